From an optimization exercise on the open Yosys and OpenROAD flow, aimed at small area; shortcuts taken in it are not production practice. At most, simulation tests tie the RTL to the original design; equivalence was not proved. Runs are listed by start time; runs that overlapped did not see each other's results, and the first one shown may already differ from the original design. Not every run is shown, and edits may drop behaviour that the tests do not exercise. Only the layout flow was run in runs 3 to 6; the RTL was not checked for function there.

**config.mk**
```make
export PLATFORM = sky130hd
export DESIGN_NAME = sent_rx
export DESIGN_NICKNAME = sent_rx
export VERILOG_FILES = /design/flow/design.v
export SDC_FILE = /design/flow/constraint.sdc
export NUM_CORES = 4
export LEC_CHECK = 0
export CAP_MARGIN = 20
export CORE_MARGIN = 2
export CORE_UTILIZATION = 40
export SLEW_MARGIN = 20
```
**constraint.sdc**
```tcl
create_clock -name core_clock -period 40.0 [get_ports {clk}]
set_input_delay 8.0000 -clock core_clock [delete_from_list [all_inputs] [get_ports {clk}]]
set_output_delay 8.0000 -clock core_clock [all_outputs]
set_load 0.01 [all_outputs]
```
**design.v**
```verilog
module sent_rx_crc_check(
	input [31:0] frame_buffer,       
	input [3:0] frame_count,         
	input [15:0] data_short_to_check_crc,
	input [29:0] data_enhanced_to_check_crc,
	output reg valid_data_fast,
	output reg valid_data_serial,
	output reg valid_data_enhanced
	);
	reg [35:0] temp_fast;
	reg [19:0] temp_data_serial;
	reg [35:0] temp_data_enhanced;
	reg [31:0] fast_bits;
	integer p;
	localparam [4:0] poly4 = 5'b11101;
	localparam [6:0] poly6 = 7'b1011001;
	always @(*) begin
		fast_bits = frame_buffer << ((4'd8 - (frame_count - 4'd1)) * 4);
		temp_fast = {4'b0101, fast_bits};
		for (p = 35; p > 3; p = p - 1) begin
			if (temp_fast[p] == 1'b1 && (p > 35 - 4 * (frame_count - 1))) begin
				temp_fast[p-0] = temp_fast[p-0] ^ 1'b1;
				temp_fast[p-1] = temp_fast[p-1] ^ poly4[3];
				temp_fast[p-2] = temp_fast[p-2] ^ poly4[2];
				temp_fast[p-3] = temp_fast[p-3] ^ poly4[1];
				temp_fast[p-4] = temp_fast[p-4] ^ poly4[0];
			end
		end
		valid_data_fast = (temp_fast[35 - 4 * (frame_count - 1) -: 4] == 4'b0000);
		temp_data_serial = {4'b0101, data_short_to_check_crc};
		for (p = 19; p > 3; p = p - 1) begin
			if (temp_data_serial[p] == 1'b1) begin
				temp_data_serial[p-0] = temp_data_serial[p-0] ^ 1'b1;
				temp_data_serial[p-1] = temp_data_serial[p-1] ^ poly4[3];
				temp_data_serial[p-2] = temp_data_serial[p-2] ^ poly4[2];
				temp_data_serial[p-3] = temp_data_serial[p-3] ^ poly4[1];
				temp_data_serial[p-4] = temp_data_serial[p-4] ^ poly4[0];
			end
		end
		valid_data_serial = (temp_data_serial[3:0] == 4'b0000);
		temp_data_enhanced = {6'b010101, data_enhanced_to_check_crc};
		for (p = 35; p > 5; p = p - 1) begin
			if (temp_data_enhanced[p] == 1'b1) begin
				temp_data_enhanced[p-0] = temp_data_enhanced[p-0] ^ 1'b1;
				temp_data_enhanced[p-1] = temp_data_enhanced[p-1] ^ poly6[5];
				temp_data_enhanced[p-2] = temp_data_enhanced[p-2] ^ poly6[4];
				temp_data_enhanced[p-3] = temp_data_enhanced[p-3] ^ poly6[3];
				temp_data_enhanced[p-4] = temp_data_enhanced[p-4] ^ poly6[2];
				temp_data_enhanced[p-5] = temp_data_enhanced[p-5] ^ poly6[1];
				temp_data_enhanced[p-6] = temp_data_enhanced[p-6] ^ poly6[0];
			end
		end
		valid_data_enhanced = (temp_data_enhanced[5:0] == 6'b000000);
	end
endmodule
module sent_rx_pulse_check (
	input clk,
	input reset,
	input data_pulse,
	output reg locked,
	output reg [7:0] tick_len,
	output reg [31:0] frame_buffer,
	output reg [3:0] frame_count,
	output reg frame_end
	);
	localparam WAIT_EDGE = 0;
	localparam CALIBRATE = 1;
	localparam RUN = 2;
	reg [1:0] state;
	reg a;
	reg [15:0] counter2;
	reg collecting;
	reg [15:0] ticks_now;
	reg [15:0] tick_calc;
	wire fall = a & ~data_pulse;
	always @(*) begin
		tick_calc = counter2 / 56;
		if (tick_len != 0) ticks_now = counter2 / tick_len;
		else ticks_now = 16'hffff;
	end
	always @(posedge clk or posedge reset) begin
		if(reset) begin
			state <= WAIT_EDGE;
			a <= 1;
			counter2 <= 0;
			locked <= 0;
			tick_len <= 0;
			collecting <= 0;
			frame_buffer <= 0;
			frame_count <= 0;
			frame_end <= 0;
		end
		else begin
			a <= data_pulse;
			frame_end <= 0;
			if (fall) counter2 <= 1;
			else if (counter2 != 16'hffff) counter2 <= counter2 + 1;
			case(state)
				WAIT_EDGE: begin
					if (fall) state <= CALIBRATE;
				end
				CALIBRATE: begin
					if (fall && tick_calc != 0) begin
						state <= RUN;
						locked <= 1;
						if (tick_calc > 255) tick_len <= 8'd255;
						else tick_len <= tick_calc[7:0];
						collecting <= 1;
						frame_count <= 0;
					end
				end
				RUN: begin
					if (collecting && ticks_now == 28) begin
						collecting <= 0;
						if (frame_count >= 3) frame_end <= 1;
					end
					if (fall) begin
						if (ticks_now == 56) begin
							collecting <= 1;
							frame_count <= 0;
						end
						else if (ticks_now >= 12 && ticks_now <= 27) begin
							if (collecting) begin
								if (frame_count == 8) begin
									collecting <= 0;
								end
								else begin
									frame_buffer <= {frame_buffer[27:0], ticks_now[3:0] - 4'd12};
									frame_count <= frame_count + 1;
								end
							end
						end
						else collecting <= 0;
					end
				end
				default: state <= WAIT_EDGE;
			endcase
		end
	end
endmodule
module sent_rx_control(
	input clk,
	input reset,
	input frame_end,
	input [31:0] frame_buffer,
	input [3:0] frame_count,
	input valid_data_fast,
	input valid_data_serial,
	input valid_data_enhanced,
	output reg [15:0] data_short_to_check_crc,
	output reg [29:0] data_enhanced_to_check_crc,
	output reg frame_valid,
	output reg frame_crc_ok,
	output reg [3:0] frame_status,
	output reg [23:0] frame_data,
	output reg [2:0] frame_nibbles,
	output reg serial_valid,
	output reg serial_enhanced,
	output reg serial_config,
	output reg [7:0] serial_id,
	output reg [15:0] serial_data
	);
	reg [17:0] bit3;
	reg [17:0] bit2;
	reg [4:0] count_frame;
	reg [17:0] bit3_next;
	reg [17:0] bit2_next;
	reg [3:0] status_now;
	reg [23:0] data_now;
	reg [31:0] shifted;
	always @(*) begin
		shifted = frame_buffer << ((4'd8 - frame_count) * 4);
		status_now = shifted[31:28];
		data_now = shifted[27:4] & ~(24'hffffff >> ((frame_count - 4'd2) * 4));
		bit3_next = {bit3[16:0], status_now[3]};
		bit2_next = {bit2[16:0], status_now[2]};
		data_short_to_check_crc = bit2_next[15:0];
		data_enhanced_to_check_crc = {bit2_next[11], bit3_next[11],
					bit2_next[10], bit3_next[10],
					bit2_next[9], bit3_next[9],
					bit2_next[8], bit3_next[8],
					bit2_next[7], bit3_next[7],
					bit2_next[6], bit3_next[6],
					bit2_next[5], bit3_next[5],
					bit2_next[4], bit3_next[4],
					bit2_next[3], bit3_next[3],
					bit2_next[2], bit3_next[2],
					bit2_next[1], bit3_next[1],
					bit2_next[0], bit3_next[0],
					bit2_next[17:12]};
	end
	always @(posedge clk or posedge reset) begin
		if(reset) begin
			bit3 <= 0;
			bit2 <= 0;
			count_frame <= 0;
			frame_valid <= 0;
			frame_crc_ok <= 0;
			frame_status <= 0;
			frame_data <= 0;
			frame_nibbles <= 0;
			serial_valid <= 0;
			serial_enhanced <= 0;
			serial_config <= 0;
			serial_id <= 0;
			serial_data <= 0;
		end
		else begin
			frame_valid <= 0;
			serial_valid <= 0;
			if (frame_end) begin
				frame_valid <= 1;
				frame_crc_ok <= valid_data_fast;
				frame_status <= status_now;
				frame_data <= data_now;
				frame_nibbles <= frame_count - 4'd2;
				if (!valid_data_fast) begin
					count_frame <= 0;
				end
				else begin
					bit3 <= bit3_next;
					bit2 <= bit2_next;
					if (count_frame != 18) count_frame <= count_frame + 1;
					if (count_frame >= 15 && bit3_next[15:0] == 16'h8000 && valid_data_serial) begin
						serial_valid <= 1;
						serial_enhanced <= 0;
						serial_config <= 0;
						serial_id <= {4'b0, bit2_next[15:12]};
						serial_data <= {8'b0, bit2_next[11:4]};
						count_frame <= 0;
					end
					else if (count_frame >= 17 && bit3_next[17:11] == 7'b1111110 && !bit3_next[5] && !bit3_next[0]
						&& valid_data_enhanced) begin
						serial_valid <= 1;
						serial_enhanced <= 1;
						serial_config <= bit3_next[10];
						if (!bit3_next[10]) begin
							serial_id <= {bit3_next[9:6], bit3_next[4:1]};
							serial_data <= {4'b0, bit2_next[11:0]};
						end
						else begin
							serial_id <= {4'b0, bit3_next[9:6]};
							serial_data <= {bit3_next[4:1], bit2_next[11:0]};
						end
						count_frame <= 0;
					end
				end
			end
		end
	end
endmodule
module sent_rx(
	input clk,
	input reset,
	input data_pulse,
	output locked,
	output [7:0] tick_len,
	output frame_valid,
	output frame_crc_ok,
	output [3:0] frame_status,
	output [23:0] frame_data,
	output [2:0] frame_nibbles,
	output serial_valid,
	output serial_enhanced,
	output serial_config,
	output [7:0] serial_id,
	output [15:0] serial_data
	);
	wire [31:0] frame_buffer;
	wire [3:0] frame_count;
	wire frame_end;
	wire valid_data_fast;
	wire valid_data_serial;
	wire valid_data_enhanced;
	wire [15:0] data_short_to_check_crc;
	wire [29:0] data_enhanced_to_check_crc;
	sent_rx_pulse_check sent_rx_pulse_check(
		.clk(clk),
		.reset(reset),
		.data_pulse(data_pulse),
		.locked(locked),
		.tick_len(tick_len),
		.frame_buffer(frame_buffer),
		.frame_count(frame_count),
		.frame_end(frame_end)
	);
	sent_rx_crc_check sent_rx_crc_check(
		.frame_buffer(frame_buffer),
		.frame_count(frame_count),
		.data_short_to_check_crc(data_short_to_check_crc),
		.data_enhanced_to_check_crc(data_enhanced_to_check_crc),
		.valid_data_fast(valid_data_fast),
		.valid_data_serial(valid_data_serial),
		.valid_data_enhanced(valid_data_enhanced)
	);
	sent_rx_control sent_rx_control(
		.clk(clk),
		.reset(reset),
		.frame_end(frame_end),
		.frame_buffer(frame_buffer),
		.frame_count(frame_count),
		.valid_data_fast(valid_data_fast),
		.valid_data_serial(valid_data_serial),
		.valid_data_enhanced(valid_data_enhanced),
		.data_short_to_check_crc(data_short_to_check_crc),
		.data_enhanced_to_check_crc(data_enhanced_to_check_crc),
		.frame_valid(frame_valid),
		.frame_crc_ok(frame_crc_ok),
		.frame_status(frame_status),
		.frame_data(frame_data),
		.frame_nibbles(frame_nibbles),
		.serial_valid(serial_valid),
		.serial_enhanced(serial_enhanced),
		.serial_config(serial_config),
		.serial_id(serial_id),
		.serial_data(serial_data)
	);
endmodule
```
**run.sh**
```bash
#!/bin/bash
# synth_recipe.tcl (not shown) runs the flow's synth.tcl, then flattens the netlist and writes it again
# the make line also repeats each setting of config.mk as NAME=value (left out here)
make -C /OpenROAD-flow-scripts/flow DESIGN_CONFIG=/design/flow/config.mk WORK_HOME=/design/flow/orfs CLKGATE_MAP_FILE= SYNTH_SCRIPT=/design/flow/synth_recipe.tcl finish
```
==> impl_metrics.py, run 1 <==
metrics = {
    "run_status": {
        "outcome": "complete, no violations",
    },
    "sta": {
        "rsz0062_at_grt": "false",
        "finalMaxSlewViolations": 0,
        "hold_viol": 0,
        "final.setup_skew_ns": 0.0127,
        "fin_crit_sh_pct": 91.3,
        "finalCriticalPeriod_ns": 36.51,
        "hold_slack_ns": 0.493,
        "clock.fmax_mhz": 27.4,
        "setup_violations": 0,
        "worst_slack_ns": 3.49,
        "relSlewSlack_pct": 26.1,
        "fin_tns_setup_ns": 0,
        "worstMarginPinSlew_ns": 1.08,
    },
    "synthesis": {
        "synth_area_leaders": "dfrtp_1, ha_1, xnor2_1, mux2_2, mux2i_1",
        "synth_edf_count": 0,
        "ys.flop_type": "dfrtp_1",
        "netlist-cell-type-count": 119,
        "synthArstFlopShare_pct": 100,
        "yosys.area.top_type": "dfrtp_1",
        "synth.ff_latch_count": 165,
        "yosysWarnings": 3,
        "yosysSeqAreaShare_pct": 22.1,
        "synth_fp_nets": 2314,
        "synthCells": 2184,
        "synth_area_um2": 18700,
        "synth.avg_cell_area_um2": 8.55,
        "synth_top_area_share_pct": 22.0,
    },
    "route": {
        "dr_total_vias": 16833,
        "drtIter0Drc": 1730,
        "drt_wl_total_um": 54600,
        "routedWlPerCell_um": 19.6,
        "vias_per_cell": 6.05,
        "first_pass_iters": 6,
        "antenna_left": 0,
        "post-route-drc-count": 0,
    },
    "worst_setup_path": {
        "cpPeakStageDelay_ns": 0.79,
        "rrSetupSlack_ns": 3.49,
        "crit_path_max_fanout": 24,
        "slowest_stage": "a21oi_1",
        "rr_worst_depth": 163,
        "end_kind": "flop",
        "cp_common_cell": "o21a_1",
        "cp.arrival_ns": 36.84,
        "criticalPathCategory": "flop to flop",
        "cp.required_ns": 40.32,
        "startpoint_type": "flop",
    },
    "cells_and_area": {
        "fin_util_pct": 43.9,
        "nNetsFinal": 2293,
        "final_cell_mix": "nor2_1, nand2_1, dfrtp_1, ha_1, xnor2_1",
        "final_common_cell": "nor2_1",
        "num_antenna_cells": 0,
        "area_delta_synth_final_pct": 9.08,
        "drive_gt1_share_pct": 10.8,
    },
    "clock_tree": {
        "cts_tree": "built",
        "clk_pin_slew_worst_paths_ns": 0.07,
        "cts-htree-levels": 4,
        "numCtsBuffers": 17,
        "insertion_delay_ns": 0.44,
        "root_buffer": "clkbuf_16",
        "cts.sinks": 165,
        "cts_setup_buffers": 0,
        "clock_path_buffers": 2,
    },
    "global_routing": {
        "antenna_found_initial": 0,
        "grt_first_pass_wirelength_um": 87000,
        "grt_usage_pct": 22.4,
        "grt_max_degree": 73,
        "first_global_vias": 15952,
        "grt-ovfl-total": 0,
    },
    "placed_design": {
        "io_buffers": 71,
        "hpwl_um": 40900,
        "place_congestion": 0.950,
        "dp_worst_setup_slack_ns": 3.61,
    },
    "floorplanning": {
        "die_h_um": 220,
        "rows": 79,
        "start_util_pct": 40.3,
        "die_x_um": 220,
        "die_area_um2": 48400,
        "coreArea_um2": 46400,
        "ios": 72,
    },
    "run": {
        "maxCapViolCount": 0,
    },
    "hold_path": {
        "hold_path_class": "flop to flop",
        "min_path_cells": 1,
    },
}
==> logic make-up (layout without fill, tap and decap cells) <==
group | after synthesis | count (layout) | synth area share (%)
xor+xnor | 195 | 195 | 10.5
simple gates | 718 | 718 | 19.4
mux | 212 | 212 | 14.1
flops | 165 | 165 | 22.1
buf+inv | 208 | 200 | 4.62
fa+ha+maj | 129 | 129 | 8.62
compound gates | 557 | 557 | 20.7
==> path summary, 6_finish.rpt <==
kind	start	endpoint
hold / removal	sent_rx_control.frame_data[20]$_DFFE_PP0P_	sent_rx_control.frame_data[20]$_DFFE_PP0P_
hold reg to reg	sent_rx_control.frame_data[20]$_DFFE_PP0P_	sent_rx_control.frame_data[20]$_DFFE_PP0P_
setup / recovery	sent_rx_pulse_check.tick_len[7]$_DFFE_PP0P_	sent_rx_pulse_check.frame_buffer[7]$_DFFE_PP0P_
setup reg to reg	sent_rx_pulse_check.tick_len[7]$_DFFE_PP0P_	sent_rx_pulse_check.frame_buffer[7]$_DFFE_PP0P_
min in group asynchronous	reset	sent_rx_pulse_check.counter2[11]$_DFFE_PP0P_
max in group asynchronous	reset	sent_rx_control.frame_data[19]$_DFFE_PP0P_
==> cell usage after synthesis, drive strengths merged (21+ instances only) <==
cell type  instances
a211oi            24
nand4             26
or3               22
mux2             121
o2bb2ai           21
a21oi            104
nand2            164
nand3             52
clkbuf           100
o211ai            28
xnor2            130
o21ai            123
nand2b            29
a31oi             25
mux2i             72
o31ai             28
dfrtp            164
inv               72
xor2              50
buf               33
and3              21
nor3             114
o21a              71
nor2             187
ha               127
==> worst max-delay path: cells and delay by family, from the launching register on <==
kind	cells	cell delay (ns)
buf+inv	4	0.81
mux	8	2.34
flops	1	0.45
fa+ha+maj	15	4.51
compound gates	98	20.15
simple gates	38	8.05
==> state kept, by name (all words and copies together), names as in the netlist, 2 cells and up <==
signal / count
sent_rx_control.count_frame: 5
sent_rx_pulse_check.state: 2
sent_rx_control.serial_data: 16
sent_rx_control.bit3: 17
sent_rx_pulse_check.frame_buffer: 32
sent_rx_pulse_check.tick_len: 8
sent_rx_control.frame_nibbles: 3
sent_rx_control.frame_data: 24
sent_rx_control.frame_status: 4
sent_rx_pulse_check.frame_count: 4
sent_rx_control.bit2: 17
sent_rx_control.serial_id: 8
sent_rx_pulse_check.counter2: 16
==> layout make-up <==
type                            instances  area (um2)
Fill cell                            4521       26000
Clock inverter                         15         191
Inverter                               75         287
Clock buffer                           17         425
Sequential cell                       165        4130
Multi-Input combinational cell       1811       13700
Tap cell                              607         759
Timing Repair Buffer                   93         876
==> stage by stage <==
stage	std cells	instance area, um2
floorplan	2184	18700
finish	2783	20400
detailed placement	2751	19700
global placement	2751	19700
global route	2783	20400
CTS	2783	20400
==> metal layers <==
layer | wire length, um | track usage (%)
met2 | 25200 | 36.6
met5 | 0 | 0
met1 | 25000 | 30.7
met3 | 2900 | 2.69
met4 | 1490 | 6.89
==> what timing repair did <==
action | in CTS | in global routing
gates resized for setup | 0 | 1
setup endpoints to repair | 0 | 4
hold buffers | 0 | 0
Power of run 1 is not shown: the default activity estimate is doubtful for this run.
==> inputs of run 2 (changes only) <==
==> design.v (replaced) <==
module sent_rx(
	input clk,
	input reset,
	input data_pulse,
	output reg locked,
	output reg [7:0] tick_len,
	output reg frame_valid,
	output reg frame_crc_ok,
	output reg [3:0] frame_status,
	output reg [23:0] frame_data,
	output reg [2:0] frame_nibbles,
	output reg serial_valid,
	output reg serial_enhanced,
	output reg serial_config,
	output reg [7:0] serial_id,
	output reg [15:0] serial_data
	);
	function [3:0] crc4_step(input [3:0] c, input [3:0] n);
		integer b;
		reg [4:0] t;
		begin
			t = {1'b0, c};
			for (b = 3; b >= 0; b = b - 1) begin
				t = {t[3:0], n[b]};
				if (t[4]) t = t ^ 5'b11101;
			end
			crc4_step = t[3:0];
		end
	endfunction
	reg a;
	reg cal;
	reg [7:0] r;
	reg [7:0] q;
	reg collecting;
	reg [3:0] fc;
	reg frame_end;
	reg [3:0] st_buf;
	reg [23:0] slots;
	reg [3:0] crc;
	reg [16:0] bit3;
	reg [16:0] bit2;
	reg [4:0] count_frame;
	wire fall = a & ~data_pulse;
	wire lock_now = !locked && cal && fall && q != 0;
	wire [7:0] modulus = locked ? tick_len : (lock_now ? q : 8'd56);
	wire [7:0] rb = fall ? modulus : r;
	wire [7:0] qb = fall ? 8'd0 : q;
	always @(posedge clk) begin
		if (rb == 8'd1) begin
			r <= modulus;
			if (qb != 8'd255) q <= qb + 8'd1;
			else q <= qb;
		end
		else begin
			r <= rb - 8'd1;
			q <= qb;
		end
	end
	always @(posedge clk or posedge reset) begin
		if (reset) begin
			a <= 1;
			cal <= 0;
			locked <= 0;
			tick_len <= 0;
			frame_end <= 0;
		end
		else begin
			a <= data_pulse;
			if (fall) cal <= 1;
			if (lock_now) begin
				locked <= 1;
				tick_len <= q;
			end
			frame_end <= locked && collecting && q == 8'd28 && fc >= 4'd3;
		end
	end
	wire is_nib = q >= 8'd12 && q <= 8'd27;
	wire [3:0] nib = q[3:0] + 4'd4;
	always @(posedge clk) begin
		if (lock_now) begin
			collecting <= 1;
			fc <= 0;
		end
		else if (locked) begin
			if (collecting && q == 8'd28) collecting <= 0;
			if (fall) begin
				if (q == 8'd56) begin
					collecting <= 1;
					fc <= 0;
				end
				else if (is_nib) begin
					if (collecting) begin
						if (fc == 4'd8) collecting <= 0;
						else begin
							fc <= fc + 4'd1;
							if (fc == 4'd0) begin
								st_buf <= nib;
								crc <= 4'b0101;
							end
							else begin
								crc <= crc4_step(crc, nib);
								if (fc <= 4'd6) slots[(6 - fc) * 4 +: 4] <= nib;
							end
						end
					end
				end
				else collecting <= 0;
			end
		end
	end
	wire good = crc == 4'd0;
	wire [2:0] nd = fc[2:0] - 3'd2;
	reg [23:0] mask;
	integer j;
	always @(*) begin
		for (j = 0; j < 6; j = j + 1)
			mask[23 - 4 * j -: 4] = (j < nd) ? 4'hf : 4'h0;
	end
	wire [17:0] bit3_next = {bit3, st_buf[3]};
	wire [17:0] bit2_next = {bit2, st_buf[2]};
	reg [19:0] ts;
	reg valid_short;
	reg [35:0] te;
	reg valid_enh;
	integer p;
	always @(*) begin
		ts = {4'b0101, bit2_next[15:0]};
		for (p = 19; p > 3; p = p - 1)
			if (ts[p]) ts[p -: 5] = ts[p -: 5] ^ 5'b11101;
		valid_short = ts[3:0] == 4'd0;
		te = {6'b010101,
			bit2_next[11], bit3_next[11], bit2_next[10], bit3_next[10],
			bit2_next[9], bit3_next[9], bit2_next[8], bit3_next[8],
			bit2_next[7], bit3_next[7], bit2_next[6], bit3_next[6],
			bit2_next[5], bit3_next[5], bit2_next[4], bit3_next[4],
			bit2_next[3], bit3_next[3], bit2_next[2], bit3_next[2],
			bit2_next[1], bit3_next[1], bit2_next[0], bit3_next[0],
			bit2_next[17:12]};
		for (p = 35; p > 5; p = p - 1)
			if (te[p]) te[p -: 7] = te[p -: 7] ^ 7'b1011001;
		valid_enh = te[5:0] == 6'd0;
	end
	always @(posedge clk) begin
		if (frame_end && good) begin
			bit3 <= bit3_next[16:0];
			bit2 <= bit2_next[16:0];
		end
	end
	always @(posedge clk or posedge reset) begin
		if (reset) begin
			count_frame <= 0;
			frame_valid <= 0;
			frame_crc_ok <= 0;
			frame_status <= 0;
			frame_data <= 0;
			frame_nibbles <= 0;
			serial_valid <= 0;
			serial_enhanced <= 0;
			serial_config <= 0;
			serial_id <= 0;
			serial_data <= 0;
		end
		else begin
			frame_valid <= frame_end;
			serial_valid <= 0;
			if (frame_end) begin
				frame_crc_ok <= good;
				frame_status <= st_buf;
				frame_data <= slots & mask;
				frame_nibbles <= nd;
				if (!good) count_frame <= 0;
				else begin
					if (count_frame != 5'd18) count_frame <= count_frame + 5'd1;
					if (count_frame >= 5'd15 && bit3_next[15:0] == 16'h8000 && valid_short) begin
						serial_valid <= 1;
						serial_enhanced <= 0;
						serial_config <= 0;
						serial_id <= {4'b0, bit2_next[15:12]};
						serial_data <= {8'b0, bit2_next[11:4]};
						count_frame <= 0;
					end
					else if (count_frame >= 5'd17 && bit3_next[17:11] == 7'b1111110 && !bit3_next[5] && !bit3_next[0]
						&& valid_enh) begin
						serial_valid <= 1;
						serial_enhanced <= 1;
						serial_config <= bit3_next[10];
						if (!bit3_next[10]) begin
							serial_id <= {bit3_next[9:6], bit3_next[4:1]};
							serial_data <= {4'b0, bit2_next[11:0]};
						end
						else begin
							serial_id <= {4'b0, bit3_next[9:6]};
							serial_data <= {bit3_next[4:1], bit2_next[11:0]};
						end
						count_frame <= 0;
					end
				end
			end
		end
	end
endmodule
==> impl_metrics.py, run 2 <==
metrics = {
    "clock_tree": {
        "cts-htree-levels": 4,
        "cts_setup_buffers": 0,
        "insertion_delay_ns": 0.43,
        "hold_buffers": 0,
        "root_buffer": "clkbuf_16",
        "cts.sinks": 164,
        "numCtsBuffers": 17,
        "clock_path_buffers": 2,
        "cts_tree": "built",
        "post_cts_resized": 0,
        "clk_pin_slew_worst_paths_ns": 0.06,
    },
    "route": {
        "top_layer": "met4",
        "routedWlPerCell_um": 17.8,
        "met2_length_um": 9800,
        "drtIter0Drc": 371,
        "met3_length_um": 757,
        "dr_total_vias": 5789,
        "drt_wl_total_um": 19100,
        "post-route-drc-count": 0,
        "antenna_left": 0,
        "first_pass_iters": 4,
        "vias_per_cell": 5.42,
        "wl_met1_um": 8250,
    },
    "synthesis": {
        "yosysMostFrequentCell": "dfrtp_1",
        "synth.avg_cell_area_um2": 11.7,
        "synth_area_leaders": "edfxtp_1, dfrtp_1, xnor2_1, dfxtp_1, mux2_2",
        "netlist-cell-type-count": 68,
        "yosys.area.top_type": "edfxtp_1",
        "synth_top_area_share_pct": 23.5,
        "synth.ff_latch_count": 164,
        "synth_edf_count": 66,
        "ys.flop_type": "dfrtp_1",
        "synth_fp_nets": 752,
        "yosysSeqAreaShare_pct": 51.3,
        "synthArstFlopShare_pct": 47.0,
        "synth_area_um2": 8440,
        "yosysWarnings": 1,
        "synthCells": 723,
        "synth.top_cells.by_count": "dfrtp_1, nand2_1, edfxtp_1, xnor2_1, nor2_1",
    },
    "placed_design": {
        "hpwl_um": 13300,
        "io_buffers": 71,
        "place_congestion": 0.829,
        "placed_cell_area_um2": 9380,
    },
    "hold_path": {
        "hold_path_class": "flop to flop",
    },
    "run_status": {
        "outcome": "complete, no violations",
    },
    "cells_and_area": {
        "final_cell_area_um2": 9960,
        "final_common_cell": "dfrtp_1",
        "final_cell_mix": "dfrtp_1, clkdlybuf4s50_1, nand2_1, edfxtp_1, xnor2_1",
        "nNetsFinal": 810,
        "num_antenna_cells": 0,
        "reg_top3": "frame_data: 24 flops, slots: 24 flops",
        "drive_gt1_share_pct": 10.8,
        "area_delta_synth_final_pct": 18.1,
    },
    "floorplanning": {
        "die_x_um": 149,
        "ios": 72,
        "die_h_um": 149,
        "rows": 53,
        "die_area_um2": 22300,
        "coreArea_um2": 20900,
        "start_util_pct": 40.4,
    },
    "worst_setup_path": {
        "crit_chain": "clkdlybuf4s50_1 > nand2b_1 > a22o_1 > nor4_1 > nand2_1 > nor3_1 > nor2_1 > a211oi_1",
        "crit_path_max_fanout": 18,
        "cp.depth": 8,
        "reg2reg_from": "fc[2]$_SDFFE_PP0P_",
        "cpPeakStageDelay_ns": 0.64,
        "cp.arrival_ns": 11.10,
        "rrSetupSlack_ns": 35.17,
        "end_kind": "flop",
        "slowest_stage": "nor4_1",
        "path_buf_inv": 1,
        "startpoint_type": "primary input",
        "rr_worst_depth": 15,
        "worstSetupEndpoint": "q[6]$_DFF_P_",
        "cp_top_family": "simple AND/OR/NAND/NOR gates",
        "critPathLaunch": "data_pulse",
        "reg2reg_to": "slots[8]$_DFFE_PP_",
        "criticalPathCategory": "primary input to flop",
        "cp.required_ns": 40.34,
    },
    "sta": {
        "fin_crit_sh_pct": 26.9,
        "finalMaxSlewViolations": 0,
        "hold_viol": 0,
        "final.setup_skew_ns": 0.00927,
        "finalCriticalPeriod_ns": 10.76,
        "setup_violations": 0,
        "worstMarginPinSlew_ns": 1.04,
        "clock.fmax_mhz": 93.0,
        "relSlewSlack_pct": 30.7,
        "rsz0062_at_grt": "false",
        "fin_tns_setup_ns": 0,
    },
    "run": {
        "maxCapViolCount": 0,
    },
    "global_routing": {
        "grt-ovfl-total": 0,
        "grt_first_pass_wirelength_um": 31600,
        "antenna_found_initial": 0,
        "grt_max_degree": 78,
        "first_global_vias": 6000,
        "grt_usage_pct": 18.1,
    },
}
-- run 2: cell type report --
type,count,area (um2)
fillers,1878,10900
multi-input cells,492,3840
flip-flops and latches,164,4330
inverters,31,118
clock buffers,18,429
well taps,275,344
repair buffers,75,744
clock inverters,14,151
-- run 2: how the worst min path moves through the flow --
stage / startpoint / endpoint / slack, ns / cells past startpoint
2_1_floorplan: frame_end$_DFF_PP0_ / frame_valid$_DFF_PP0_ / 0.35 / 0
3_3_place_gp: bit3[15]$_DFFE_PP_ / bit3[16]$_DFFE_PP_ / 0.43 / 0
3_5_place_dp: bit3[15]$_DFFE_PP_ / bit3[16]$_DFFE_PP_ / 0.45 / 0
4_1_cts: bit3[15]$_DFFE_PP_ / bit3[16]$_DFFE_PP_ / 0.46 / 0
5_1_grt: bit3[15]$_DFFE_PP_ / bit3[16]$_DFFE_PP_ / 0.48 / 0
6_report: bit3[15]$_DFFE_PP_ / bit3[16]$_DFFE_PP_ / 0.47 / 0
-- run 2: metal layers --
metal	GRT usage, %	up-vias
met5	0	-
met4	5.62	0
met3	3.21	25
met2	31.8	133
met1	22.8	2872
li1	-	2759
-- run 2: logic make-up (layout without fill, tap and decap cells) --
logic type	count (synthesis)	in the layout	share of synthesized area, %
xor gates and xnor gates	83	83	12.1
adders and majority gates	26	26	3.86
buffers and inverters	67	138	3.17
DFF	164	164	51.3
and+or+nand+nor	207	207	12.1
AOI/OAI and AO/OA	136	136	12.2
muxes	40	40	5.24
-- run 2: through the flow --
stage	utilization, %	cells	hold WS, ns	setup slack (ns)
final	47.7	1069	0.468	29.24
after global routing	47.7	1069	0.483	29.07
after detailed placement	44.9	1037	0.446	28.88
after CTS	47.7	1069	0.459	29.31
after floorplan	-	723	0.352	27.93
after global placement	44.9	1037	0.431	29.04
Power of run 2 is not shown: the default activity estimate is doubtful for this run.
==> inputs of run 3 (changes only) <==
--- a/design.v
+++ b/design.v
@@ -14,4 +14,4 @@
 	output reg serial_config,
-	output reg [7:0] serial_id,
-	output reg [15:0] serial_data
+	output [7:0] serial_id,
+	output [15:0] serial_data
 	);
@@ -39,2 +39,9 @@
 	reg [3:0] crc;
+	reg [3:0] sid_a;
+	reg [3:0] sid_b;
+	reg [11:0] sdata;
+	wire enh_c1 = serial_enhanced & serial_config;
+	wire enh_c0 = serial_enhanced & ~serial_config;
+	assign serial_id = {sid_a & {4{enh_c0}}, enh_c1 ? sid_a : sid_b};
+	assign serial_data = {sid_b & {4{enh_c1}}, sdata};
 	reg [16:0] bit3;
@@ -44,15 +51,11 @@
 	wire lock_now = !locked && cal && fall && q != 0;
-	wire [7:0] modulus = locked ? tick_len : (lock_now ? q : 8'd56);
-	wire [7:0] rb = fall ? modulus : r;
-	wire [7:0] qb = fall ? 8'd0 : q;
+	wire [7:0] modulus = locked ? tick_len : 8'd56;
+	wire [7:0] r_inc = r + 8'd1;
+	wire wrap = fall ? (locked ? tick_len == 8'd1 : (cal && q == 8'd1)) : (r_inc == modulus);
 	always @(posedge clk) begin
-		if (rb == 8'd1) begin
-			r <= modulus;
-			if (qb != 8'd255) q <= qb + 8'd1;
-			else q <= qb;
-		end
-		else begin
-			r <= rb - 8'd1;
-			q <= qb;
-		end
+		if (wrap) r <= 8'd0;
+		else if (fall) r <= 8'd1;
+		else r <= r_inc;
+		if (fall) q <= {7'd0, wrap};
+		else if (wrap && q != 8'd255) q <= q + 8'd1;
 	end
@@ -101,3 +104,11 @@
 								crc <= crc4_step(crc, nib);
-								if (fc <= 4'd6) slots[(6 - fc) * 4 +: 4] <= nib;
+								case (fc)
+									4'd1: slots[23:20] <= nib;
+									4'd2: slots[19:16] <= nib;
+									4'd3: slots[15:12] <= nib;
+									4'd4: slots[11:8] <= nib;
+									4'd5: slots[7:4] <= nib;
+									4'd6: slots[3:0] <= nib;
+									default: ;
+								endcase
 							end
@@ -159,4 +170,5 @@
 			serial_config <= 0;
-			serial_id <= 0;
-			serial_data <= 0;
+			sid_a <= 0;
+			sid_b <= 0;
+			sdata <= 0;
 		end
@@ -177,4 +189,5 @@
 						serial_config <= 0;
-						serial_id <= {4'b0, bit2_next[15:12]};
-						serial_data <= {8'b0, bit2_next[11:4]};
+						sid_a <= bit3_next[9:6];
+						sid_b <= bit2_next[15:12];
+						sdata <= {4'b0, bit2_next[11:4]};
 						count_frame <= 0;
@@ -186,10 +199,5 @@
 						serial_config <= bit3_next[10];
-						if (!bit3_next[10]) begin
-							serial_id <= {bit3_next[9:6], bit3_next[4:1]};
-							serial_data <= {4'b0, bit2_next[11:0]};
-						end
-						else begin
-							serial_id <= {4'b0, bit3_next[9:6]};
-							serial_data <= {bit3_next[4:1], bit2_next[11:0]};
-						end
+						sid_a <= bit3_next[9:6];
+						sid_b <= bit3_next[4:1];
+						sdata <= bit2_next[11:0];
 						count_frame <= 0;
--- a/config.mk
+++ b/config.mk
@@ -10,2 +10,3 @@
 export CORE_UTILIZATION = 40
+export CTS_BUF_LIST = sky130_fd_sc_hd__clkbuf_8
 export SLEW_MARGIN = 20
==> impl_metrics.py, run 3 <==
metrics = {
    "cells_and_area": {
        "area_delta_synth_final_pct": 18.1,
        "drive_gt1_share_pct": 7.58,
        "final_common_cell": "dfrtp_1",
        "reg_top3": "frame_data: 24 flops, slots: 24 flops",
        "nNetsFinal": 723,
        "nFillCells": 1681,
        "num_antenna_cells": 0,
        "final_cell_mix": "dfrtp_1, clkdlybuf4s50_1, edfxtp_1, xnor2_1, nand2_1",
    },
    "sta": {
        "finalCriticalPeriod_ns": 10.32,
        "fin_crit_sh_pct": 25.8,
        "hold_slack_ns": 0.452,
        "relSlewSlack_pct": 35.6,
        "rsz0062_at_grt": "false",
        "clock.fmax_mhz": 96.9,
        "hold_viol": 0,
        "finalMaxSlewViolations": 0,
        "final.setup_skew_ns": 0.0129,
        "setup_violations": 0,
        "worstMarginPinSlew_ns": 0.965,
        "fin_tns_setup_ns": 0,
    },
    "route": {
        "met2_length_um": 7000,
        "first_pass_iters": 4,
        "met3_length_um": 810,
        "drt_wl_total_um": 16300,
        "antenna_left": 0,
        "wl_met1_um": 8250,
        "vias_per_cell": 5.27,
        "post-route-drc-count": 0,
        "dr_total_vias": 4983,
        "drtIter0Drc": 292,
        "top_layer": "met4",
        "routedWlPerCell_um": 17.2,
    },
    "synthesis": {
        "synth_top_area_share_pct": 26.5,
        "synth.avg_cell_area_um2": 12.0,
        "synth_edf_count": 67,
        "ys.flop_type": "dfrtp_1",
        "synthArstFlopShare_pct": 45.6,
        "synth_area_um2": 7580,
        "synth.top_cells.by_count": "dfrtp_1, edfxtp_1, xnor2_1, nand2_1",
        "yosys.area.top_type": "edfxtp_1",
        "synthCells": 631,
        "synth_fp_nets": 654,
        "synth_area_leaders": "edfxtp_1, dfrtp_1, xnor2_1, dfxtp_1, ha_1",
        "synth.ff_latch_count": 160,
        "yosysMostFrequentCell": "dfrtp_1",
        "yosysWarnings": 1,
        "netlist-cell-type-count": 61,
        "yosysSeqAreaShare_pct": 56.0,
    },
    "clock_tree": {
        "clock_path_buffers": 2,
        "cts_tree": "built",
        "hold_buffers": 0,
        "numCtsBuffers": 17,
        "cts.sinks": 160,
        "post_cts_resized": 0,
        "cts-htree-levels": 4,
        "root_buffer": "clkbuf_8",
        "insertion_delay_ns": 0.45,
        "clk_pin_slew_worst_paths_ns": 0.08,
        "cts_setup_buffers": 0,
    },
    "worst_setup_path": {
        "cp.arrival_ns": 10.46,
        "startpoint_type": "primary input",
        "crit_chain": "clkdlybuf4s50_1 > nor2b_1 > and2_1 > and4_1 > nor3b_1 > and2_1",
        "criticalPathCategory": "primary input to flop",
        "cpPeakStageDelay_ns": 0.65,
        "crit_path_max_fanout": 13,
        "cp_common_cell": "and2_1",
        "slowest_stage": "nor2b_1",
        "end_kind": "flop",
        "cp.required_ns": 40.14,
    },
    "global_routing": {
        "grt_max_degree": 74,
        "grt_usage_pct": 17.3,
        "grt_first_pass_wirelength_um": 26900,
        "first_global_vias": 4960,
        "grt-ovfl-total": 0,
        "antenna_found_initial": 0,
    },
    "run": {
        "maxCapViolCount": 0,
    },
    "placed_design": {
        "hpwl_um": 11300,
        "io_buffers": 71,
        "place_congestion": 0.855,
    },
    "floorplanning": {
        "coreArea_um2": 18600,
        "die_h_um": 142,
        "die_x_um": 142,
        "rows": 50,
        "die_area_um2": 20100,
        "ios": 72,
        "start_util_pct": 40.7,
    },
    "hold_path": {
        "hold_path_class": "flop to flop",
    },
    "run_status": {
        "outcome": "complete, no violations",
    },
}
==> run 3: cell count changes after synthesis, sizes merged, moves of 7 or more <==
| cell | before | now |
|---|---|---|
| xor2 | 13 | 20 |
| clkbuf | 29 | 15 |
| a22o | 20 | 10 |
| and2 | 7 | 15 |
| xnor2 | 50 | 60 |
| o22ai | 19 | 12 |
| mux2 | 33 | 16 |
| nand2 | 70 | 46 |
| nor2 | 38 | 31 |
| a221oi | 8 | 1 |
| xnor3 | 17 | 9 |
| nand3 | 13 | 25 |
| nand2b | 10 | 3 |
==> run 3: per-layer routing <==
metal  track usage [%]  up-vias
met4              5.05        0
li1                  -     2381
met3              4.29       17
met2              24.8      123
met5                 0        -
met1              26.0     2462
==> run 3: final timing paths <==
kind                                     from                    endpoint  slack [ns]  cells after the start
hold reg to reg            bit3[14]$_DFFE_PP_          bit3[15]$_DFFE_PP_        0.45                      0
max in group asynchronous               reset  frame_data[14]$_DFFE_PP0P_       31.20                      3
setup reg to reg            bit2[9]$_DFFE_PP_        sid_a[3]$_DFFE_PP0P_       35.85                      9
min in group asynchronous               reset        sdata[3]$_DFFE_PP0P_        8.12                      3
hold / removal             bit3[14]$_DFFE_PP_          bit3[15]$_DFFE_PP_        0.45                      0
setup / recovery                   data_pulse          slots[4]$_DFFE_PP_       29.68                      6
==> run 3: metrics by stage <==
stage | cell area, um2 | std cells | util (%) | setup WS [ns]
floorplan | 7580 | 631 | - | 30.15
global placement | 8490 | 915 | 45.5 | 29.25
detailed placement | 8490 | 915 | 45.5 | 29.21
CTS | 8950 | 946 | 48.0 | 29.69
global route | 8950 | 946 | 48.0 | 29.50
finish | 8950 | 946 | 48.0 | 29.68
==> run 3: cell type report <==
| class | instances | area [um2] | area share [%] |
|---|---|---|---|
| clock buffers | 18 | 248 | 2.77 |
| clock inverters | 13 | 209 | 2.33 |
| inverters | 32 | 120 | 1.34 |
| multi-input cells | 416 | 3120 | 34.8 |
| flip-flops and latches | 160 | 4240 | 47.4 |
| well taps | 234 | 293 | 3.27 |
| repair buffers | 73 | 726 | 8.11 |
==> run 3: cell families after synthesis <==
| family | count (synthesis) | synth area share (%) |
|---|---|---|
| AOI/OAI and AO/OA | 105 | 10.1 |
| and+or+nand+nor | 178 | 11.9 |
| xor gates and xnor gates | 90 | 12.4 |
| muxes | 23 | 3.30 |
| buffers and inverters | 55 | 3.00 |
| DFF | 160 | 56.0 |
| adders and majority gates | 20 | 3.30 |
==> run 3: critical path, delay by kind of cell <==
family | cells | cell delay, ns
buf+inv | 1 | 0.44
simple gates | 5 | 2.02
Power of run 3 is not shown: the default activity estimate is doubtful for this run.
==> inputs of run 4 (changes only) <==
--- a/design.v
+++ b/design.v
@@ -154,3 +154,3 @@
 	always @(posedge clk) begin
-		if (frame_end && good) begin
+		if (frame_end) begin
 			bit3 <= bit3_next[16:0];
@@ -161,3 +161,3 @@
 		if (reset) begin
-			count_frame <= 0;
+			count_frame <= 5'd14;
 			frame_valid <= 0;
@@ -182,6 +182,6 @@
 				frame_nibbles <= nd;
-				if (!good) count_frame <= 0;
+				if (!good) count_frame <= 5'd14;
 				else begin
-					if (count_frame != 5'd18) count_frame <= count_frame + 5'd1;
-					if (count_frame >= 5'd15 && bit3_next[15:0] == 16'h8000 && valid_short) begin
+					if (count_frame != 5'd31) count_frame <= count_frame + 5'd1;
+					if (count_frame >= 5'd29 && bit3_next[15:0] == 16'h8000 && valid_short) begin
 						serial_valid <= 1;
@@ -192,5 +192,5 @@
 						sdata <= {4'b0, bit2_next[11:4]};
-						count_frame <= 0;
+						count_frame <= 5'd14;
 					end
-					else if (count_frame >= 5'd17 && bit3_next[17:11] == 7'b1111110 && !bit3_next[5] && !bit3_next[0]
+					else if (count_frame == 5'd31 && bit3_next[17:11] == 7'b1111110 && !bit3_next[5] && !bit3_next[0]
 						&& valid_enh) begin
@@ -202,3 +202,3 @@
 						sdata <= bit2_next[11:0];
-						count_frame <= 0;
+						count_frame <= 5'd14;
 					end
==> flow/run.sh (new file) <==
#!/bin/bash
# The standard layout, with the smallest buffer on each port and a clock
# tree of clkbuf_8 without dummy loads. Each tool's output goes to a log here.
set -euo pipefail
export BUFFER_PORTS_ARGS="-buffer_cell sky130_fd_sc_hd__buf_1"
export CTS_ARGS="-sink_clustering_enable -repair_clock_nets -buf_list sky130_fd_sc_hd__clkbuf_8 -dont_use_dummy_load"
bash standard.sh > standard_flow.log 2>&1
==> standard.sh (new file) <==
#!/bin/bash
# synth_recipe.tcl (not shown) runs the flow's synth.tcl, then flattens the netlist and writes it again
# the make line also repeats each setting of config.mk as NAME=value (left out here)
make -C /OpenROAD-flow-scripts/flow DESIGN_CONFIG=/design/flow/config.mk WORK_HOME=/design/flow/orfs CLKGATE_MAP_FILE= SYNTH_SCRIPT=/design/flow/synth_recipe.tcl "${@:-finish}"
--- a/config.mk
+++ b/config.mk
@@ -10,3 +10,2 @@
 export CORE_UTILIZATION = 40
-export CTS_BUF_LIST = sky130_fd_sc_hd__clkbuf_8
 export SLEW_MARGIN = 20
removed: run.sh
==> impl_metrics.py, run 4 <==
metrics = {
    "floorplanning": {
        "die_h_um": 141,
        "die_area_um2": 19800,
        "start_util_pct": 41.2,
        "die_x_um": 141,
        "ios": 72,
        "rows": 49,
        "coreArea_um2": 18100,
    },
    "global_routing": {
        "grt_max_degree": 74,
        "first_global_vias": 5015,
        "use_met3_pct": 3.60,
        "grt_usage_pct": 17.0,
        "grt.busiest_layer": "met2",
        "grt_util_met2_pct": 29.2,
        "grt-ovfl-total": 0,
        "grt_first_pass_wirelength_um": 26500,
        "use_met1_pct": 21.5,
        "antenna_found_initial": 0,
    },
    "route": {
        "drt_wl_total_um": 16000,
        "dr_total_vias": 4837,
        "drtIter0Drc": 271,
        "routedWlPerCell_um": 17.3,
        "vias_per_cell": 5.25,
        "first_pass_iters": 5,
        "post-route-drc-count": 0,
        "antenna_left": 0,
    },
    "cells_and_area": {
        "final_common_cell": "buf_1",
        "reg_top3": "frame_data: 24 flops, slots: 24 flops",
        "drive_gt1_share_pct": 7.23,
        "final_cell_area_um2": 8200,
        "final_cell_mix": "buf_1, dfrtp_1, edfxtp_1, xnor2_1, nor2_1",
        "fin_util_pct": 45.2,
        "area_delta_synth_final_pct": 9.71,
        "nFillCells": 1713,
        "nNetsFinal": 716,
        "num_antenna_cells": 0,
    },
    "sta": {
        "fin_tns_setup_ns": 0,
        "finalCriticalPeriod_ns": 9.94,
        "finalMaxSlewViolations": 0,
        "worst_slack_ns": 30.06,
        "hold_viol": 0,
        "rsz0062_at_grt": "false",
        "fin_crit_sh_pct": 24.9,
        "worstMarginPinSlew_ns": 0.939,
        "clock.fmax_mhz": 101,
        "setup_violations": 0,
        "relSlewSlack_pct": 37.4,
        "final.setup_skew_ns": 0.0314,
    },
    "worst_setup_path": {
        "critPathLaunch": "data_pulse",
        "startpoint_type": "primary input",
        "reg2reg_from": "bit2[9]$_DFFE_PP_",
        "rrSetupSlack_ns": 35.73,
        "slowest_stage": "a2111oi_0",
        "cpPeakStageDelay_ns": 0.67,
        "worstSetupEndpoint": "q[6]$_SDFFE_PP0P_",
        "cp.depth": 10,
        "cp_top_family": "compound AO/OA/AOI/OAI gates",
        "criticalPathCategory": "primary input to flop",
        "crit_chain": "buf_1 > nor2b_1 > buf_4 > a21oi_1 > o2111ai_1 > a2111oi_0 > o21a_1 > or3b_2 > xor2_1 > nor2_1",
        "rr_worst_depth": 9,
        "cp.arrival_ns": 10.28,
        "end_kind": "flop",
        "reg2reg_to": "sid_a[3]$_DFFE_PP0P_",
        "path_buf_inv": 2,
        "cp.required_ns": 40.34,
        "crit_path_max_fanout": 16,
    },
    "clock_tree": {
        "cts_tree": "built",
        "hold_buffers": 0,
        "root_buffer": "clkbuf_8",
        "cts.sinks": 160,
        "clk_pin_slew_worst_paths_ns": 0.07,
        "clock_path_buffers": 2,
        "insertion_delay_ns": 0.46,
        "cts-htree-levels": 4,
        "cts_setup_buffers": 0,
        "numCtsBuffers": 17,
        "post_cts_resized": 0,
    },
    "synthesis": {
        "yosysMostFrequentCell": "dfrtp_1",
        "synth.avg_cell_area_um2": 12.0,
        "synth_area_leaders": "edfxtp_1, dfrtp_1, xnor2_1, dfxtp_1, xnor3_1",
        "synth.top_cells.by_count": "dfrtp_1, edfxtp_1, xnor2_1, nor2_1, nand2_1",
        "synthCells": 621,
        "yosysSeqAreaShare_pct": 56.8,
        "yosysWarnings": 1,
        "synth.ff_latch_count": 160,
        "synth_edf_count": 67,
        "yosys.area.top_type": "edfxtp_1",
        "synth_area_um2": 7470,
        "ys.flop_type": "dfrtp_1",
        "netlist-cell-type-count": 59,
        "synth_fp_nets": 643,
        "synth_top_area_share_pct": 26.9,
        "synthArstFlopShare_pct": 45.6,
    },
    "placed_design": {
        "hpwl_um": 11200,
        "dp_worst_setup_slack_ns": 29.62,
        "io_buffers": 71,
        "placed_cell_area_um2": 7960,
        "place_congestion": 0.863,
    },
    "run": {
        "maxCapViolCount": 0,
    },
    "run_status": {
        "outcome": "complete, no violations",
    },
    "hold_path": {
        "hold_path_class": "flop to flop",
    },
}
run 4: area by class of cell:
class | instances | area [um2] | share of cell area (%)
multi-input combinational | 405 | 3010 | 36.7
tap | 229 | 287 | 3.50
inverter | 36 | 136 | 1.66
clock buffer | 17 | 234 | 2.85
sequential | 160 | 4250 | 51.8
timing repair buffer | 74 | 289 | 3.53
run 4: logic make-up (layout without fill, tap and decap cells):
group           count (synthesis)  after routing  share of synthesized area, %
flops                         160            160                          56.8
compound gates                 98             98                          9.23
fa+ha+maj                      19             19                          3.18
xor+xnor                       84             84                          12.6
mux                            19             19                          3.00
simple gates                  185            185                          12.3
buf+inv                        56            127                          2.96
run 4: routing by layer:
metal / part of all wire, % / vias up / wire (um)
met4: 1.6 / 0 / 250
met1: 45 / 2400 / 7260
li1: - / 2334 / -
met3: 3.0 / 19 / 474
met5: 0 / - / 0
met2: 50 / 84 / 7980
run 4: how the worst min path moves through the flow:
stage                                  startpoint             endpoint  slack, ns  depth (start not counted)
after floorplan                bit3[14]$_DFFE_PP_   bit3[15]$_DFFE_PP_       0.42                          0
after global placement         bit3[15]$_DFFE_PP_   bit3[16]$_DFFE_PP_       0.44                          0
after detailed placement       bit3[14]$_DFFE_PP_   bit3[15]$_DFFE_PP_       0.45                          0
after CTS                      bit3[14]$_DFFE_PP_   bit3[15]$_DFFE_PP_       0.46                          0
after global routing      collecting$_SDFFE_PP1P_  frame_end$_DFF_PP0_       0.48                          2
final                          bit3[14]$_DFFE_PP_   bit3[15]$_DFFE_PP_       0.45                          0
run 4: stage by stage:
stage                     hold WS [ns]  instances
after floorplan                  0.417        621
after CTS                        0.457        921
after global routing             0.480        921
after global placement           0.438        904
after detailed placement         0.447        904
final                            0.449        921
Power of run 4 is not shown: the default activity estimate is doubtful for this run.
==> inputs of run 5 (changes only) <==
--- a/flow/run.sh
+++ b/flow/run.sh
@@ -5,3 +5,3 @@
 export BUFFER_PORTS_ARGS="-buffer_cell sky130_fd_sc_hd__buf_1"
-export CTS_ARGS="-sink_clustering_enable -repair_clock_nets -buf_list sky130_fd_sc_hd__clkbuf_8 -dont_use_dummy_load"
+export CTS_ARGS="-sink_clustering_enable -repair_clock_nets -buf_list sky130_fd_sc_hd__clkbuf_8 -sink_clustering_size 30 -sink_clustering_max_diameter 100 -dont_use_dummy_load"
 bash standard.sh > standard_flow.log 2>&1
==> impl_metrics.py, run 5 <==
metrics = {
    "synthesis": {
        "synth.avg_cell_area_um2": 12.0,
        "yosysSeqAreaShare_pct": 56.8,
        "yosysMostFrequentCell": "dfrtp_1",
        "synth_area_leaders": "edfxtp_1, dfrtp_1, xnor2_1, dfxtp_1, xnor3_1",
        "yosys.area.top_type": "edfxtp_1",
        "synthAdderAreaFrac_pct": 3.18,
        "ys.flop_type": "dfrtp_1",
        "synth_area_um2": 7470,
        "synth_top_family_by_area": "XOR/XNOR gates",
        "netlist-cell-type-count": 59,
        "synth_edf_count": 67,
        "synthArstFlopShare_pct": 45.6,
        "yosys-mux-area-fraction_pct": 3.00,
        "synth_top_area_share_pct": 26.9,
        "synth.top_cells.by_count": "dfrtp_1, edfxtp_1, xnor2_1, nor2_1, nand2_1",
        "synth.ff_latch_count": 160,
        "synth-compound-area-share_pct": 9.23,
        "synth_xor_xnor_area_share_pct": 12.6,
        "synth_fp_nets": 643,
        "synthCells": 621,
        "synth_simple_gate_area_share_pct": 12.3,
        "yosysWarnings": 1,
    },
    "sta": {
        "finalCriticalPeriod_ns": 9.94,
        "worst_slack_ns": 30.06,
        "finalMaxSlewViolations": 0,
        "clock.fmax_mhz": 101,
        "relSlewSlack_pct": 37.4,
        "setup_violations": 0,
        "fin_crit_sh_pct": 24.9,
        "final.setup_skew_ns": 0.0314,
        "fin_tns_setup_ns": 0,
        "hold_viol": 0,
        "worstMarginPinSlew_ns": 0.939,
        "rsz0062_at_grt": "false",
    },
    "floorplanning": {
        "start_util_pct": 41.2,
        "ios": 72,
        "rows": 49,
        "coreArea_um2": 18100,
        "die_h_um": 141,
        "die_area_um2": 19800,
        "die_x_um": 141,
    },
    "route": {
        "routedWlPerCell_um": 17.3,
        "vias_per_cell": 5.25,
        "post-route-drc-count": 0,
        "dr_total_vias": 4837,
        "drt_wl_total_um": 16000,
        "first_pass_iters": 5,
        "wl_met1_um": 7260,
        "met2_length_um": 7980,
        "antenna_left": 0,
        "top_layer": "met4",
        "met3_length_um": 474,
        "drtIter0Drc": 271,
    },
    "cells_and_area": {
        "reg_top3": "frame_data: 24 flops, slots: 24 flops",
        "drive_gt1_share_pct": 7.23,
        "area_delta_synth_final_pct": 9.71,
        "final_cell_mix": "buf_1, dfrtp_1, edfxtp_1, xnor2_1, nor2_1",
        "fin_util_pct": 45.2,
        "nNetsFinal": 716,
        "final_common_cell": "buf_1",
        "num_antenna_cells": 0,
    },
    "global_routing": {
        "grt_max_degree": 74,
        "antenna_found_initial": 0,
        "grt_usage_pct": 17.0,
        "grt-ovfl-total": 0,
        "grt_first_pass_wirelength_um": 26500,
        "first_global_vias": 5015,
    },
    "placed_design": {
        "io_buffers": 71,
        "hpwl_um": 11200,
        "place_congestion": 0.863,
        "dp_worst_setup_slack_ns": 29.62,
    },
    "worst_setup_path": {
        "startpoint_type": "primary input",
        "criticalPathCategory": "primary input to flop",
        "slowest_stage": "a2111oi_0",
        "cpPeakStageDelay_ns": 0.67,
        "cp.required_ns": 40.34,
        "cp.arrival_ns": 10.28,
        "crit_path_max_fanout": 16,
        "end_kind": "flop",
        "crit_chain": "buf_1 > nor2b_1 > buf_4 > a21oi_1 > o2111ai_1 > a2111oi_0 > o21a_1 > or3b_2 > xor2_1 > nor2_1",
    },
    "run": {
        "maxCapViolCount": 0,
    },
    "clock_tree": {
        "clk_pin_slew_worst_paths_ns": 0.07,
        "root_buffer": "clkbuf_8",
        "clock_path_buffers": 2,
        "cts.sinks": 160,
        "cts_setup_buffers": 0,
        "post_cts_resized": 0,
        "cts-htree-levels": 4,
        "cts_tree": "built",
        "hold_buffers": 0,
        "insertion_delay_ns": 0.46,
        "numCtsBuffers": 17,
    },
    "run_status": {
        "outcome": "complete, no violations",
    },
    "hold_path": {
        "hold_path_class": "flop to flop",
    },
}
## run 5: cell counts after synthesis
No cell type changed its count.
## run 5: worst paths after layout
| path | startpoint | to | slack, ns | depth (start not counted) |
|---|---|---|---|---|
| max | data_pulse | q[6]$_SDFFE_PP0P_ | 30.06 | 10 |
| min | bit3[14]$_DFFE_PP_ | bit3[15]$_DFFE_PP_ | 0.45 | 0 |
| max reg2reg | bit2[9]$_DFFE_PP_ | sid_a[3]$_DFFE_PP0P_ | 35.73 | 9 |
| min reg2reg | bit3[14]$_DFFE_PP_ | bit3[15]$_DFFE_PP_ | 0.45 | 0 |
| max in group asynchronous | reset | frame_end$_DFF_PP0_ | 31.52 | 3 |
| min in group asynchronous | reset | frame_data[0]$_DFFE_PP0P_ | 7.81 | 3 |
## run 5: logic make-up after synthesis
kind of cell | count (synthesis)
xor gates and xnor gates | 84
adders and majority gates | 19
AOI/OAI and AO/OA | 98
and+or+nand+nor | 185
DFF | 160
muxes | 19
buffers and inverters | 56
## run 5: final cells by class
type	count	area, um2
fill	1713	9950
clock buffer	17	234
multi-input combinational	405	3010
inverter	36	136
sequential	160	4250
tap	229	287
timing repair buffer	74	289
## run 5: worst max-delay path, delay by kind of cell
family,cells,cell delay [ns]
AOI/OAI and AO/OA,4,1.26
and+or+nand+nor,3,0.58
buffers and inverters,2,0.30
xor gates and xnor gates,1,0.14
## run 5: per-layer routing
layer / vias to the layer above / global-route usage [%]
met5: - / 0
met4: 0 / 5.95
met3: 19 / 3.60
met2: 84 / 29.2
met1: 2400 / 21.5
li1: 2334 / -
## run 5: through the flow
step                      cell area [um2]  hold WS, ns  std cells
after floorplan                      7470        0.417        621
after global routing                 8200        0.480        921
final                                8200        0.449        921
after detailed placement             7960        0.447        904
after CTS                            8200        0.457        921
after global placement               7960        0.438        904
Power of run 5 is not shown: the default activity estimate is doubtful for this run.
==> inputs of run 6 (changes only) <==
==> flow/run.sh (replaced) <==
#!/bin/bash
# The standard layout, with the smallest buffer on each port and a clock
# tree of clkbuf_8 without dummy loads. Each tool's output goes to a log here.
set -euo pipefail
export BUFFER_PORTS_ARGS="-buffer_cell sky130_fd_sc_hd__buf_1"
export CTS_ARGS="-sink_clustering_enable -repair_clock_nets -buf_list sky130_fd_sc_hd__clkbuf_16 -sink_clustering_size 50 -sink_clustering_max_diameter 100 -dont_use_dummy_load"
bash standard.sh > standard_flow.log 2>&1
==> impl_metrics.py, run 6 <==
metrics = {
    "placed_design": {
        "place_congestion": 0.863,
        "io_buffers": 71,
        "hpwl_um": 11200,
    },
    "clock_tree": {
        "clock_path_buffers": 2,
        "cts_setup_buffers": 0,
        "cts.sinks": 160,
        "post_cts_resized": 0,
        "insertion_delay_ns": 0.43,
        "root_buffer": "clkbuf_16",
        "clk_pin_slew_worst_paths_ns": 0.05,
        "numCtsBuffers": 17,
        "cts-htree-levels": 4,
        "cts_tree": "built",
        "hold_buffers": 0,
    },
    "hold_path": {
        "hold_path_class": "flop to flop",
        "min_from": "bit3[14]$_DFFE_PP_",
        "hold_end": "bit3[15]$_DFFE_PP_",
        "min_path_cells": 0,
    },
    "worst_setup_path": {
        "rrSetupSlack_ns": 35.74,
        "cp.arrival_ns": 10.27,
        "reg2reg_to": "sid_a[3]$_DFFE_PP0P_",
        "crit_path_max_fanout": 16,
        "cp_top_family": "compound AO/OA/AOI/OAI gates",
        "cp.required_ns": 40.31,
        "startpoint_type": "primary input",
        "reg2reg_from": "bit2[9]$_DFFE_PP_",
        "rr_worst_depth": 9,
        "path_buf_inv": 2,
        "crit_chain": "buf_1 > nor2b_1 > buf_4 > a21oi_1 > o2111ai_1 > a2111oi_0 > o21a_1 > or3b_2 > xor2_1 > nor2_1",
        "end_kind": "flop",
        "slowest_stage": "a2111oi_0",
        "criticalPathCategory": "primary input to flop",
        "cpPeakStageDelay_ns": 0.66,
    },
    "floorplanning": {
        "ios": 72,
        "coreArea_um2": 18100,
        "start_util_pct": 41.2,
        "die_area_um2": 19800,
        "rows": 49,
        "die_x_um": 141,
        "die_h_um": 141,
    },
    "cells_and_area": {
        "area_delta_synth_final_pct": 12.3,
        "num_antenna_cells": 0,
        "fin_util_pct": 46.2,
        "nNetsFinal": 716,
        "drive_gt1_share_pct": 7.23,
        "reg_top3": "frame_data: 24 flops, slots: 24 flops",
        "final_cell_mix": "buf_1, dfrtp_1, edfxtp_1, xnor2_1, nor2_1",
        "final_common_cell": "buf_1",
    },
    "sta": {
        "rsz0062_at_grt": "false",
        "hold_slack_ns": 0.451,
        "hold_viol": 0,
        "worstMarginPinSlew_ns": 0.942,
        "finalCriticalPeriod_ns": 9.96,
        "relSlewSlack_pct": 37.2,
        "finalMaxSlewViolations": 0,
        "fin_tns_setup_ns": 0,
        "final.setup_skew_ns": 0.0178,
        "fin_crit_sh_pct": 24.9,
        "clock.fmax_mhz": 100,
        "setup_violations": 0,
    },
    "global_routing": {
        "grt_max_degree": 74,
        "antenna_found_initial": 0,
        "grt_usage_pct": 17.1,
        "grt_first_pass_wirelength_um": 26700,
        "first_global_vias": 5082,
        "grt-ovfl-total": 0,
    },
    "synthesis": {
        "synth.avg_cell_area_um2": 12.0,
        "yosysSeqAreaShare_pct": 56.8,
        "yosys.area.top_type": "edfxtp_1",
        "yosysMostFrequentCell": "dfrtp_1",
        "synth.ff_latch_count": 160,
        "yosysWarnings": 1,
        "synth_top_area_share_pct": 26.9,
        "synthCells": 621,
        "ys.flop_type": "dfrtp_1",
        "netlist-cell-type-count": 59,
        "synth_fp_nets": 643,
        "synth.top_cells.by_count": "dfrtp_1, edfxtp_1, xnor2_1, nor2_1, nand2_1",
        "synthArstFlopShare_pct": 45.6,
        "synth_area_um2": 7470,
        "synth_area_leaders": "edfxtp_1, dfrtp_1, xnor2_1, dfxtp_1, xnor3_1",
        "synth_edf_count": 67,
    },
    "route": {
        "vias_per_cell": 5.28,
        "dr_total_vias": 4862,
        "drtIter0Drc": 248,
        "post-route-drc-count": 0,
        "antenna_left": 0,
        "routedWlPerCell_um": 17.4,
        "first_pass_iters": 4,
        "drt_wl_total_um": 16000,
    },
    "run": {
        "maxCapViolCount": 0,
    },
    "run_status": {
        "outcome": "complete, no violations",
    },
}
==> run 6: cell counts after synthesis <==
Identical to the previous run, type by type.
==> run 6: kinds of logic (layout without fill, tap and decap cells) <==
family          Yosys count  count (layout)  synth area share [%]
fa+ha+maj                19              19                  3.18
buf+inv                  56             127                  2.96
xor+xnor                 84              84                  12.6
mux                      19              19                  3.00
compound gates           98              98                  9.23
flops                   160             160                  56.8
simple gates            185             185                  12.3
==> run 6: per-layer routing <==
metal	vias up	track usage, %	share of wire (%)	routed length [um]
met5	-	0	0	0
met3	19	3.43	3.4	542
li1	2340	-	-	-
met2	106	29.6	51	8110
met1	2397	21.4	44	7080
met4	0	6.11	1.7	273
==> run 6: worst max path at each step <==
stage               startpoint                end  slack [ns]  cells past startpoint
detailed placement  data_pulse  q[6]$_SDFFE_PP0P_       29.62                     10
global route        data_pulse  q[6]$_SDFFE_PP0P_       29.88                     10
floorplan           data_pulse  q[6]$_SDFFE_PP0P_       30.07                      9
CTS                 data_pulse  q[6]$_SDFFE_PP0P_       30.05                     10
finish              data_pulse  q[6]$_SDFFE_PP0P_       30.04                     10
global placement    data_pulse  q[6]$_SDFFE_PP0P_       29.69                     10
==> run 6: worst reg2reg max path: stages (launching register included) <==
cell,delay [ns]
edfxtp_1,0.49
xnor2_1,0.41
xnor3_1,0.41
xnor2_1,0.23
xnor3_2,0.49
xnor2_1,0.22
or3_1,0.15
a221o_1,0.60
a21o_1,0.73
mux2_2,0.41
==> run 6: metrics by stage <==
step | setup WS [ns] | instance area, um2 | instances
after floorplan | 30.07 | 7470 | 621
after global placement | 29.69 | 7960 | 904
after detailed placement | 29.62 | 7960 | 904
after CTS | 30.05 | 8390 | 921
after global routing | 29.88 | 8390 | 921
final | 30.04 | 8390 | 921
==> run 6: final cells by class <==
cell class                 count  area, um2
tap                          229        287
timing repair buffer          74        289
inverter                      36        136
clock buffer                  17        425
fill                        1684       9760
sequential                   160       4250
multi-input combinational    405       3010
Power of run 6 is not shown: the default activity estimate is doubtful for this run.
==> inputs of run 7 (changes only) <==
--- a/design.v
+++ b/design.v
@@ -131,24 +131,42 @@
 	wire [17:0] bit2_next = {bit2, st_buf[2]};
-	reg [19:0] ts;
-	reg valid_short;
-	reg [35:0] te;
-	reg valid_enh;
-	integer p;
-	always @(*) begin
-		ts = {4'b0101, bit2_next[15:0]};
-		for (p = 19; p > 3; p = p - 1)
-			if (ts[p]) ts[p -: 5] = ts[p -: 5] ^ 5'b11101;
-		valid_short = ts[3:0] == 4'd0;
-		te = {6'b010101,
-			bit2_next[11], bit3_next[11], bit2_next[10], bit3_next[10],
-			bit2_next[9], bit3_next[9], bit2_next[8], bit3_next[8],
-			bit2_next[7], bit3_next[7], bit2_next[6], bit3_next[6],
-			bit2_next[5], bit3_next[5], bit2_next[4], bit3_next[4],
-			bit2_next[3], bit3_next[3], bit2_next[2], bit3_next[2],
-			bit2_next[1], bit3_next[1], bit2_next[0], bit3_next[0],
-			bit2_next[17:12]};
-		for (p = 35; p > 5; p = p - 1)
-			if (te[p]) te[p -: 7] = te[p -: 7] ^ 7'b1011001;
-		valid_enh = te[5:0] == 6'd0;
-	end
+	wire [29:0] enh_bits = {
+		bit2_next[11], bit3_next[11], bit2_next[10], bit3_next[10],
+		bit2_next[9], bit3_next[9], bit2_next[8], bit3_next[8],
+		bit2_next[7], bit3_next[7], bit2_next[6], bit3_next[6],
+		bit2_next[5], bit3_next[5], bit2_next[4], bit3_next[4],
+		bit2_next[3], bit3_next[3], bit2_next[2], bit3_next[2],
+		bit2_next[1], bit3_next[1], bit2_next[0], bit3_next[0],
+		bit2_next[17:12]};
+	wire [15:0] short_bits = bit2_next[15:0];
+	wire ce_t0 = enh_bits[8] ^ enh_bits[10];
+	wire ce_t1 = enh_bits[11] ^ enh_bits[21];
+	wire ce_t2 = enh_bits[6] ^ ce_t0;
+	wire ce_t3 = enh_bits[7] ^ ce_t1;
+	wire ce_t4 = enh_bits[9] ^ enh_bits[22];
+	wire ce_t5 = enh_bits[12] ^ enh_bits[14];
+	wire ce_t6 = enh_bits[13] ^ enh_bits[15];
+	wire ce_t7 = enh_bits[16] ^ enh_bits[18];
+	wire ce_t8 = enh_bits[17] ^ enh_bits[22];
+	wire ce_t9 = enh_bits[19] ^ enh_bits[20];
+	wire ce_t10 = enh_bits[23] ^ enh_bits[24];
+	wire ce_t11 = enh_bits[25] ^ enh_bits[26];
+	wire ce_t12 = enh_bits[27] ^ enh_bits[28];
+	wire ce_t13 = enh_bits[29] ^ ce_t3;
+	wire ce_t14 = ce_t2 ^ ce_t6;
+	wire [5:0] enh_syn = {enh_bits[5] ^ enh_bits[8] ^ enh_bits[16] ^ enh_bits[26] ^ enh_bits[27] ^ ce_t3 ^ ce_t4 ^ ce_t5 ^ ce_t9,
+		enh_bits[4] ^ enh_bits[18] ^ ce_t9 ^ ce_t11 ^ ce_t13 ^ ce_t14,
+		enh_bits[3] ^ enh_bits[24] ^ ce_t1 ^ ce_t2 ^ ce_t7 ^ ce_t8 ^ ce_t11 ^ ce_t12,
+		enh_bits[2] ^ enh_bits[11] ^ enh_bits[15] ^ enh_bits[19] ^ enh_bits[25] ^ enh_bits[29] ^ ce_t0 ^ ce_t5 ^ ce_t8 ^ ce_t10,
+		enh_bits[1] ^ enh_bits[10] ^ enh_bits[13] ^ enh_bits[14] ^ enh_bits[28] ^ ce_t4 ^ ce_t7 ^ ce_t10 ^ ce_t13,
+		enh_bits[0] ^ enh_bits[12] ^ enh_bits[17] ^ enh_bits[20] ^ enh_bits[21] ^ enh_bits[23] ^ ce_t4 ^ ce_t12 ^ ce_t14};
+	wire cs_t0 = short_bits[4] ^ short_bits[11];
+	wire cs_t1 = short_bits[5] ^ short_bits[12];
+	wire cs_t2 = short_bits[6] ^ short_bits[13];
+	wire cs_t3 = cs_t0 ^ cs_t1;
+	wire [3:0] short_syn = {short_bits[3] ^ short_bits[10] ^ cs_t0 ^ cs_t2,
+		short_bits[2] ^ short_bits[9] ^ cs_t2 ^ cs_t3,
+		short_bits[1] ^ short_bits[8] ^ short_bits[15] ^ cs_t1 ^ cs_t2,
+		short_bits[0] ^ short_bits[7] ^ short_bits[14] ^ cs_t3};
+	wire valid_enh = enh_syn == 6'b100110;
+	wire valid_short = short_syn == 4'b1001;
 	always @(posedge clk) begin
==> flow/run.sh (replaced) <==
#!/bin/bash
# The standard layout, with the smallest buffer on each port and a clock
# tree of clkbuf_8 without dummy loads. Each tool's output goes to a log here.
set -euo pipefail
export BUFFER_PORTS_ARGS="-buffer_cell sky130_fd_sc_hd__buf_1"
export CTS_ARGS="-sink_clustering_enable -repair_clock_nets -buf_list sky130_fd_sc_hd__clkbuf_8 -dont_use_dummy_load"
bash standard.sh > standard_flow.log 2>&1
==> impl_metrics.py, run 7 <==
metrics = {
    "run_status": {
        "outcome": "complete, no violations",
    },
    "synthesis": {
        "yosys.area.top_type": "edfxtp_1",
        "ys.flop_type": "dfrtp_1",
        "yosysMostFrequentCell": "dfrtp_1",
        "yosysWarnings": 1,
        "synth_fp_nets": 627,
        "netlist-cell-type-count": 56,
        "synth_area_leaders": "edfxtp_1, dfrtp_1, xnor2_1, dfxtp_1, ha_1",
        "synth.top_cells.by_count": "dfrtp_1, edfxtp_1, xnor2_1, nand2_1, nor2_1",
        "synth.ff_latch_count": 160,
        "synth_top_area_share_pct": 27.2,
        "synth_edf_count": 67,
        "yosysSeqAreaShare_pct": 57.4,
        "synthArstFlopShare_pct": 45.6,
        "synth_area_um2": 7390,
        "synthCells": 605,
        "synth.avg_cell_area_um2": 12.2,
    },
    "floorplanning": {
        "coreArea_um2": 18000,
        "die_x_um": 140,
        "die_area_um2": 19600,
        "die_h_um": 140,
        "ios": 72,
        "start_util_pct": 41.0,
        "rows": 49,
    },
    "clock_tree": {
        "post_cts_resized": 0,
        "hold_buffers": 0,
        "cts.sinks": 160,
        "numCtsBuffers": 17,
        "cts-htree-levels": 4,
        "root_buffer": "clkbuf_8",
        "clk_pin_slew_worst_paths_ns": 0.06,
        "cts_setup_buffers": 0,
        "insertion_delay_ns": 0.44,
        "clock_path_buffers": 2,
        "cts_tree": "built",
    },
    "route": {
        "antenna_left": 0,
        "drt_wl_total_um": 16100,
        "drtIter0Drc": 430,
        "vias_per_cell": 5.37,
        "post-route-drc-count": 0,
        "first_pass_iters": 5,
        "dr_total_vias": 4856,
        "routedWlPerCell_um": 17.7,
    },
    "cells_and_area": {
        "nNetsFinal": 700,
        "drive_gt1_share_pct": 7.69,
        "final_common_cell": "buf_1",
        "area_delta_synth_final_pct": 9.77,
        "final_cell_mix": "buf_1, dfrtp_1, edfxtp_1, xnor2_1, nand2_1",
        "nFillCells": 1686,
        "num_antenna_cells": 0,
        "multi_input_area_um2": 2960,
        "reg_top3": "frame_data: 24 flops, slots: 24 flops",
        "seq_area_um2": 4250,
        "fin_util_pct": 45.0,
    },
    "sta": {
        "setup_violations": 0,
        "hold_slack_ns": 0.454,
        "final.setup_skew_ns": 0.0321,
        "hold_viol": 0,
        "worstMarginPinSlew_ns": 1.05,
        "fin_tns_setup_ns": 0,
        "relSlewSlack_pct": 29.9,
        "clock.fmax_mhz": 102,
        "finalCriticalPeriod_ns": 9.79,
        "finalMaxSlewViolations": 0,
        "rsz0062_at_grt": "false",
        "fin_crit_sh_pct": 24.5,
    },
    "placed_design": {
        "place_congestion": 0.855,
        "hpwl_um": 11300,
        "io_buffers": 71,
    },
    "worst_setup_path": {
        "cp_common_cell": "and2_1",
        "criticalPathCategory": "primary input to flop",
        "startpoint_type": "primary input",
        "cpPeakStageDelay_ns": 0.53,
        "cp.required_ns": 40.12,
        "crit_chain": "buf_1 > nor2b_1 > and2_1 > nand4_1 > nor4_1 > and2_1",
        "cp.arrival_ns": 9.91,
        "crit_path_max_fanout": 10,
        "slowest_stage": "nor2b_1",
        "path_buf_inv": 1,
        "cp_top_family": "simple AND/OR/NAND/NOR gates",
        "end_kind": "flop",
    },
    "global_routing": {
        "grt_first_pass_wirelength_um": 26200,
        "grt_max_degree": 74,
        "grt-ovfl-total": 0,
        "antenna_found_initial": 0,
        "grt_usage_pct": 16.8,
        "first_global_vias": 4866,
    },
    "hold_path": {
        "hold_path_class": "flop to flop",
    },
    "run": {
        "maxCapViolCount": 0,
    },
}
==> run 7: worst paths after layout <==
| path | slack, ns | start | to | cells past startpoint |
|---|---|---|---|---|
| max in group asynchronous | 31.47 | reset | frame_end$_DFF_PP0_ | 3 |
| worst min-delay path | 0.45 | bit3[15]$_DFFE_PP_ | bit3[16]$_DFFE_PP_ | 0 |
| worst max-delay path | 30.21 | data_pulse | slots[12]$_DFFE_PP_ | 6 |
| min in group asynchronous | 7.84 | reset | sdata[8]$_DFFE_PP0P_ | 3 |
| worst max register to register | 36.38 | st_buf[2]$_DFFE_PP_ | sid_a[1]$_DFFE_PP0P_ | 7 |
| worst min register to register | 0.45 | bit3[15]$_DFFE_PP_ | bit3[16]$_DFFE_PP_ | 0 |
==> run 7: kinds of logic after synthesis <==
group,after synthesis,share of synthesized area (%)
flops,160,57.4
compound gates,101,10.1
xor+xnor,78,10.7
mux,26,3.91
simple gates,174,12.1
fa+ha+maj,19,3.22
buf+inv,47,2.54
==> run 7: layout make-up <==
type	count	area share, %
well taps	229	3.53
inverters	28	1.31
flip-flops and latches	160	52.3
clock buffers	17	2.88
multi-input cells	398	36.5
repair buffers	73	3.47
==> run 7: routing by layer <==
layer  GRT usage, %  wire length (um)  vias up
met5              0                 0        -
met4           4.84               163        0
met3           3.28               515       14
met2           28.5              8290      101
met1           22.2              7090     2434
li1               -                 -     2307
==> run 7: metrics by stage <==
step	area [um2]	setup WS, ns	std cells
floorplan	7390	30.15	605
global placement	7880	29.90	888
detailed placement	7880	29.81	888
CTS	8110	30.29	905
global route	8110	30.01	905
finish	8110	30.21	905
Power of run 7 is not shown: the default activity estimate is doubtful for this run.
==> inputs of run 8 (changes only) <==
--- a/flow/run.sh
+++ b/flow/run.sh
@@ -5,3 +5,3 @@
 export BUFFER_PORTS_ARGS="-buffer_cell sky130_fd_sc_hd__buf_1"
-export CTS_ARGS="-sink_clustering_enable -repair_clock_nets -buf_list sky130_fd_sc_hd__clkbuf_8 -dont_use_dummy_load"
+export CTS_ARGS="-sink_clustering_enable -repair_clock_nets -buf_list sky130_fd_sc_hd__clkbuf_4 -dont_use_dummy_load"
 bash standard.sh > standard_flow.log 2>&1
--- a/config.mk
+++ b/config.mk
@@ -9,3 +9,3 @@
 export CORE_MARGIN = 2
-export CORE_UTILIZATION = 40
+export CORE_UTILIZATION = 70
 export SLEW_MARGIN = 20
==> impl_metrics.py, run 8 <==
metrics = {
    "hold_path": {
        "min_path_cells": 1,
        "min_from": "cal$_DFFE_PP0P_",
        "hold_path_class": "flop to flop",
        "hold_end": "cal$_DFFE_PP0P_",
    },
    "worst_setup_path": {
        "cp_top_family": "flip-flops",
        "slowest_stage": "dfrtp_1",
        "path_buf_inv": 1,
        "end_kind": "output port",
        "rrSetupSlack_ns": 36.44,
        "cp.arrival_ns": 1.66,
        "crit_chain": "nand2_1 > mux2_2 > buf_1",
        "reg2reg_to": "sid_a[1]$_DFFE_PP0P_",
        "crit_path_max_fanout": 8,
        "rr_worst_depth": 7,
        "reg2reg_from": "st_buf[2]$_DFFE_PP_",
        "startpoint_type": "flop",
        "cpPeakStageDelay_ns": 0.47,
        "criticalPathCategory": "flop to output port",
        "cp.required_ns": 32.00,
    },
    "clock_tree": {
        "hold_buffers": 0,
        "clock_path_buffers": 2,
        "cts_tree": "built",
        "clk_pin_slew_worst_paths_ns": 0.10,
        "post_cts_resized": 0,
        "root_buffer": "clkbuf_4",
        "cts-htree-levels": 4,
        "cts.sinks": 160,
        "cts_setup_buffers": 0,
        "numCtsBuffers": 17,
        "insertion_delay_ns": 0.54,
    },
    "sta": {
        "clock.fmax_mhz": 104,
        "fin_tns_setup_ns": 0,
        "relSlewSlack_pct": 34.0,
        "worstMarginPinSlew_ns": 0.990,
        "finalMaxSlewViolations": 0,
        "setup_violations": 0,
        "fin_crit_sh_pct": 24.1,
        "hold_slack_ns": 0.469,
        "final.setup_skew_ns": 0.0307,
        "hold_viol": 0,
        "rsz0062_at_grt": "false",
        "finalCriticalPeriod_ns": 9.66,
    },
    "global_routing": {
        "grt_max_degree": 74,
        "grt-ovfl-total": 0,
        "grt_usage_pct": 28.2,
        "grt_first_pass_wirelength_um": 24600,
        "first_global_vias": 4941,
        "antenna_found_initial": 0,
    },
    "synthesis": {
        "yosysSeqAreaShare_pct": 57.4,
        "synth_edf_count": 67,
        "ys.flop_type": "dfrtp_1",
        "synth.ff_latch_count": 160,
        "yosysWarnings": 1,
        "synth_fp_nets": 627,
        "yosysMostFrequentCell": "dfrtp_1",
        "synth_top_area_share_pct": 27.2,
        "synth_area_leaders": "edfxtp_1, dfrtp_1, xnor2_1, dfxtp_1, ha_1",
        "synth.avg_cell_area_um2": 12.2,
        "yosys.area.top_type": "edfxtp_1",
        "synth_area_um2": 7390,
        "synthArstFlopShare_pct": 45.6,
        "synth.top_cells.by_count": "dfrtp_1, edfxtp_1, xnor2_1, nand2_1, nor2_1",
        "netlist-cell-type-count": 56,
        "synthCells": 605,
    },
    "route": {
        "vias_per_cell": 6.09,
        "antenna_left": 0,
        "routedWlPerCell_um": 18.7,
        "first_pass_iters": 8,
        "drt_wl_total_um": 15200,
        "post-route-drc-count": 0,
        "dr_total_vias": 4952,
        "drtIter0Drc": 249,
    },
    "floorplanning": {
        "start_util_pct": 71.9,
        "rows": 37,
        "coreArea_um2": 10300,
        "die_x_um": 107,
        "die_area_um2": 11400,
        "ios": 72,
        "die_h_um": 107,
    },
    "cells_and_area": {
        "drive_gt1_share_pct": 7.83,
        "area_delta_synth_final_pct": 6.84,
        "final_common_cell": "buf_1",
        "nNetsFinal": 701,
        "num_antenna_cells": 0,
        "final_cell_area_um2": 7900,
        "reg_top3": "frame_data: 24 flops, slots: 24 flops",
        "final_cell_mix": "buf_1, dfrtp_1, edfxtp_1, xnor2_1, nand2_1",
    },
    "placed_design": {
        "io_buffers": 71,
        "placed_cell_area_um2": 7770,
        "place_congestion": 0.906,
        "hpwl_um": 10800,
    },
    "run": {
        "maxCapViolCount": 0,
    },
    "run_status": {
        "outcome": "complete, no violations",
    },
}
run 8: cell counts after synthesis:
Identical to the previous run, type by type.
run 8: kinds of logic after synthesis:
family                   share of synthesized area [%]
AO/OA/AOI/OAI                                     10.1
XOR/XNOR                                          10.7
adder cells (fa/ha/maj)                           3.22
buffers and inverters                             2.54
flip-flops                                        57.4
multiplexers                                      3.91
AND/OR/NAND/NOR                                   12.1
run 8: final cells by class:
class                   count  area [um2]
flip-flops and latches    160        4250
multi-input cells         398        2960
fillers                   687        2380
repair buffers             74         289
well taps                 136         170
clock buffers              17         128
inverters                  28         105
run 8: how the worst max path moves through the flow:
stage,start,endpoint,slack (ns),depth (start not counted)
floorplan,reset,cal$_DFFE_PP0P_,30.15,1
global route,data_pulse,q[5]$_SDFFE_PP0P_,30.19,9
CTS,serial_enhanced$_DFFE_PP0P_,serial_id[2],30.31,3
detailed placement,data_pulse,tick_len[7]$_DFFE_PP0P_,29.88,5
global placement,data_pulse,tick_len[5]$_DFFE_PP0P_,29.93,5
finish,serial_enhanced$_DFFE_PP0P_,serial_id[2],30.34,3
run 8: per-layer routing:
metal / global-route usage (%) / share of wire [%] / wire (um) / up-vias
met5: 0 / 0 / 0 / -
met4: 9.93 / 2.0 / 302 / 0
met3: 5.96 / 4.3 / 661 / 26
met2: 48.2 / 51 / 7810 / 156
met1: 35.9 / 42 / 6450 / 2443
li1: - / - / - / 2327
run 8: through the flow:
stage	setup slack, ns	utilization [%]	instances
floorplan	30.15	-	605
global placement	29.93	75.6	796
detailed placement	29.88	75.6	796
CTS	30.31	76.8	813
global route	30.19	76.8	813
finish	30.34	76.8	813
Power of run 8 is not shown: the default activity estimate is doubtful for this run.

-- afterwards: timing with drivers on the ports --
No port has a modelled driver above. Below, the same layouts with a new extraction and two added sets of constraints. Step 1: set_driving_cell puts a clkbuf_16 on clk and a buf_2 on each other input, an assumption about the parent block. Step 2 also shifts input and output timing later by t, the mid clock arrival at the registers, as if the neighbouring blocks saw the same clock. Slacks: ideal ports / drivers / drivers and shift; pairs: ideal ports / drivers.
run	t, ns	setup slack, ns	hold slack, ns	clock arrival spread, ns	cell pins on the clock port's net
run 1	0.482	3.487 / 3.487 / 3.487	0.493 / 0.493 / 0.493	0.013 / 0.013	1
run 2	0.468	29.244 / 29.259 / 28.791	0.468 / 0.468 / 0.468	0.009 / 0.009	1
run 3	0.483	29.678 / 29.693 / 29.210	0.452 / 0.452 / 0.452	0.014 / 0.014	1
run 4	0.483	30.057 / 30.075 / 29.592	0.449 / 0.449 / 0.449	0.036 / 0.036	1
run 5	0.483	30.057 / 30.075 / 29.592	0.449 / 0.449 / 0.449	0.036 / 0.036	1
run 6	0.461	30.040 / 30.060 / 29.599	0.451 / 0.451 / 0.451	0.025 / 0.026	1
run 7	0.465	30.209 / 30.222 / 29.758	0.454 / 0.454 / 0.454	0.032 / 0.033	1
run 8	0.552	30.341 / 30.310 / 29.891	0.469 / 0.469 / 0.469	0.034 / 0.035	1
After both steps every run listed still meets setup and hold. For run 3, which loses most, drivers alone change the setup slack by +0.015 ns; drivers and shift together by -0.468 ns.
